Source: an optimization exercise on an open RTL-to-GDS flow (aim: small area). Production flows keep margins and buffers that such runs may drop.
The RTL was checked by simulation tests, not by an equivalence proof against the original design.
Runs are listed by start time; runs that overlapped did not see each other's results, and the first one shown may already differ from the original design.
Not every run is shown, and edits may drop behaviour that the tests do not exercise.
In runs 4 to 8 the design's own scripts or RTL, not TritonCTS, make the clock network.
The clock port is modelled as an ideal driver, which makes a skipped or thinned clock tree look cheaper than it is; a real chip needs a root buffer or a tree.
Power and IR drop assume default switching activity.

## flow/design.v

```verilog
module fifo (clk,rst,wr,rd,wrptr,rdptr,din,dout,housefull,nostock);
input clk,rst,wr,rd;
input [7:0] din;
output [7:0] dout;
output housefull;
output nostock;
output [3:0] wrptr;
output [3:0] rdptr;
wire [3:0] wrptrplus1;
wire [3:0] rdptrplus1;
reg [7:0] dout;
parameter EMP=0,PAR=1,FUL=2;
reg [1:0] state;
reg [3:0] wrptr,rdptr;
wire housefull,nostock;
integer i;
reg [7:0] Box[1:10];
always @ (posedge clk or posedge rst)
begin
     if (rst)
	     for (i=1;i<=10;i=i+1) 
		   Box[i] <=0;
     else 
	 case (state)
	 EMP,PAR: Box[wrptr]<=wr ? din: Box[wrptr];
	 endcase
end
always @ (posedge clk or posedge rst)
begin
   if (rst) dout<=0;
   else 
   case (state)
   PAR,FUL: dout<=rd ? Box[rdptr] : dout;
   endcase
end
always @ (posedge clk or posedge rst)
begin
     if (rst) state<=EMP;
	 else
	 case (state)
	 EMP: state <= wr? PAR: EMP;
	 PAR: if (wr && wrptrplus1==rdptr) state<=FUL;
	      else if (rd && (rdptrplus1==wrptr))
		     state<=EMP;
		  else state<=PAR;
	FUL: state <= rd ? PAR : FUL;
	endcase
end
assign housefull= (state==FUL);
assign nostock = (state==EMP);
always @ (posedge clk or posedge rst)
begin
if (rst) rdptr <=1;
else
    case (state)
	EMP: rdptr <= rdptr;
	PAR,FUL: rdptr<=rd ? rdptrplus1 : rdptr;
	endcase
end
assign wrptrplus1 = (wrptr==10) ? 1: wrptr+1;
assign rdptrplus1 =  (rdptr==10) ? 1: rdptr+1;
always @ (posedge clk or posedge rst)
begin
    if (rst) wrptr <=1;
	else 
	     case (state)
		 EMP,PAR: wrptr <= wr? wrptrplus1 : wrptr;
		 FUL: wrptr<=wrptr;
		 endcase
	end
endmodule
```

## flow/run.sh

```bash
#!/bin/bash
# synth_recipe.tcl (not shown) runs the flow's synth.tcl, then flattens the netlist and writes it again
# the make line also repeats each setting of config.mk as NAME=value (left out here)
make -C /OpenROAD-flow-scripts/flow DESIGN_CONFIG=/design/flow/config.mk WORK_HOME=/design/flow/orfs CLKGATE_MAP_FILE= SYNTH_SCRIPT=/design/flow/synth_recipe.tcl finish
```

## flow/config.mk

```make
export PLATFORM = sky130hd
export DESIGN_NAME = fifo
export DESIGN_NICKNAME = fifo
export VERILOG_FILES = /design/flow/design.v
export SDC_FILE = /design/flow/constraint.sdc
export NUM_CORES = 4
export LEC_CHECK = 0
export CAP_MARGIN = 20
export CORE_MARGIN = 2
export CORE_UTILIZATION = 40
export SLEW_MARGIN = 20
```

## flow/constraint.sdc

```tcl
create_clock -name core_clock -period 5.0 [get_ports {clk}]
set_input_delay 1.0000 -clock core_clock [delete_from_list [all_inputs] [get_ports {clk}]]
set_output_delay 1.0000 -clock core_clock [all_outputs]
set_load 0.01 [all_outputs]
```

==> impl_results.md, run 1 <==
* Result of the run: timing/DRC/antenna clean
* Launch point of the worst reg-to-reg path: wrptr[1]$_DFFE_PP0P_
* Detailed-route via count at 5675
* Clk Latency, worst-skew pair at between 0.3 and 0.4 ns
* Worst max-slew margin expressed relative to the limit at 21.88%
* Min-Delay Path Class: reg -> reg
* Floorplan Core Area at roughly 15000 sq um
* Mean instance size in the synthesized netlist at 9.094 sq um
* Number of nets in the finished design at just under 700
* Vias per cell at about 6.6
* Slowest stage cell on the critical path: sky130_fd_sc_hd__nor2b_1
* Number of port buffers at 29
* Worst path required time at around 5.3 ns
* Biggest area consumer among synthesized cells: sky130_fd_sc_hd__dfrtp_1
* Crit path max fanout at 24
* Cell variety after synth at 76
* Area overhead of the layout relative to synthesis at 9.963%
* Die area at 16420 sq um
* TritonCTS clock tree: built
* Synthesized flop and latch total at 106
* Critical Path, Cell by Cell: nor2b_1 > a221oi_1 > o221a_1 > o21ai_1 > mux2_2
* Worst hold path startpoint: dout[7]$_DFFE_PP0P_
* Hold Path Stages at 2
* Worst reg2reg setup slack at 1.80 ns
* Resize count post-CTS at 0
* Warnings, synthesis at 2
* Cell area after synthesis at approximately 6200 sq um
* Number of cells on the critical path at 5
* Unrepaired setup endpoints after global routing: no
* Vertical extent of the die at 128.2 microns
* Sequential cell area at approximately 2700 sq um
* Max Cap Violations at 0
* RD Place Congestion at roughly 0.93
* IO Pins at 30
* Kind of cell adding the most delay to the critical path: compound AO/OA/AOI/OAI gates
* Cell at the root of the clock tree: sky130_fd_sc_hd__clkbuf_16
* Number of global-route vias before repair at roughly 5400
* DRT antenna net count at 0
* Wire length of the first global-routing pass at 32690 microns
* Clock buffer count from CTS at 9
* Crit path DAT at between 3 and 4 ns
* Path type of the worst setup path: reg -> reg
* Maximum operating frequency at between 0.3 and 0.4 GHz
* Clock Sink Count at around 110
* Pin count of the biggest net entering global routing at 85
* Share of synthesized area occupied by flip-flops and latches at a little over two fifths
* FF-to-FF End: Box[7][5]$_DFFE_PP0P_
* TritonRoute pass-1 iters at 9
* Global route total overflow at 0
* Top post-synthesis cells by area: sky130_fd_sc_hd__dfrtp_1 (39%), sky130_fd_sc_hd__a31oi_1 (7.6%), sky130_fd_sc_hd__nor2_1 (5.8%)
* Crit-path max cell delay at 0.95 ns
* Estimated wirelength of the detail-placed design at approximately 14000 microns
* Number of fillers in the final layout at between 1000 and 1500
* CTS clock-pin slew for the worst setup and hold paths at roughly 0.070 ns
* Number of buffers inserted by hold repair at cts at 0
* Setup fix buffers added after clock tree synthesis at 0
* Number of standard cells in the layout, taps in and fillers out at around 860
* Horizontal die dimension at 128.2 microns
* Share of flip-flops with an asynchronous set or reset at 92.45%
* Gate Count Post-Synth at between 600 and 700
* Iter 0 DRT Violations at around 710
* Reg2Reg Depth at 5
* Number of DRC violations after detailed routing at 0
* Detail-routed net length per standard cell at 24.59 microns
* H-tree depth reported by CTS at 3
* Synthesized Nets at between 600 and 700
* Endpoint kind of the worst setup timing path: register
* Most common cell after layout, fill and taps aside: sky130_fd_sc_hd__dfrtp_1
* Worst setup path start: wrptr[1]$_DFFE_PP0P_
* Total of endpoints with negative setup slack in the final report at 0
* Most frequent cells in the layout: sky130_fd_sc_hd__dfrtp_1 (96), sky130_fd_sc_hd__nor2_1 (94), sky130_fd_sc_hd__a31oi_1 (75)
* Instance count after placement with tap cells included at 845
* Initial antenna violation count at 0
* Final Hold Vio Count at 0
* Share of the synthesized area in the top cell type at about 39%
* Total routed wirelength at 21180 microns
* Fin Clk Skew at 0.007744 ns
* Antenna cells at 0
* Number of placement rows at 45
* Power density cells at roughly 750 nW/um^2
* Multi-input logic area at ~3100 sq um
* Count of flip-flops with a built-in enable after synthesis at 8
* Worst Hold End: dout[7]$_DFFE_PP0P_
* Starting utilization of the core area at ~41%
* Leading register cell type out of synthesis: sky130_fd_sc_hd__dfrtp_1
* Setup TNS at 0 ns
* Nature of the critical path startpoint: register
* Clock Tree Buf Depth at 2
* Slew at the pin closest to its max-slew limit at between 1 and 1.5 ns
* Final Critical Period at approximately 3.2 ns
* Global-route total usage across every layer at between 20% and 30%
* Total count of max-transition violations in the final report at 0
* CP Buf/Inv Count at 0
* Final cycle utilization of the critical path at a little under two thirds
* Largest vdd supply drop at roughly 0.32 mV
* Share of cells above drive strength 1 at 8.915%
* Static Leak at between 2 and 3 nW
[power by group]
| part | switching (mW) | leakage (nW) | total, mW | internal [mW] |
|---|---|---|---|---|
| registers | 0.480 | 1.15 | 1.73 | 1.25 |
| logic | 1.61 | 1.32 | 2.71 | 1.10 |
| clock network | 0.315 | 0.127 | 0.667 | 0.352 |
[worst reg2reg max path, cell delays in order (launching register included)]
cell	delay [ns]
sky130_fd_sc_hd__dfrtp_1	0.87
sky130_fd_sc_hd__nor2b_1	0.95
sky130_fd_sc_hd__a221oi_1	0.25
sky130_fd_sc_hd__o221a_1	0.28
sky130_fd_sc_hd__o21ai_1	0.51
sky130_fd_sc_hd__mux2_2	0.27
[through the flow]
| stage | worst slack (ns) | cell area [sq um] | hold slack (ns) | power [mW] | util [%] |
|---|---|---|---|---|---|
| after floorplan | 1.441 | 6166 | 0.4881 | 3.496 | - |
| after global placement | 1.742 | 6511 | 0.4683 | 4.295 | 42.99 |
| after detailed placement | 1.719 | 6511 | 0.4816 | 4.359 | 42.99 |
| after CTS | 1.926 | 6778 | 0.4966 | 5.028 | 44.75 |
| after global routing | 1.587 | 6780 | 0.5262 | 5.410 | 44.77 |
| final | 1.805 | 6780 | 0.4868 | 5.106 | 44.77 |
[registers in the layout, indices dropped and copies added, names as in the netlist]
| signal | count |
|---|---|
| Box | 88 |
| wrptr | 4 |
| state | 2 |
| dout | 8 |
| rdptr | 4 |
[layer usage]
layer  GRT usage (%)  wire length (microns)
met5               0                      0
met4           12.73                    905
met3           5.634                   1966
met2           40.23                   9331
met1           36.68                   8972
[synthesized netlist by cell type (3+ instances only)]
cell / instances
sky130_fd_sc_hd__nor3b_1: 3
sky130_fd_sc_hd__and3b_1: 6
sky130_fd_sc_hd__nor3_1: 7
sky130_fd_sc_hd__clkbuf_1: 23
sky130_fd_sc_hd__and2_1: 5
sky130_fd_sc_hd__nand2b_1: 12
sky130_fd_sc_hd__a21o_1: 5
sky130_fd_sc_hd__nand2_1: 43
sky130_fd_sc_hd__ha_1: 4
sky130_fd_sc_hd__buf_1: 5
sky130_fd_sc_hd__nor2_1: 95
sky130_fd_sc_hd__mux2_2: 11
sky130_fd_sc_hd__dfrtp_1: 96
sky130_fd_sc_hd__o2bb2ai_1: 4
sky130_fd_sc_hd__nor2b_1: 16
sky130_fd_sc_hd__nand3_1: 8
sky130_fd_sc_hd__a221oi_1: 3
sky130_fd_sc_hd__mux2i_1: 7
sky130_fd_sc_hd__edfxtp_1: 8
sky130_fd_sc_hd__inv_1: 10
sky130_fd_sc_hd__a222oi_1: 4
sky130_fd_sc_hd__o221ai_1: 6
sky130_fd_sc_hd__a21oi_1: 18
sky130_fd_sc_hd__a22o_1: 24
sky130_fd_sc_hd__nand4_1: 3
sky130_fd_sc_hd__buf_2: 33
sky130_fd_sc_hd__a32oi_1: 4
sky130_fd_sc_hd__a22oi_1: 16
sky130_fd_sc_hd__o22ai_1: 11
sky130_fd_sc_hd__o21ai_0: 28
sky130_fd_sc_hd__inv_2: 3
sky130_fd_sc_hd__a211oi_1: 5
sky130_fd_sc_hd__o21ai_1: 8
sky130_fd_sc_hd__nor2_2: 3
sky130_fd_sc_hd__o2111a_1: 3
sky130_fd_sc_hd__and3_1: 6
sky130_fd_sc_hd__xnor2_1: 5
sky130_fd_sc_hd__a31oi_1: 75
[cell type report]
cell class	instances	area share, %
multi-input combinational	494	46.17
sequential	106	39.75
inverter	14	0.8489
clock buffer	14	3.746
timing repair buffer	43	5.831
clock inverter	2	0.1845
tap	188	3.469
[worst max-delay path by stage]
stage	to
detailed placement	state[0]$_DFFE_PP0P_
global placement	state[0]$_DFFE_PP0P_
floorplan	Box[10][0]$_DFFE_PP0P_
CTS	rdptr[0]
global route	Box[10][6]$_DFFE_PP0P_
finish	Box[7][5]$_DFFE_PP0P_
[cell families after synthesis]
family                   Yosys count  share of synthesized area (%)
AO/OA/AOI/OAI                    239                          27.07
AND/OR/NAND/NOR                  223                          17.69
flip-flops                       106                          43.71
buffers and inverters             78                          5.722
multiplexers                      21                          3.876
XOR/XNOR                           7                          1.116
adder cells (fa/ha/maj)            4                         0.8117
==> inputs of run 2 (changes only) <==
==> flow/design.v (replaced) <==
module fifo (clk,rst,wr,rd,wrptr,rdptr,din,dout,housefull,nostock);
input clk,rst,wr,rd;
input [7:0] din;
output [7:0] dout;
output housefull;
output nostock;
output [3:0] wrptr;
output [3:0] rdptr;
reg [7:0] dout;
reg housefull, nostock;
reg [3:0] wrptr, rdptr;
reg [7:0] Box [1:10];
wire we = wr & ~housefull;
wire re = rd & ~nostock;
function [3:0] succ;
  input [3:0] p;
  begin
    succ[0] = ~p[0];
    succ[1] = (p[1] ^ p[0]) & ~(p[3] & p[1]);
    succ[2] = p[2] ^ (p[1] & p[0]);
    succ[3] = (p[2] & p[1] & p[0]) | (p[3] & ~p[1]);
  end
endfunction
function [10:1] dec;
  input [3:0] p;
  begin
    dec[1]  = ~p[3] & ~p[2] & ~p[1] &  p[0];
    dec[2]  = ~p[3] & ~p[2] &  p[1] & ~p[0];
    dec[3]  = ~p[2] &  p[1] &  p[0];
    dec[4]  =  p[2] & ~p[1] & ~p[0];
    dec[5]  =  p[2] & ~p[1] &  p[0];
    dec[6]  =  p[2] &  p[1] & ~p[0];
    dec[7]  =  p[2] &  p[1] &  p[0];
    dec[8]  =  p[3] & ~p[1] & ~p[0];
    dec[9]  =  p[3] &  p[0];
    dec[10] =  p[3] &  p[1];
  end
endfunction
wire [3:0] wrnext = succ(wrptr);
wire [3:0] rdnext = succ(rdptr);
wire [10:1] wsel = dec(wrptr);
wire [10:1] rsel = dec(rdptr);
integer k;
reg [7:0] rdata;
always @* begin
  rdata = 8'd0;
  for (k = 1; k <= 10; k = k + 1)
    rdata = rdata | ({8{rsel[k]}} & Box[k]);
end
always @(posedge clk) begin
  for (k = 1; k <= 10; k = k + 1)
    if (we & wsel[k]) Box[k] <= din;
end
always @(posedge clk or posedge rst)
  if (rst) dout <= 8'd0;
  else if (re) dout <= rdata;
always @(posedge clk or posedge rst)
  if (rst) wrptr <= 4'd1;
  else if (we) wrptr <= wrnext;
always @(posedge clk or posedge rst)
  if (rst) rdptr <= 4'd1;
  else if (re) rdptr <= rdnext;
always @(posedge clk or posedge rst)
  if (rst) begin
    nostock <= 1'b1;
    housefull <= 1'b0;
  end else if (nostock) begin
    if (wr) nostock <= 1'b0;
  end else if (housefull) begin
    if (rd) housefull <= 1'b0;
  end else begin
    if (wr && wrnext == rdptr) housefull <= 1'b1;
    else if (rd && rdnext == wrptr) nostock <= 1'b1;
  end
endmodule
==> impl_results.md, run 2 <==
* Result of the run: timing/DRC/antenna clean
* Number of fillers in the final layout at 858 (-42%)
* Slowest stage cell on the critical path: sky130_fd_sc_hd__dfstp_2
* Number of port buffers at 29 (unchanged)
* Iter 0 DRT Violations at 191 (-73%)
* Mean instance size in the synthesized netlist at 14.77 sq um (+62%)
* Synth top cells by count: sky130_fd_sc_hd__edfxtp_1 (80), sky130_fd_sc_hd__nand2_1 (16), sky130_fd_sc_hd__dfrtp_1 (15), sky130_fd_sc_hd__nor2_1 (15), sky130_fd_sc_hd__a22o_1 (10)
* Share of cells above drive strength 1 at 11.59% (+2.7 points)
* Reg with most FFs: Box
* Clk Latency, worst-skew pair at 0.36 ns (about the same)
* Final Hold Vio Count at 0 (unchanged)
* Clock Tree Buf Depth at 2 (unchanged)
* RD Place Congestion at 0.8190 (-12%)
* Largest registers: Box: 80 flops, dout: 8 flops
* Count of flip-flops with a built-in enable after synthesis at 80 (+72)
* Die area at 10860 sq um (-34%)
* Cell variety after synth at 47 (-38%)
* Vias per cell at 5.644 (-14%)
* Number of buffers inserted by hold repair at cts at 0 (unchanged)
* Area overhead of the layout relative to synthesis at 15.14%
* Final Critical Period at 3.101 ns (-0.09411 ns)
* Endpoint kind of the worst setup timing path: output pin
* Setup TNS at 0 ns (unchanged)
* Maximum operating frequency at 0.3224 GHz (+3.0%)
* TritonCTS clock tree: built
* Starting utilization of the core area at 41.10% (+0.39 points)
* Wire length of the first global-routing pass at 14610 microns (-55%)
* Most common cell after layout, fill and taps aside: sky130_fd_sc_hd__edfxtp_1
* Crit-path max cell delay at 1.05 ns (+0.10 ns)
* Resize count post-CTS at 0 (unchanged)
* Total count of max-transition violations in the final report at 0 (unchanged)
* Detailed-route via count at 2455 (-57%)
* Cell area after synthesis at 4018 sq um (-35%)
* Number of global-route vias before repair at 2438 (-55%)
* Warnings, synthesis at 2 (unchanged)
* Total routed wirelength at 9418 microns (-56%)
* Horizontal die dimension at 104.2 microns (-19%)
* Number of DRC violations after detailed routing at 0 (unchanged)
* Critical Path, Cell by Cell: clkdlybuf4s50_1
* Crit path DAT at 2.10 ns (-1.39 ns)
* Synthesized flop and latch total at 98 (-7.5%)
* Clock buffer count from CTS at 9 (unchanged)
* Cell at the root of the clock tree: sky130_fd_sc_hd__clkbuf_8
* Slew at the pin closest to its max-slew limit at 1.014 ns (-0.1555 ns)
* Total of endpoints with negative setup slack in the final report at 0 (unchanged)
* Unrepaired setup endpoints after global routing: no
* Max Cap Violations at 0 (unchanged)
* Overall Power at 2.697 mW (-47%)
* Worst path setup slack after routing at 1.899 ns (+0.09411 ns)
* Power density cells at 583.1 nW/um^2 (-23%)
* Static Leak at 1.582 nW (-39%)
* Most frequent cells in the layout: sky130_fd_sc_hd__edfxtp_1 (80), sky130_fd_sc_hd__clkdlybuf4s50_1 (29), sky130_fd_sc_hd__nand2_1 (16)
* CTS clock-pin slew for the worst setup and hold paths at 0.09 ns (+0.02 ns)
* Synthesized Nets at 286 (-59%)
* Crit path max fanout at 39 (+63%)
* Fin Clk Skew at 0.007165 ns (-0.0005789 ns)
* Gate Count Post-Synth at 272 (-60%)
* IO Pins at 30 (unchanged)
* DRT antenna net count at 0 (unchanged)
* Worst path required time at 4.00 ns (-1.29 ns)
* Setup fix buffers added after clock tree synthesis at 0 (unchanged)
* Most frequently used cell type in the post-synthesis netlist: sky130_fd_sc_hd__edfxtp_1
* Final cycle utilization of the critical path at 62.03% (-1.9 points)
* Nature of the critical path startpoint: register
* Max FFs per register at 80 (-9.1%)
* Sequential cell area at 2856 sq um (+6.0%)
* Detail-routed net length per standard cell at 21.65 microns (-12%)
* Final-layout worst hold slack at 0.5147 ns (+0.02795 ns)
* Number of nets in the finished design at 311 (-55%)
* Share of synthesized area occupied by flip-flops and latches at 71.10% (+27 points)
* Global route total overflow at 0 (unchanged)
* Antenna cells at 0 (unchanged)
* Top post-synthesis cells by area: sky130_fd_sc_hd__edfxtp_1 (60%), sky130_fd_sc_hd__dfrtp_1 (9.3%), sky130_fd_sc_hd__a22o_1 (2.2%)
* Path type of the worst setup path: reg -> out
* Clock Sink Count at 98 (-7.5%)
* Number of placement rows at 36 (-20%)
* Floorplan Core Area at 9774 sq um (-35%)
* Multi-input logic area at 1065 sq um (-66%)
* Worst max-slew margin expressed relative to the limit at 31.84% (+10 points)
* Estimated wirelength of the detail-placed design at 6127 microns (-57%)
* Share of the synthesized area in the top cell type at 59.79% (+21 points)
* Global-route total usage across every layer at 18.33% (-8.4 points)
* Largest vdd supply drop at 0.3552 mV (+9.6%)
* TritonRoute pass-1 iters at 5 (-4)
* Vertical extent of the die at 104.2 microns (-19%)
* Post-Place Setup Slack at 1.733 ns (+0.01404 ns)
* Kind of cell adding the most delay to the critical path: flip-flops
* H-tree depth reported by CTS at 3 (unchanged)
* CP Buf/Inv Count at 1 (+1)
* Share of flip-flops with an asynchronous set or reset at 18.37% (-74 points)
* Pin count of the biggest net entering global routing at 40 (-53%)
* Biggest area consumer among synthesized cells: sky130_fd_sc_hd__edfxtp_1
* Leading register cell type out of synthesis: sky130_fd_sc_hd__edfxtp_1
* Min-Delay Path Class: reg -> reg
* Initial antenna violation count at 0 (unchanged)
==> run 2: kinds of logic after synthesis <==
logic type / share of synthesized area (%)
flip-flops: 71.10
AO/OA/AOI/OAI: 12.39
AND/OR/NAND/NOR: 7.755
buffers and inverters: 2.958
XOR/XNOR: 2.398
multiplexers: 2.772
adder cells (fa/ha/maj): 0.6228
==> run 2: report_power, final <==
part	leakage [nW]	switching [mW]	total, mW	internal, mW
registers	0.935	0.185	1.24	1.05
logic	0.554	0.515	0.949	0.434
clock network	0.0925	0.277	0.509	0.232
==> run 2: layer usage <==
metal | track usage, % | wire (microns)
met1 | 25.25 | 4110
met5 | 0 | 0
met2 | 28.20 | 4416
met4 | 9.073 | 338
met3 | 3.195 | 552
==> run 2: final timing paths <==
kind	slack [ns]	to	startpoint	cells after the start
setup reg to reg	2.65	dout[0]$_DFFE_PP0P_	rdptr[0]$_DFFE_PP1P_	4
max in group asynchronous	3.37	dout[6]$_DFFE_PP0P_	rst	2
hold / removal	0.51	dout[4]$_DFFE_PP0P_	dout[4]$_DFFE_PP0P_	1
hold reg to reg	0.51	dout[4]$_DFFE_PP0P_	dout[4]$_DFFE_PP0P_	1
min in group asynchronous	1.11	wrptr[1]$_DFFE_PP0P_	rst	2
setup / recovery	1.90	rdptr[0]	rdptr[0]$_DFFE_PP1P_	1
==> run 2: through the flow <==
stage / instance area (sq um) / util, % / cells
detailed placement: 4420 / 45.23 / 419
floorplan: 4018 / - / 272
finish: 4626 / 47.32 / 435
global placement: 4420 / 45.23 / 419
CTS: 4616 / 47.22 / 435
global route: 4626 / 47.32 / 435
==> run 2: layout make-up <==
cell class | count | area share (%)
flip-flops and latches | 98 | 61.75
multi-input cells | 149 | 23.02
repair buffers | 33 | 6.925
well taps | 133 | 3.598
clock buffers | 10 | 2.759
clock inverters | 6 | 1.461
inverters | 6 | 0.4869
==> inputs of run 3 (changes only) <==
==> flow/flow/run.sh (new file) <==
#!/bin/bash
# Own layout flow: the standard ORFS flow with
#  - synthesis mapped by an area-oriented ABC script (registers are mapped by
#    the same dfflibmap step before ABC, so they match the standard synthesis),
#  - port buffers made of buf_1 cells,
#  - clock tree synthesis without dummy loads.
set -euo pipefail
W=$(pwd)
export AREA_ABC_SCRIPT=$W/flow/area.abc
bash standard.sh \
  SYNTH_SCRIPT=$W/flow/synth.tcl \
  "BUFFER_PORTS_ARGS=-buffer_cell sky130_fd_sc_hd__buf_1" \
  "CTS_ARGS=-sink_clustering_enable -repair_clock_nets -dont_use_dummy_load" \
  finish > $W/flow_make.log 2>&1
==> flow/flow/area.abc (new file) <==
strash
dch -f
map -a
strash
dch -f
map -a
strash
dch -f
map -a
topo
==> flow/flow/synth.tcl (new file) <==
# The standard synthesis script, except that the final ABC mapping uses
# an area-oriented script (flow/area.abc) instead of ORFS's speed script.
proc synth {args} { yosys synth -nofsm -noshare {*}$args }
proc abc {args} {
  set i [lsearch -exact $args -script]
  if { $i >= 0 } { lset args [expr {$i + 1}] $::env(AREA_ABC_SCRIPT) }
  yosys abc {*}$args
}
source $::env(SCRIPTS_DIR)/synth.tcl
# left out here: clear keep_hierarchy, flatten, clean up, hide names made inside functions, write 1_2_yosys.v
==> flow/standard.sh (new file) <==
#!/bin/bash
# synth_recipe.tcl (not shown) runs the flow's synth.tcl, then flattens the netlist and writes it again
# the make line also repeats each setting of config.mk as NAME=value (left out here)
make -C /OpenROAD-flow-scripts/flow DESIGN_CONFIG=/design/flow/config.mk WORK_HOME=/design/flow/orfs CLKGATE_MAP_FILE= SYNTH_SCRIPT=/design/flow/synth_recipe.tcl "${@:-finish}"
removed: flow/run.sh
==> impl_results.md, run 3 <==
* Result of the run: timing/DRC/antenna clean
* Maximum operating frequency at 0.3309 GHz (+2.6%)
* Endpoint kind of the worst setup timing path: register
* Largest vdd supply drop at 0.1488 mV (-58%)
* DRT antenna net count at 0 (unchanged)
* Most common cell after layout, fill and taps aside: sky130_fd_sc_hd__edfxtp_1
* Layout Utilization at 45.54% (-1.8 points)
* Share of synthesized area occupied by flip-flops and latches at 75.70% (+4.6 points)
* CP Buf/Inv Count at 3 (+2)
* Leading register cell type out of synthesis: sky130_fd_sc_hd__edfxtp_1
* Biggest area consumer among synthesized cells: sky130_fd_sc_hd__edfxtp_1
* Min-Delay Path Class: reg -> reg
* Cell area after synthesis at 3774 sq um (-6.1%)
* Resize count post-CTS at 0 (unchanged)
* Slowest stage cell on the critical path: sky130_fd_sc_hd__nor3_1
* Detailed-route via count at 2289 (-6.8%)
* Setup TNS at 0 ns (unchanged)
* Post-placement cell area at 4049 sq um (-8.4%)
* Floorplan Core Area at 9196 sq um (-5.9%)
* Most utilized layer in the global route result: met1
* GR Layer Usage met1 at 26.67% (+1.4 points)
* Number of DRC violations after detailed routing at 0 (unchanged)
* Post-route cell area at 4188 sq um (-9.5%)
* Warnings, synthesis at 2 (unchanged)
* Crit path DAT at 2.99 ns (+0.89 ns)
* Nature of the critical path startpoint: input port
* Sequential Power Share at 51.5% (+5.6 points)
* Clock Sink Count at 98 (unchanged)
* Adder-cell share of the synthesized area at 0.6631% (+0.040 points)
* Clk Latency, worst-skew pair at 0.37 ns (about the same)
* Simple-gate share of the synthesized area at 7.261% (-0.49 points)
* Global-route total usage across every layer at 18.15% (-0.18 points)
* XOR/XNOR Fraction of Synth Area at 1.625% (-0.77 points)
* Wire length of the first global-routing pass at 13230 microns (-9.4%)
* Estimated wirelength of the detail-placed design at 5870 microns (-4.2%)
* Total of endpoints with negative setup slack in the final report at 0 (unchanged)
* Kind of cell adding the most delay to the critical path: simple AND/OR/NAND/NOR gates
* Total count of max-transition violations in the final report at 0 (unchanged)
* Detail-routed net length per standard cell at 20.60 microns (-4.9%)
* Antenna cells at 0 (unchanged)
* Area overhead of the layout relative to synthesis at 10.97%
* Initial antenna violation count at 0 (unchanged)
* Setup fix buffers added after clock tree synthesis at 0 (unchanged)
* Crit path max fanout at 8 (-79%)
* Clock buffer count from CTS at 9 (unchanged)
* Path type of the worst setup path: in -> reg
* Horizontal die dimension at 101.1 microns (-3.0%)
* Final cycle utilization of the critical path at 60.43% (-1.6 points)
* CTS clock-pin slew for the worst setup and hold paths at 0.06 ns (-0.03 ns)
* Vertical extent of the die at 101.1 microns (-3.0%)
* Vias per cell at 5.529 (-2.0%)
* Cell variety after synth at 26 (-45%)
* Unrepaired setup endpoints after global routing: no
* Combinational group share of total power at 31.3% (-3.9 points)
* Most frequent cells in the layout: sky130_fd_sc_hd__edfxtp_1 (80), sky130_fd_sc_hd__buf_1 (29), sky130_fd_sc_hd__clkinv_1 (28)
* RD Place Congestion at 0.8319 (+1.6%)
* Number of port buffers at 29 (unchanged)
* Largest family of logic cells by synthesized area: compound AO/OA/AOI/OAI gates
* Max FFs per register at 80 (unchanged)
* Number of placement rows at 35 (-2.8%)
* H-tree depth reported by CTS at 3 (unchanged)
* Synth top cells by count: sky130_fd_sc_hd__edfxtp_1 (80), sky130_fd_sc_hd__clkinv_1 (28), sky130_fd_sc_hd__nor2_1 (27), sky130_fd_sc_hd__nand2_1 (21), sky130_fd_sc_hd__a221oi_1 (18)
* Slew at the pin closest to its max-slew limit at 1.092 ns (+0.07808 ns)
* Global route total overflow at 0 (unchanged)
* Final Critical Period at 3.022 ns (-0.07962 ns)
* Synthesized-area fraction occupied by ao, oa, aoi and oai cells at 11.97% (-0.43 points)
* TritonRoute pass-1 iters at 4 (-1)
* Total routed wirelength at 8527 microns (-9.5%)
* Gate Count Post-Synth at 261 (-4.0%)
* Share of cells above drive strength 1 at 7.261% (-4.3 points)
* Most frequently used cell type in the post-synthesis netlist: sky130_fd_sc_hd__edfxtp_1
* Cell at the root of the clock tree: sky130_fd_sc_hd__clkbuf_8
* Number of global-route vias before repair at 2240 (-8.1%)
* M3 GR Usage at 4.969% (+1.8 points)
* Met2 track demand over resource in global routing at 26.54% (-1.7 points)
* Share of the synthesized area in the top cell type at 63.66% (+3.9 points)
* Final Hold Vio Count at 0 (unchanged)
* Power density cells at 548.7 nW/um^2 (-5.9%)
* Synthesized flop and latch total at 98 (unchanged)
* TritonCTS clock tree: built
* Number of buffers inserted by hold repair at cts at 0 (unchanged)
* Switching power summed over all nets at 838.3 uW (-14%)
* Pint at 1.460 mW (-15%)
* Fin Clk Skew at 0.02700 ns (+0.01984 ns)
* Synthesized Nets at 275 (-3.8%)
* Most frequent CP cell: sky130_fd_sc_hd__clkinv_1
* Overall Power at 2.298 mW (-15%)
* Clock Tree Buf Depth at 2 (unchanged)
* Mux cell area share after synthesis at 0% (-2.8 points)
* Clk network pwr share at 17.2% (-1.7 points)
* Sw Ratio at 36.48% (+0.26 points)
* Static Leak at 1.332 nW (-16%)
* Critical Path, Cell by Cell: buf_1 > clkinv_1 > nor2_1 > clkinv_1 > or2_2 > nor3_1
* Worst max-slew margin expressed relative to the limit at 26.64% (-5.2 points)
* Crit-path max cell delay at 0.84 ns (-0.21 ns)
* Reg with most FFs: Box
* Mean instance size in the synthesized netlist at 14.46 sq um (-2.1%)
* Largest registers: Box: 80 flops, dout: 8 flops
* IO Pins at 30 (unchanged)
* Instance count after placement with tap cells included at 404 (-3.6%)
* Iter 0 DRT Violations at 278 (+46%)
* Top post-synthesis cells by area: sky130_fd_sc_hd__edfxtp_1 (64%), sky130_fd_sc_hd__dfrtp_1 (9.9%), sky130_fd_sc_hd__a221oi_1 (4.2%)
* Count of flip-flops with a built-in enable after synthesis at 80 (unchanged)
* Worst path required time at 4.96 ns (+0.96 ns)
* Share of flip-flops with an asynchronous set or reset at 18.37% (unchanged)
* Starting utilization of the core area at 41.03% (-0.069 points)
* Die area at 10230 sq um (-5.8%)
* Number of nets in the finished design at 319 (+2.6%)
* Number of standard cells in the layout, taps in and fillers out at 414 (-4.8%)
* Max Cap Violations at 0 (unchanged)
* Pin count of the biggest net entering global routing at 19 (-53%)
## run 3: cell type report
cell class	instances	area [sq um]
tap	111	138.9
multi-input combinational	135	827.0
clock buffer	9	123.9
sequential	98	2856
timing repair buffer	33	136.4
inverter	28	105.1
fill	846	5009
## run 3: per-layer routing
metal | part of all wire, % | wire length [microns]
met5 | 0 | 0
met4 | 1.3 | 109
met3 | 6.0 | 513
met2 | 48 | 4060
met1 | 45 | 3843
## run 3: logic make-up after synthesis
| kind of cell | after synthesis |
|---|---|
| XOR/XNOR | 7 |
| adder cells (fa/ha/maj) | 2 |
| AO/OA/AOI/OAI | 60 |
| flip-flops | 98 |
| buffers and inverters | 28 |
| AND/OR/NAND/NOR | 66 |
## run 3: per-stage QoR
| step | setup WS (ns) | hold WS (ns) |
|---|---|---|
| finish | 1.978 | 0.5163 |
| global route | 1.808 | 0.5498 |
| CTS | 1.978 | 0.5172 |
| detailed placement | 1.617 | 0.5096 |
| global placement | 1.746 | 0.4887 |
| floorplan | 1.946 | 0.4938 |
## run 3: worst paths after layout
check	startpoint	endpoint	slack, ns	cells past startpoint
setup / recovery	wr	Box[4][0]$_DFFE_PP_	1.98	6
hold / removal	nostock$_DFF_PP1_	nostock$_DFF_PP1_	0.52	2
setup reg to reg	housefull$_DFFE_PP0N_	Box[4][0]$_DFFE_PP_	2.42	4
hold reg to reg	nostock$_DFF_PP1_	nostock$_DFF_PP1_	0.52	2
max in group asynchronous	rst	nostock$_DFF_PP1_	3.99	2
min in group asynchronous	rst	dout[2]$_DFFE_PP0P_	0.63	2
## run 3: tightest hold or removal path, delay by kind of cell, from the launching register on
family          cells  cell delay [ns]
compound gates      1             0.07
buf+inv             1             0.05
flops               1             0.38
## run 3: power groups by stage
stage	clock, mW	sequential, mW	combinational (mW)
6_report	0.395	1.18	0.720
5_1_grt	0.440	1.21	0.806
4_1_cts	0.405	1.18	0.715
3_5_place_dp	0	1.20	0.712
3_3_place_gp	0	1.20	0.705
2_1_floorplan	0	1.20	0.443
==> inputs of run 4 (changes only) <==
--- a/flow/flow/run.sh
+++ b/flow/flow/run.sh
@@ -5,3 +5,3 @@
 #  - port buffers made of buf_1 cells,
-#  - clock tree synthesis without dummy loads.
+#  - a small hand-built clock tree (flow/manual_cts.tcl) in place of TritonCTS.
 set -euo pipefail
@@ -9,2 +9,6 @@
 export AREA_ABC_SCRIPT=$W/flow/area.abc
+export MANUAL_CTS_LEAVES=${MANUAL_CTS_LEAVES:-5}
+export MANUAL_CTS_LEAF=${MANUAL_CTS_LEAF:-sky130_fd_sc_hd__clkbuf_8}
+export MANUAL_CTS_ROOT=${MANUAL_CTS_ROOT:-sky130_fd_sc_hd__clkbuf_8}
+export MANUAL_CTS_DIRECT_MAX=${MANUAL_CTS_DIRECT_MAX:-4}
 bash standard.sh \
@@ -12,3 +16,4 @@
   "BUFFER_PORTS_ARGS=-buffer_cell sky130_fd_sc_hd__buf_1" \
-  "CTS_ARGS=-sink_clustering_enable -repair_clock_nets -dont_use_dummy_load" \
+  PRE_CTS_TCL=$W/flow/manual_cts.tcl \
+  ${EXTRA_MAKE_ARGS:-} \
   finish > $W/flow_make.log 2>&1
==> flow/flow/manual_cts.tcl (new file) <==
# Manual clock tree, run as ORFS's PRE_CTS_TCL hook: the clock port drives one
# root buffer, which drives MANUAL_CTS_LEAVES leaf buffers (0: the root drives
# the flip-flops itself), each placed at the centre of a balanced k-means
# cluster of the flip-flop clock pins. With at most MANUAL_CTS_DIRECT_MAX
# leaves there is no root buffer: the clock port drives the leaves. clock_tree_synthesis is then made a no-op.
proc clock_tree_synthesis { args } {
  puts "clock_tree_synthesis skipped: manual clock tree built in PRE_CTS_TCL"
}
set nleaf $::env(MANUAL_CTS_LEAVES)
set leaf_cell $::env(MANUAL_CTS_LEAF)
set root_cell $::env(MANUAL_CTS_ROOT)
set block [ord::get_db_block]
set dbu [$block getDbUnitsPerMicron]
set clknet [$block findNet clk]
set sinks {}
foreach it [$clknet getITerms] {
  set xy [$it getAvgXY]
  lappend sinks [list [[$it getInst] getName]/[[$it getMTerm] getName] \
    [expr {[lindex $xy 1] / double($dbu)}] [expr {[lindex $xy 2] / double($dbu)}]]
}
puts "manual cts: [llength $sinks] sinks"
proc centre { pts } {
  set sx 0.0; set sy 0.0
  foreach p $pts { set sx [expr {$sx + [lindex $p 1]}]; set sy [expr {$sy + [lindex $p 2]}] }
  set n [llength $pts]
  return [list [expr {$sx / $n}] [expr {$sy / $n}]]
}
if { $nleaf > 0 } {
  # k-means, seeded with sinks spread through the list sorted by x+y
  set sorted [lsort -real -command {apply {{a b} {
    expr {([lindex $a 1]+[lindex $a 2]) < ([lindex $b 1]+[lindex $b 2]) ? -1 : 1}}}} $sinks]
  set cents {}
  for {set k 0} {$k < $nleaf} {incr k} {
    set p [lindex $sorted [expr {int(($k + 0.5) * [llength $sorted] / $nleaf)}]]
    lappend cents [list [lindex $p 1] [lindex $p 2]]
  }
  # balanced k-means: each cluster takes at most ceil(n / nleaf) sinks,
  # assigned greedily by distance to the current centres
  set cap [expr {int(ceil([llength $sinks] / double($nleaf)))}]
  for {set iter 0} {$iter < 30} {incr iter} {
    set pairs {}
    set i 0
    foreach p $sinks {
      for {set k 0} {$k < $nleaf} {incr k} {
        set c [lindex $cents $k]
        lappend pairs [list [expr {abs([lindex $p 1]-[lindex $c 0]) + abs([lindex $p 2]-[lindex $c 1])}] $i $k]
      }
      incr i
    }
    set pairs [lsort -real -index 0 $pairs]
    for {set k 0} {$k < $nleaf} {incr k} { set grp($k) {}; set cnt($k) 0 }
    array unset done
    foreach pr $pairs {
      lassign $pr d i k
      if { [info exists done($i)] || $cnt($k) >= $cap } continue
      set done($i) 1
      incr cnt($k)
      lappend grp($k) [lindex $sinks $i]
    }
    set cents {}
    for {set k 0} {$k < $nleaf} {incr k} {
      if { [llength $grp($k)] } { lappend cents [centre $grp($k)] } else { lappend cents {0 0} }
    }
  }
  for {set k 0} {$k < $nleaf} {incr k} {
    if { ![llength $grp($k)] } continue
    set pins {}
    foreach p $grp($k) { lappend pins [get_pins [lindex $p 0]] }
    set c [lindex $cents $k]
    puts "manual cts: leaf $k drives [llength $pins] sinks at $c"
    insert_buffer -buffer_cell $leaf_cell -net clk -load_pins $pins -location $c \
      -buffer_name clkleaf_$k -net_name clknet_leaf_$k
  }
  set direct [expr {$nleaf <= $::env(MANUAL_CTS_DIRECT_MAX)}]
  set lc {}
  for {set k 0} {$k < $nleaf} {incr k} { if { [llength $grp($k)] } { lappend lc [list x [lindex $cents $k 0] [lindex $cents $k 1]] } }
  set rc [centre $lc]
} else {
  set direct 0
  set rc [centre $sinks]
}
if { !$direct } {
  insert_buffer -buffer_cell $root_cell -net clk -location $rc -buffer_name clkroot -net_name clknet_root
}
foreach n [list clknet_root {*}[lmap k [lsort [array names grp]] {set x clknet_leaf_$k}]] {
  set dn [$block findNet $n]
  if { $dn != "NULL" } { $dn setSigType CLOCK }
}
$clknet setSigType CLOCK
set_propagated_clock [all_clocks]
--- a/flow/config.mk
+++ b/flow/config.mk
@@ -9,3 +9,3 @@
 export CORE_MARGIN = 2
-export CORE_UTILIZATION = 40
+export CORE_UTILIZATION = 70
 export SLEW_MARGIN = 20
==> impl_results.md, run 4 <==
* Result of the run: timing/DRC/antenna clean
* Number of port buffers at 29 (unchanged)
* Final cycle utilization of the critical path at 62.12% (+1.7 points)
* Top post-synthesis cells by area: sky130_fd_sc_hd__edfxtp_1 (64%), sky130_fd_sc_hd__dfrtp_1 (9.9%), sky130_fd_sc_hd__a221oi_1 (4.2%)
* Initial antenna violation count at 0 (unchanged)
* Total count of max-transition violations in the final report at 0 (unchanged)
* Number of global-route vias before repair at 2270 (+1.3%)
* Maximum operating frequency at 0.3219 GHz (-2.7%)
* Horizontal die dimension at 77.42 microns (-23%)
* Unrepaired setup endpoints after global routing: no
* Nature of the critical path startpoint: input port
* Estimated wirelength of the detail-placed design at 5835 microns (-0.59%)
* Fin Clk Skew at 0.01039 ns (-0.01661 ns)
* Number of buffers inserted by hold repair at cts at 0 (unchanged)
* Biggest area consumer among synthesized cells: sky130_fd_sc_hd__edfxtp_1
* Mux cell area share after synthesis at 0% (unchanged)
* Area overhead of the layout relative to synthesis at 8.455%
* Starting utilization of the core area at 73.42% (+32 points)
* Slew at the pin closest to its max-slew limit at 1.071 ns (-0.02100 ns)
* Crit path max fanout at 8 (unchanged)
* Wire length of the first global-routing pass at 12720 microns (-3.9%)
* Synthesized-area fraction occupied by ao, oa, aoi and oai cells at 11.97% (unchanged)
* Path type of the worst setup path: in -> reg
* Power density cells at 549.9 nW/um^2 (+0.23%)
* Largest family of logic cells by synthesized area: compound AO/OA/AOI/OAI gates
* Synthesized flop and latch total at 98 (unchanged)
* Share of flip-flops with an asynchronous set or reset at 18.37% (unchanged)
* Max Cap Violations at 0 (unchanged)
* Vertical extent of the die at 77.42 microns (-23%)
* Mean instance size in the synthesized netlist at 14.46 sq um (unchanged)
* Synthesized Nets at 275 (unchanged)
* Detailed-route via count at 2448 (+6.9%)
* Share of cells above drive strength 1 at 6.376% (-0.88 points)
* Antenna cells at 0 (unchanged)
* Synth top cells by count: sky130_fd_sc_hd__edfxtp_1 (80), sky130_fd_sc_hd__clkinv_1 (28), sky130_fd_sc_hd__nor2_1 (27), sky130_fd_sc_hd__nand2_1 (21), sky130_fd_sc_hd__a221oi_1 (18)
* Largest vdd supply drop at 0.3756 mV (+150%)
* Share of synthesized area occupied by flip-flops and latches at 75.70% (unchanged)
* Number of placement rows at 26 (-26%)
* Crit path DAT at 3.08 ns (+0.09 ns)
* Warnings, synthesis at 2 (unchanged)
* CTS clock-pin slew for the worst setup and hold paths at 0.11 ns (+0.05 ns)
* Static Leak at 1.300 nW (-2.4%)
* Number of nets in the finished design at 314 (-1.6%)
* Reg with most FFs: Box
* Floorplan Core Area at 5140 sq um (-44%)
* TritonRoute pass-1 iters at 5 (+1)
* Number of fillers in the final layout at 326 (-61%)
* Global-route total usage across every layer at 28.78% (+11 points)
* XOR/XNOR Fraction of Synth Area at 1.625% (unchanged)
* Final Hold Vio Count at 0 (unchanged)
* Leading register cell type out of synthesis: sky130_fd_sc_hd__edfxtp_1
* Setup fix buffers added after clock tree synthesis at 0 (unchanged)
* Most common cell after layout, fill and taps aside: sky130_fd_sc_hd__edfxtp_1
* Max FFs per register at 80 (unchanged)
* Adder-cell share of the synthesized area at 0.6631% (unchanged)
* Final Critical Period at 3.106 ns (+0.08449 ns)
* Most frequent cells in the layout: sky130_fd_sc_hd__edfxtp_1 (80), sky130_fd_sc_hd__buf_1 (29), sky130_fd_sc_hd__clkinv_1 (28)
* Cell variety after synth at 26 (unchanged)
* Cell area after synthesis at 3774 sq um (unchanged)
* Simple-gate share of the synthesized area at 7.261% (unchanged)
* Gate Count Post-Synth at 261 (unchanged)
* IO Pins at 30 (unchanged)
* DRT antenna net count at 0 (unchanged)
* Endpoint kind of the worst setup timing path: register
* Die area at 5994 sq um (-41%)
* Min-Delay Path Class: reg -> reg
* Number of DRC violations after detailed routing at 0 (unchanged)
* Global route total overflow at 0 (unchanged)
* Setup TNS at 0 ns (unchanged)
* Vias per cell at 6.652 (+20%)
* Instance count after placement with tap cells included at 361 (-11%)
* Total of endpoints with negative setup slack in the final report at 0 (unchanged)
* Share of the synthesized area in the top cell type at 63.66% (unchanged)
* Worst path required time at 4.97 ns (about the same)
* Iter 0 DRT Violations at 295 (+6.1%)
* Most frequently used cell type in the post-synthesis netlist: sky130_fd_sc_hd__edfxtp_1
* Number of standard cells in the layout, taps in and fillers out at 368 (-11%)
* Clk Latency, worst-skew pair at 0.34 ns (-0.03 ns)
* Worst max-slew margin expressed relative to the limit at 28.05% (+1.4 points)
* Pin count of the biggest net entering global routing at 21 (+2)
* Detail-routed net length per standard cell at 22.92 microns (+11%)
* Resize count post-CTS at 0 (unchanged)
* Count of flip-flops with a built-in enable after synthesis at 80 (unchanged)
* Total routed wirelength at 8436 microns (-1.1%)
* RD Place Congestion at 0.9015 (+8.4%)
* Largest registers: Box: 80 flops, dout: 8 flops
[run 4: stage by stage]
| step | hold WS (ns) | utilization (%) | cell area (sq um) | power, mW | worst slack, ns |
|---|---|---|---|---|---|
| 2_1_floorplan | 0.4938 | - | 3774 | 1.643 | 1.946 |
| 3_3_place_gp | 0.4941 | 77.63 | 3990 | 1.898 | 1.724 |
| 3_5_place_dp | 0.5008 | 77.63 | 3990 | 1.925 | 1.606 |
| 4_1_cts | 0.5173 | 79.24 | 4073 | 2.228 | 1.878 |
| 5_1_grt | 0.5509 | 79.63 | 4093 | 2.368 | 1.713 |
| 6_report | 0.5264 | 79.63 | 4093 | 2.251 | 1.894 |
[run 4: per-layer routing]
metal	vias to the layer above	global-route usage, %	share of wire (%)	wire (microns)
li1	1074	-	-	-
met1	1184	40.07	37	3146
met2	165	46.96	49	4102
met3	25	5.465	11	933
met4	0	9.286	3.0	254
met5	-	0	0	0
[run 4: worst paths after layout]
| path | from | to | slack (ns) | cells past startpoint |
|---|---|---|---|---|
| setup / recovery | wr | Box[4][0]$_DFFE_PP_ | 1.89 | 6 |
| hold / removal | nostock$_DFF_PP1_ | nostock$_DFF_PP1_ | 0.53 | 2 |
| setup reg to reg | housefull$_DFFE_PP0N_ | Box[4][0]$_DFFE_PP_ | 2.32 | 4 |
| hold reg to reg | nostock$_DFF_PP1_ | nostock$_DFF_PP1_ | 0.53 | 2 |
| max in group asynchronous | rst | wrptr[0]$_DFFE_PP1P_ | 3.99 | 2 |
| min in group asynchronous | rst | rdptr[3]$_DFFE_PP0P_ | 0.64 | 2 |
[run 4: power breakdown]
group          switching (mW)  internal [mW]
clock                   0.209          0.110
combinational           0.488          0.240
sequential              0.149           1.06
[run 4: worst max-delay path, cell delays in order]
cell	delay, ns
sky130_fd_sc_hd__buf_1	0.12
sky130_fd_sc_hd__clkinv_1	0.10
sky130_fd_sc_hd__nor2_1	0.40
sky130_fd_sc_hd__clkinv_1	0.23
sky130_fd_sc_hd__or2_2	0.40
sky130_fd_sc_hd__nor3_1	0.84
[run 4: cell type report, without the clock buffers]
| cell class | count | area (sq um) | share of cell area, % |
|---|---|---|---|
| timing repair buffer | 31 | 121.4 | 2.965 |
| inverter | 28 | 105.1 | 2.568 |
| multi-input combinational | 135 | 839.6 | 20.51 |
| tap | 70 | 87.58 | 2.140 |
| sequential | 98 | 2856 | 69.80 |
[run 4: logic make-up after synthesis]
group	Yosys count
DFF	98
and+or+nand+nor	66
AOI/OAI and AO/OA	60
buffers and inverters	28
xor gates and xnor gates	7
adders and majority gates	2
==> inputs of run 5 (changes only) <==
--- a/flow/design.v
+++ b/flow/design.v
@@ -43,8 +43,9 @@
 integer k;
-reg [7:0] rdata;
-always @* begin
-  rdata = 8'd0;
-  for (k = 1; k <= 10; k = k + 1)
-    rdata = rdata | ({8{rsel[k]}} & Box[k]);
-end
+wire [10:1] s = {10{re}} & rsel;
+wire hold = ~re;
+wire [7:0] t1 = ~(({8{s[1]}} & Box[1]) | ({8{s[2]}} & Box[2]) | ({8{s[3]}} & Box[3]));
+wire [7:0] t2 = ~(({8{s[4]}} & Box[4]) | ({8{s[5]}} & Box[5]) | ({8{s[6]}} & Box[6]));
+wire [7:0] t3 = ~(({8{s[7]}} & Box[7]) | ({8{s[8]}} & Box[8]) | ({8{s[9]}} & Box[9]));
+wire [7:0] t4 = ~(({8{s[10]}} & Box[10]) | ({8{hold}} & dout));
+wire [7:0] rdata = ~(t1 & t2 & t3 & t4);
 always @(posedge clk) begin
@@ -55,3 +56,3 @@
   if (rst) dout <= 8'd0;
-  else if (re) dout <= rdata;
+  else dout <= rdata;
 always @(posedge clk or posedge rst)
==> flow/flow/area.abc (replaced) <==
strash
&get -n
&dch -f
&nf -E 100 -R 1000
&put
==> impl_results.md, run 5 <==
* Result of the run: timing/DRC/antenna clean
* Pin count of the biggest net entering global routing at 21 (unchanged)
* Number of nets in the finished design at 267 (-15%)
* Slowest stage cell on the critical path: sky130_fd_sc_hd__nor3_1
* Most frequently used cell type in the post-synthesis netlist: sky130_fd_sc_hd__edfxtp_1
* Resize count post-CTS at 0 (unchanged)
* Path type of the worst setup path: in -> reg
* Largest vdd supply drop at 0.3102 mV (-17%)
* Largest registers: Box: 80 flops, dout: 8 flops
* Setup TNS at 0 ns (unchanged)
* Worst path required time at 5.28 ns (+0.31 ns)
* Total of endpoints with negative setup slack in the final report at 0 (unchanged)
* Wire length on met1 at 2943 microns (-6.5%)
* Global route total overflow at 0 (unchanged)
* Die area at 5797 sq um (-3.3%)
* Leading register cell type out of synthesis: sky130_fd_sc_hd__edfxtp_1
* Starting utilization of the core area at 71.77% (-1.6 points)
* Number of global-route vias before repair at 2100 (-7.5%)
* IO Pins at 30 (unchanged)
* Crit path max fanout at 16 (+8)
* Top Layer Used: met4
* CP Buf/Inv Count at 1 (-2)
* Max Cap Violations at 0 (unchanged)
* CTS clock-pin slew for the worst setup and hold paths at 0.12 ns (about the same)
* Power density cells at 531.8 nW/um^2 (-3.3%)
* Detailed-route via count at 2241 (-8.5%)
* Worst path setup slack after routing at 2.146 ns (+0.2525 ns)
* Clk Latency, worst-skew pair at 0.34 ns (about the same)
* Number of placement rows at 26 (unchanged)
* Warnings, synthesis at 2 (unchanged)
* Estimated wirelength of the detail-placed design at 5206 microns (-11%)
* Post-Place Setup Slack at 1.807 ns (+0.2002 ns)
* Sum of met2 wire segment lengths after detailed routing at 3704 microns (-9.7%)
* Nature of the critical path startpoint: input port
* Final Hold Vio Count at 0 (unchanged)
* Slew at the pin closest to its max-slew limit at 1.056 ns (-0.01479 ns)
* Crit path DAT at 3.13 ns (+0.05 ns)
* Cell variety after synth at 27 (+3.8%)
* Wire length of the first global-routing pass at 11560 microns (-9.1%)
* Critical Path, Cell by Cell: buf_1 > nand2_1 > nor2_1 > nand2_1 > nor3_1 > a222oi_1 > nand3_1 > a221o_1
* Share of flip-flops with an asynchronous set or reset at 18.37% (unchanged)
* Crit-path max cell delay at 0.75 ns (-0.09 ns)
* Count of flip-flops with a built-in enable after synthesis at 80 (unchanged)
* Final-layout worst hold slack at 0.4876 ns (-0.03880 ns)
* Maximum operating frequency at 0.3504 GHz (+8.8%)
* Share of synthesized area occupied by flip-flops and latches at 78.43% (+2.7 points)
* Most frequent cells in the layout: sky130_fd_sc_hd__edfxtp_1 (80), sky130_fd_sc_hd__buf_1 (29), sky130_fd_sc_hd__a222oi_1 (24)
* Gate Count Post-Synth at 214 (-18%)
* Worst max-slew margin expressed relative to the limit at 29.43% (+1.4 points)
* Detail-routed net length per standard cell at 23.49 microns (+2.5%)
* Mean instance size in the synthesized netlist at 17.02 sq um (+18%)
* Most frequent CP cell: sky130_fd_sc_hd__nand2_1
* TritonRoute pass-1 iters at 7 (+2)
* Synthesized flop and latch total at 98 (unchanged)
* Synthesized Nets at 228 (-17%)
* Share of cells above drive strength 1 at 6.375% (about the same)
* Floorplan Core Area at 5075 sq um (-1.3%)
* Antenna cells at 0 (unchanged)
* Kind of cell adding the most delay to the critical path: simple AND/OR/NAND/NOR gates
* Horizontal die dimension at 76.14 microns (-1.7%)
* Area overhead of the layout relative to synthesis at 8.794%
* DRT antenna net count at 0 (unchanged)
* Most common cell after layout, fill and taps aside: sky130_fd_sc_hd__edfxtp_1
* Top post-synthesis cells by area: sky130_fd_sc_hd__edfxtp_1 (66%), sky130_fd_sc_hd__dfrtp_1 (10%), sky130_fd_sc_hd__a222oi_1 (6.6%)
* Number of DRC violations after detailed routing at 0 (unchanged)
* Total count of max-transition violations in the final report at 0 (unchanged)
* Iter 0 DRT Violations at 313 (+6.1%)
* Fin Clk Skew at 0.01402 ns (+0.003634 ns)
* Initial antenna violation count at 0 (unchanged)
* Cell area after synthesis at 3642 sq um (-3.5%)
* Total length of routed met3 wires at 788 microns (-16%)
* RD Place Congestion at 0.8461 (-6.1%)
* Vias per cell at 6.981 (+4.9%)
* Setup fix buffers added after clock tree synthesis at 0 (unchanged)
* Final Critical Period at 2.854 ns (-0.2525 ns)
* Share of the synthesized area in the top cell type at 65.96% (+2.3 points)
* Max FFs per register at 80 (unchanged)
* Vertical extent of the die at 76.14 microns (-1.7%)
* Endpoint kind of the worst setup timing path: register
* Biggest area consumer among synthesized cells: sky130_fd_sc_hd__edfxtp_1
* Unrepaired setup endpoints after global routing: no
* Min-Delay Path Class: reg -> reg
* Static Leak at 1.298 nW (-0.17%)
* Number of buffers inserted by hold repair at cts at 0 (unchanged)
* Overall Power at 2.107 mW (-6.4%)
* Synth top cells by count: sky130_fd_sc_hd__edfxtp_1 (80), sky130_fd_sc_hd__a222oi_1 (24), sky130_fd_sc_hd__dfrtp_1 (15), sky130_fd_sc_hd__nand2_1 (14), sky130_fd_sc_hd__nor2_1 (13)
* Reg with most FFs: Box
* Global-route total usage across every layer at 26.32% (-2.5 points)
* Number of port buffers at 29 (unchanged)
* Number of standard cells in the layout, taps in and fillers out at 321 (-13%)
* Final cycle utilization of the critical path at 57.08% (-5.0 points)
* Total routed wirelength at 7539 microns (-11%)
* Instance count after placement with tap cells included at 315 (-13%)
[run 5: worst register-to-register path: stages, from the launching register on]
cell and delay [ns]:
sky130_fd_sc_hd__dfstp_2 0.58, sky130_fd_sc_hd__clkinv_1 0.09, sky130_fd_sc_hd__nand2_1 0.46, sky130_fd_sc_hd__nor2_1 0.11
sky130_fd_sc_hd__and2_0 0.37, sky130_fd_sc_hd__a222oi_1 0.46, sky130_fd_sc_hd__nand3_1 0.15, sky130_fd_sc_hd__a221o_1 0.29
[run 5: cells by family after synthesis]
logic type / Yosys count / share of synthesized area, %
xor+xnor: 5 / 1.202
compound gates: 50 / 11.95
buf+inv: 2 / 0.2062
flops: 98 / 78.43
fa+ha+maj: 2 / 0.6869
simple gates: 57 / 7.523
[run 5: worst paths after layout]
check	from	endpoint	slack (ns)	cells after the start
hold / removal	Box[10][3]$_DFFE_PP_	dout[3]$_DFF_PP0_	0.49	1
setup / recovery	rd	dout[1]$_DFF_PP0_	2.15	8
max in group asynchronous	rst	nostock$_DFF_PP1_	4.00	2
min in group asynchronous	rst	wrptr[3]$_DFFE_PP0P_	0.64	2
setup reg to reg	nostock$_DFF_PP1_	dout[4]$_DFF_PP0_	2.38	7
hold reg to reg	Box[10][3]$_DFFE_PP_	dout[3]$_DFF_PP0_	0.49	1
[run 5: cell type report, without the clock buffers]
type	instances	area, sq um
sequential	98	2856
fill	308	1112
multi-input combinational	114	804.5
timing repair buffer	31	123.9
tap	70	87.58
inverter	2	7.507
[run 5: stage by stage]
step                util [%]  cell area (sq um)
finish                 78.08               3963
global route           78.08               3963
CTS                    77.79               3948
detailed placement     76.16               3865
global placement       75.94               3854
floorplan                  -               3642
[run 5: report_power, final]
group	leakage (nW)	total (mW)	internal (mW)	switching (mW)
logic	0.317	0.576	0.219	0.356
clock network	0.0431	0.323	0.110	0.213
registers	0.938	1.21	1.05	0.154
[run 5: layer usage]
| metal | track usage (%) | vias up |
|---|---|---|
| met5 | 0 | - |
| met1 | 40.39 | 1092 |
| met4 | 4.182 | 0 |
| met2 | 44.11 | 158 |
| met3 | 1.659 | 13 |
| li1 | - | 978 |
==> inputs of run 6 (changes only) <==
--- a/flow/flow/run.sh
+++ b/flow/flow/run.sh
@@ -9,3 +9,3 @@
 export AREA_ABC_SCRIPT=$W/flow/area.abc
-export MANUAL_CTS_LEAVES=${MANUAL_CTS_LEAVES:-5}
+export MANUAL_CTS_LEAVES=${MANUAL_CTS_LEAVES:-6}
 export MANUAL_CTS_LEAF=${MANUAL_CTS_LEAF:-sky130_fd_sc_hd__clkbuf_8}
@@ -13,2 +13,5 @@
 export MANUAL_CTS_DIRECT_MAX=${MANUAL_CTS_DIRECT_MAX:-4}
+export MANUAL_CTS_METHOD=${MANUAL_CTS_METHOD:-bisect}
+export MANUAL_CTS_MAX_SLEW=${MANUAL_CTS_MAX_SLEW:-0.112}
+export MANUAL_CTS_BIG=${MANUAL_CTS_BIG:-sky130_fd_sc_hd__clkbuf_16}
 bash standard.sh \
--- a/flow/flow/manual_cts.tcl
+++ b/flow/flow/manual_cts.tcl
@@ -27,37 +27,62 @@
 }
+# recursive bisection: split the sinks along the wider side of their bounding
+# box, in proportion to the number of leaves each side gets
+proc bisect { pts k } {
+  if { $k <= 1 } { return [list $pts] }
+  set xs [lmap p $pts {lindex $p 1}]
+  set ys [lmap p $pts {lindex $p 2}]
+  set w [expr {[tcl::mathfunc::max {*}$xs] - [tcl::mathfunc::min {*}$xs]}]
+  set h [expr {[tcl::mathfunc::max {*}$ys] - [tcl::mathfunc::min {*}$ys]}]
+  set idx [expr {$w >= $h ? 1 : 2}]
+  set sorted [lsort -real -index $idx $pts]
+  set k1 [expr {$k / 2}]
+  set n1 [expr {int(round([llength $pts] * double($k1) / $k))}]
+  return [concat [bisect [lrange $sorted 0 [expr {$n1 - 1}]] $k1] \
+    [bisect [lrange $sorted $n1 end] [expr {$k - $k1}]]]
+}
 if { $nleaf > 0 } {
-  # k-means, seeded with sinks spread through the list sorted by x+y
-  set sorted [lsort -real -command {apply {{a b} {
-    expr {([lindex $a 1]+[lindex $a 2]) < ([lindex $b 1]+[lindex $b 2]) ? -1 : 1}}}} $sinks]
-  set cents {}
-  for {set k 0} {$k < $nleaf} {incr k} {
-    set p [lindex $sorted [expr {int(($k + 0.5) * [llength $sorted] / $nleaf)}]]
-    lappend cents [list [lindex $p 1] [lindex $p 2]]
-  }
-  # balanced k-means: each cluster takes at most ceil(n / nleaf) sinks,
-  # assigned greedily by distance to the current centres
-  set cap [expr {int(ceil([llength $sinks] / double($nleaf)))}]
-  for {set iter 0} {$iter < 30} {incr iter} {
-    set pairs {}
-    set i 0
-    foreach p $sinks {
-      for {set k 0} {$k < $nleaf} {incr k} {
-        set c [lindex $cents $k]
-        lappend pairs [list [expr {abs([lindex $p 1]-[lindex $c 0]) + abs([lindex $p 2]-[lindex $c 1])}] $i $k]
-      }
-      incr i
+  if { [info exists ::env(MANUAL_CTS_METHOD)] && $::env(MANUAL_CTS_METHOD) == "bisect" } {
+    set k 0
+    set cents {}
+    foreach g [bisect $sinks $nleaf] {
+      set grp($k) $g
+      lappend cents [centre $g]
+      incr k
     }
-    set pairs [lsort -real -index 0 $pairs]
-    for {set k 0} {$k < $nleaf} {incr k} { set grp($k) {}; set cnt($k) 0 }
-    array unset done
-    foreach pr $pairs {
-      lassign $pr d i k
-      if { [info exists done($i)] || $cnt($k) >= $cap } continue
-      set done($i) 1
-      incr cnt($k)
-      lappend grp($k) [lindex $sinks $i]
-    }
+  } else {
+    # k-means, seeded with sinks spread through the list sorted by x+y
+    set sorted [lsort -real -command {apply {{a b} {
+      expr {([lindex $a 1]+[lindex $a 2]) < ([lindex $b 1]+[lindex $b 2]) ? -1 : 1}}}} $sinks]
     set cents {}
     for {set k 0} {$k < $nleaf} {incr k} {
-      if { [llength $grp($k)] } { lappend cents [centre $grp($k)] } else { lappend cents {0 0} }
+      set p [lindex $sorted [expr {int(($k + 0.5) * [llength $sorted] / $nleaf)}]]
+      lappend cents [list [lindex $p 1] [lindex $p 2]]
+    }
+    # balanced k-means: each cluster takes at most ceil(n / nleaf) sinks,
+    # assigned greedily by distance to the current centres
+    set cap [expr {int(ceil([llength $sinks] / double($nleaf)))}]
+    for {set iter 0} {$iter < 30} {incr iter} {
+      set pairs {}
+      set i 0
+      foreach p $sinks {
+        for {set k 0} {$k < $nleaf} {incr k} {
+          set c [lindex $cents $k]
+          lappend pairs [list [expr {abs([lindex $p 1]-[lindex $c 0]) + abs([lindex $p 2]-[lindex $c 1])}] $i $k]
+        }
+        incr i
+      }
+      set pairs [lsort -real -index 0 $pairs]
+      for {set k 0} {$k < $nleaf} {incr k} { set grp($k) {}; set cnt($k) 0 }
+      array unset done
+      foreach pr $pairs {
+        lassign $pr d i k
+        if { [info exists done($i)] || $cnt($k) >= $cap } continue
+        set done($i) 1
+        incr cnt($k)
+        lappend grp($k) [lindex $sinks $i]
+      }
+      set cents {}
+      for {set k 0} {$k < $nleaf} {incr k} {
+        if { [llength $grp($k)] } { lappend cents [centre $grp($k)] } else { lappend cents {0 0} }
+      }
     }
@@ -90 +115,21 @@
 set_propagated_clock [all_clocks]
+# Upsize any buffer whose output slew, estimated from the placement, is over
+# MANUAL_CTS_MAX_SLEW ns (root first, since its slew feeds the leaves').
+if { [info exists ::env(MANUAL_CTS_MAX_SLEW)] } {
+  set limit $::env(MANUAL_CTS_MAX_SLEW)
+  set roots {}
+  set leaves {}
+  foreach i [$block getInsts] {
+    if { [string match clkroot* [$i getName]] } { lappend roots [$i getName] }
+    if { [string match clkleaf_* [$i getName]] } { lappend leaves [$i getName] }
+  }
+  set bufs [concat $roots $leaves]
+  foreach b $bufs {
+    estimate_parasitics -placement
+    set sl [get_property [get_pins $b/X] slew_max]
+    if { $sl > $limit } {
+      puts "manual cts: $b slew $sl over $limit, upsized to $::env(MANUAL_CTS_BIG)"
+      replace_cell [get_cells $b] $::env(MANUAL_CTS_BIG)
+    }
+  }
+}
--- a/flow/config.mk
+++ b/flow/config.mk
@@ -7,5 +7,5 @@
 export LEC_CHECK = 0
-export CAP_MARGIN = 20
+export CAP_MARGIN = 5
 export CORE_MARGIN = 2
 export CORE_UTILIZATION = 70
-export SLEW_MARGIN = 20
+export SLEW_MARGIN = 5
==> impl_results.md, run 6 <==
* Sw Ratio at 33.78% (-0.58 points)
* Largest registers: Box: 80 flops, dout: 8 flops
* Post-placement cell area at 3854 sq um (-0.29%)
* Last element of the critical path: dout[5]$_DFF_PP0_
* Switching power summed over all nets at 714.1 uW (-1.4%)
* Final Hold Vio Count at 0 (unchanged)
* Floorplan Core Area at 5075 sq um (unchanged)
* Worst max-slew margin expressed relative to the limit at 21.63% (-7.8 points)
* Number of placement rows at 26 (unchanged)
* Number of port buffers at 29 (unchanged)
* Worst reg2reg setup slack at 2.34 ns (-0.04 ns)
* Initial antenna violation count at 0 (unchanged)
* Warnings, synthesis at 2 (unchanged)
* Number of buffers inserted by hold repair at cts at 0 (unchanged)
* Leading register cell type out of synthesis: sky130_fd_sc_hd__edfxtp_1
* Detailed-route via count at 2197 (-2.0%)
* Fin Clk Skew at 0.01684 ns (+0.002817 ns)
* Worst setup path start: rd
* Synthesized Nets at 228 (unchanged)
* Iter 0 DRT Violations at 343 (+9.6%)
* Starting utilization of the core area at 71.77% (unchanged)
* Synthesized flop and latch total at 98 (unchanged)
* Detail-routed net length per standard cell at 23.21 microns (-1.2%)
* Min-Delay Path Class: reg -> reg
* Multi-input logic area at 778.2 sq um (-3.3%)
* Endpoint kind of the worst setup timing path: register
* Combinational group share of total power at 27.0% (-0.3 points)
* Antenna cells at 0 (unchanged)
* Biggest area consumer among synthesized cells: sky130_fd_sc_hd__edfxtp_1
* Share of cells above drive strength 1 at 5.512% (-0.86 points)
* Share of the synthesized area in the top cell type at 65.96% (unchanged)
* Reg2Reg Depth at 7 (unchanged)
* Largest vdd supply drop at 0.3499 mV (+13%)
* Estimated wirelength of the detail-placed design at 5237 microns (+0.59%)
* Power density cells at 533.8 nW/um^2 (+0.37%)
* Cell area after synthesis at 3642 sq um (unchanged)
* TritonRoute pass-1 iters at 7 (unchanged)
* Setup fix buffers added after clock tree synthesis at 0 (unchanged)
* Synth top cells by count: sky130_fd_sc_hd__edfxtp_1 (80), sky130_fd_sc_hd__a222oi_1 (24), sky130_fd_sc_hd__dfrtp_1 (15), sky130_fd_sc_hd__nand2_1 (14), sky130_fd_sc_hd__nor2_1 (13)
* Pint at 1.400 mW (+1.2%)
* Most frequent cells in the layout: sky130_fd_sc_hd__edfxtp_1 (80), sky130_fd_sc_hd__buf_1 (29), sky130_fd_sc_hd__a222oi_1 (24)
* Global-route total usage across every layer at 26.10% (-0.21 points)
* Slew at the pin closest to its max-slew limit at 1.173 ns (+0.1168 ns)
* Die area at 5797 sq um (unchanged)
* Horizontal die dimension at 76.14 microns (unchanged)
* Final Critical Period at 2.839 ns (-0.01440 ns)
* Gate Count Post-Synth at 214 (unchanged)
* Post-route cell area at 3960 sq um (about the same)
* Number of DRC violations after detailed routing at 0 (unchanged)
* Total of endpoints with negative setup slack in the final report at 0 (unchanged)
* Vias per cell at 6.781 (-2.9%)
* Worst path required time at 5.28 ns (about the same)
* Path type of the worst setup path: in -> reg
* Most common cell after layout, fill and taps aside: sky130_fd_sc_hd__edfxtp_1
* Worst hold path startpoint: Box[10][0]$_DFFE_PP_
* Sequential cell area at 2856 sq um (unchanged)
* Maximum operating frequency at 0.3522 GHz (+0.51%)
* Share of synthesized area occupied by flip-flops and latches at 78.43% (unchanged)
* Number of global-route vias before repair at 2158 (+2.8%)
* Resize count post-CTS at 0 (unchanged)
* Clk network pwr share at 16.1% (+0.8 points)
* Static Leak at 1.310 nW (+0.95%)
* Top post-synthesis cells by area: sky130_fd_sc_hd__edfxtp_1 (66%), sky130_fd_sc_hd__dfrtp_1 (10%), sky130_fd_sc_hd__a222oi_1 (6.6%)
* Mean instance size in the synthesized netlist at 17.02 sq um (unchanged)
* Final cycle utilization of the critical path at 56.79% (-0.29 points)
* Crit path max fanout at 16 (unchanged)
* RD Place Congestion at 0.8461 (unchanged)
* Sequential Power Share at 56.9% (-0.4 points)
* Most frequently used cell type in the post-synthesis netlist: sky130_fd_sc_hd__edfxtp_1
* Global route total overflow at 0 (unchanged)
* Reg with most FFs: Box
* Max FFs per register at 80 (unchanged)
* FF-to-FF End: dout[4]$_DFF_PP0_
* Crit path DAT at 3.12 ns (about the same)
* IO Pins at 30 (unchanged)
* Vertical extent of the die at 76.14 microns (unchanged)
* Total count of max-transition violations in the final report at 0 (unchanged)
* Launch point of the worst reg-to-reg path: nostock$_DFF_PP1_
* Wire length of the first global-routing pass at 11550 microns (-0.12%)
* Max Cap Violations at 0 (unchanged)
* Pin count of the biggest net entering global routing at 19 (-9.5%)
* Cell variety after synth at 27 (unchanged)
* Nature of the critical path startpoint: input port
* Unrepaired setup endpoints after global routing: no
* Share of flip-flops with an asynchronous set or reset at 18.37% (unchanged)
* CTS clock-pin slew for the worst setup and hold paths at 0.10 ns (-0.02 ns)
* Total routed wirelength at 7521 microns (-0.24%)
* Number of nets in the finished design at 270 (+1.1%)
* Number of fillers in the final layout at 310 (+0.65%)
* Count of flip-flops with a built-in enable after synthesis at 80 (unchanged)
* Clk Latency, worst-skew pair at 0.34 ns (about the same)
* Setup TNS at 0 ns (unchanged)
* Area overhead of the layout relative to synthesis at 8.726% (about the same)
* DRT antenna net count at 0 (unchanged)
* Result of the run: timing/DRC/antenna clean
-- run 6: worst min-delay path by stage --
stage,depth (start not counted),to
6_report,1,dout[0]$_DFF_PP0_
5_1_grt,1,dout[5]$_DFF_PP0_
3_5_place_dp,1,dout[0]$_DFF_PP0_
4_1_cts,1,dout[3]$_DFF_PP0_
2_1_floorplan,1,dout[0]$_DFF_PP0_
3_3_place_gp,1,dout[3]$_DFF_PP0_
-- run 6: layout make-up, without the clock buffers --
type,instances,area share [%]
Inverter,2,0.1896
Tap cell,70,2.212
Multi-Input combinational cell,114,19.65
Sequential cell,98,72.13
Timing Repair Buffer,33,3.381
-- run 6: per-layer routing --
layer	up-vias	GRT usage [%]	wire length, microns
li1	985	-	-
met1	1068	38.01	2916
met2	135	44.02	3790
met3	9	2.962	712
met4	0	5.818	102
met5	-	0	0
-- run 6: worst max-delay path, stage by stage --
cell and delay, ns:
sky130_fd_sc_hd__buf_1 0.12, sky130_fd_sc_hd__nand2_1 0.36, sky130_fd_sc_hd__nor3_1 0.97, sky130_fd_sc_hd__a222oi_1 0.34, sky130_fd_sc_hd__nand3_1 0.21, sky130_fd_sc_hd__a221o_1 0.12
-- run 6: power groups by stage --
stage	clock network [mW]	logic, mW	registers (mW)
after floorplan	0	0.356	1.21
after CTS	0.341	0.568	1.20
after global placement	0	0.540	1.20
final	0.341	0.570	1.20
after global routing	0.375	0.625	1.22
after detailed placement	0	0.563	1.22
-- run 6: logic make-up (layout without fill, tap and decap cells) --
kind of cell | after synthesis | after routing | share of synthesized area, %
adder cells (fa/ha/maj) | 2 | 2 | 0.6869
buffers and inverters | 2 | 42 | 0.2062
AND/OR/NAND/NOR | 57 | 57 | 7.523
XOR/XNOR | 5 | 5 | 1.202
AO/OA/AOI/OAI | 50 | 50 | 11.95
flip-flops | 98 | 98 | 78.43
-- run 6: metrics by stage --
step	setup WS [ns]	hold WS [ns]	util, %	power, mW	std cells
after global routing	1.970	0.5055	78.03	2.221	324
final	2.161	0.4854	78.03	2.114	324
after floorplan	2.362	0.4554	-	1.563	214
after global placement	1.733	0.4589	75.94	1.742	315
after detailed placement	1.695	0.4692	75.94	1.780	315
after CTS	2.017	0.4878	77.84	2.107	322
==> inputs of run 7 (changes only) <==
==> flow/flow/run.sh (replaced) <==
#!/bin/bash
# Own layout flow: the standard ORFS flow with
#  - synthesis mapped by an area-oriented ABC script (registers are mapped by
#    the same dfflibmap step before ABC, so they match the standard synthesis),
#  - port buffers made of buf_1 cells,
#  - a small hand-built clock tree of two inverter levels (flow/manual_cts.tcl)
#    in place of TritonCTS.
set -euo pipefail
W=$(pwd)
export AREA_ABC_SCRIPT=$W/flow/area.abc
export MANUAL_CTS_LEAVES=${MANUAL_CTS_LEAVES:-6}
export MANUAL_CTS_LEAF=${MANUAL_CTS_LEAF:-sky130_fd_sc_hd__inv_6}
export MANUAL_CTS_ROOT=${MANUAL_CTS_ROOT:-sky130_fd_sc_hd__inv_8}
export MANUAL_CTS_LEAF_BIG=${MANUAL_CTS_LEAF_BIG:-sky130_fd_sc_hd__inv_8}
export MANUAL_CTS_ROOT_BIG=${MANUAL_CTS_ROOT_BIG:-sky130_fd_sc_hd__inv_12}
export MANUAL_CTS_MAX_SLEW=${MANUAL_CTS_MAX_SLEW:-0.112}
export MANUAL_CTS_ROOT_MAX_SLEW=${MANUAL_CTS_ROOT_MAX_SLEW:-0.25}
bash standard.sh \
  SYNTH_SCRIPT=$W/flow/synth.tcl \
  "BUFFER_PORTS_ARGS=-buffer_cell sky130_fd_sc_hd__buf_1" \
  PRE_CTS_TCL=$W/flow/manual_cts.tcl \
  ${EXTRA_MAKE_ARGS:-} \
  finish > $W/flow_make.log 2>&1
==> flow/flow/manual_cts.tcl (replaced) <==
# Manual clock tree, run as ORFS's PRE_CTS_TCL hook in place of TritonCTS.
# The flip-flops' clock pins are split by recursive bisection of their
# placement into MANUAL_CTS_LEAVES groups of near-equal size. Each group is
# driven by one leaf cell (MANUAL_CTS_LEAF) at the group's centre; a root cell
# (MANUAL_CTS_ROOT) at the centre of the leaves drives the leaves from the
# clock port. Root and leaf are both buffers or both inverters, so the clock
# keeps its polarity. Any root or leaf whose output slew, estimated from the
# placement, is over MANUAL_CTS_MAX_SLEW ns (MANUAL_CTS_ROOT_MAX_SLEW for the
# root, whose output reaches no flip-flop) is then upsized to
# MANUAL_CTS_ROOT_BIG or MANUAL_CTS_LEAF_BIG. clock_tree_synthesis is made a
# no-op (and so is repair_clock_inverters), and the rest of ORFS's CTS step (placement legalisation, timing
# repair) runs as usual.
proc clock_tree_synthesis { args } {
  puts "clock_tree_synthesis skipped: manual clock tree built in PRE_CTS_TCL"
}
# ORFS clones clock inverters next to their loads after this hook; the tree's
# own inverters must stay as built.
proc repair_clock_inverters { args } {
  puts "repair_clock_inverters skipped: manual clock tree built in PRE_CTS_TCL"
}
set nleaf $::env(MANUAL_CTS_LEAVES)
set ::mcts_block [ord::get_db_block]
set ::mcts_db [ord::get_db]
set ::mcts_dbu [$::mcts_block getDbUnitsPerMicron]
set block $::mcts_block
set dbu $::mcts_dbu
set clknet [$block findNet clk]

proc centre { pts } {
  set sx 0.0; set sy 0.0
  foreach p $pts { set sx [expr {$sx + [lindex $p 1]}]; set sy [expr {$sy + [lindex $p 2]}] }
  set n [llength $pts]
  return [list [expr {$sx / $n}] [expr {$sy / $n}]]
}

# split along the wider side of the bounding box, in proportion to the number
# of groups each side gets
proc bisect { pts k } {
  if { $k <= 1 } { return [list $pts] }
  set xs [lmap p $pts {lindex $p 1}]
  set ys [lmap p $pts {lindex $p 2}]
  set w [expr {[tcl::mathfunc::max {*}$xs] - [tcl::mathfunc::min {*}$xs]}]
  set h [expr {[tcl::mathfunc::max {*}$ys] - [tcl::mathfunc::min {*}$ys]}]
  set idx [expr {$w >= $h ? 1 : 2}]
  set sorted [lsort -real -index $idx $pts]
  set k1 [expr {$k / 2}]
  set n1 [expr {int(round([llength $pts] * double($k1) / $k))}]
  return [concat [bisect [lrange $sorted 0 [expr {$n1 - 1}]] $k1] \
    [bisect [lrange $sorted $n1 end] [expr {$k - $k1}]]]
}

# a driver cell of the given master at loc (um), input on innet, output on a
# new clock net that the given iterms move to
proc add_driver { cell name innet iterms loc } {
  set block $::mcts_block
  set db $::mcts_db
  set dbu $::mcts_dbu
  set master [$db findMaster $cell]
  set inst [odb::dbInst_create $block $master $name]
  set outnet [odb::dbNet_create $block ${name}_net]
  $outnet setSigType CLOCK
  foreach it $iterms {
    $it disconnect
    $it connect $outnet
  }
  foreach mt [$master getMTerms] {
    if { [$mt getSigType] != "SIGNAL" } continue
    if { [$mt getIoType] == "INPUT" } {
      [$inst findITerm [$mt getName]] connect $innet
    } elseif { [$mt getIoType] == "OUTPUT" } {
      [$inst findITerm [$mt getName]] connect $outnet
    }
  }
  set x [expr {int([lindex $loc 0] * $dbu - [$master getWidth] / 2)}]
  set y [expr {int([lindex $loc 1] * $dbu - [$master getHeight] / 2)}]
  $inst setLocation $x $y
  $inst setPlacementStatus PLACED
  return $inst
}

set sinks {}
foreach it [$clknet getITerms] {
  set xy [$it getAvgXY]
  lappend sinks [list $it [expr {[lindex $xy 1] / double($dbu)}] \
    [expr {[lindex $xy 2] / double($dbu)}]]
}
puts "manual cts: [llength $sinks] sinks, $nleaf leaves"

# root first, driving nothing yet; the leaves then take their inputs from it.
# With MANUAL_CTS_ROOT none the clock port drives the leaves itself.
set has_root [expr {$::env(MANUAL_CTS_ROOT) != "none"}]
if { $has_root } {
  set root [add_driver $::env(MANUAL_CTS_ROOT) clkroot $clknet {} [centre $sinks]]
  set rootnet [$block findNet clkroot_net]
} else {
  set rootnet $clknet
}
set leaves {}
set lcs {}
set k 0
foreach g [bisect $sinks $nleaf] {
  set c [centre $g]
  lappend lcs [list x {*}$c]
  lappend leaves [add_driver $::env(MANUAL_CTS_LEAF) clkleaf_$k $rootnet \
    [lmap p $g {lindex $p 0}] $c]
  puts "manual cts: leaf $k drives [llength $g] sinks at $c"
  incr k
}
set rc [centre $lcs]
if { $has_root } {
$root setLocation [expr {int([lindex $rc 0] * $dbu)}] [expr {int([lindex $rc 1] * $dbu)}]
}
$clknet setSigType CLOCK
set_propagated_clock [all_clocks]

proc out_slew { inst } {
  foreach it [$inst getITerms] {
    if { [$it isOutputSignal] } {
      set pin [get_pins [$inst getName]/[[$it getMTerm] getName]]
      return [get_property $pin slew_max]
    }
  }
}
set drivers $leaves
set bigs [lrepeat [llength $leaves] $::env(MANUAL_CTS_LEAF_BIG)]
set limits [lrepeat [llength $leaves] $::env(MANUAL_CTS_MAX_SLEW)]
if { $has_root } {
  set drivers [list $root {*}$drivers]
  set bigs [list $::env(MANUAL_CTS_ROOT_BIG) {*}$bigs]
  set limits [list $::env(MANUAL_CTS_ROOT_MAX_SLEW) {*}$limits]
}
foreach inst $drivers big $bigs limit $limits {
  estimate_parasitics -placement
  set sl [out_slew $inst]
  puts "manual cts: [$inst getName] output slew $sl"
  if { $sl > $limit } {
    puts "manual cts: [$inst getName] over $limit, upsized to $big"
    replace_cell [get_cells [$inst getName]] $big
  }
}
==> impl_results.md, run 7 <==
* Number of fillers in the final layout at 311 (+0.32%)
* Share of flip-flops with an asynchronous set or reset at 18.37% (unchanged)
* Die area at 5797 sq um (unchanged)
* Overall Power at 2.060 mW (-2.5%)
* CTS clock-pin slew for the worst setup and hold paths at 0.11 ns (about the same)
* Endpoint kind of the worst setup timing path: register
* Min-Delay Path Class: reg -> reg
* DRT antenna net count at 0 (unchanged)
* Reg2Reg Depth at 7 (unchanged)
* Number of DRC violations after detailed routing at 0 (unchanged)
* Share of synthesized area occupied by flip-flops and latches at 78.43% (unchanged)
* RD Place Congestion at 0.8461 (unchanged)
* Worst Hold End: dout[0]$_DFF_PP0_
* Gate Count Post-Synth at 214 (unchanged)
* Maximum operating frequency at 0.3320 GHz (-5.7%)
* Estimated wirelength of the detail-placed design at 5237 microns (unchanged)
* Static Leak at 1.289 nW (-1.6%)
* Share of the synthesized area in the top cell type at 65.96% (unchanged)
* Setup TNS at 0 ns (unchanged)
* Detailed-route via count at 2246 (+2.2%)
* Initial antenna violation count at 0 (unchanged)
* Number of port buffers at 29 (unchanged)
* Global route total overflow at 0 (unchanged)
* TritonRoute pass-1 iters at 8 (+1)
* Fin Clk Skew at 0.01680 ns (-0.00003740 ns)
* Floorplan Core Area at 5075 sq um (unchanged)
* Number of nets in the finished design at 269 (-0.37%)
* Post-route cell area at 3928 sq um (-0.82%)
* Mean instance size in the synthesized netlist at 17.02 sq um (unchanged)
* Most frequent cells in the layout: sky130_fd_sc_hd__edfxtp_1 (80), sky130_fd_sc_hd__buf_1 (29), sky130_fd_sc_hd__a222oi_1 (24)
* Sequential Power Share at 58.3% (+1.4 points)
* Synthesized flop and latch total at 98 (unchanged)
* Critical Path, Cell by Cell: buf_1 > nand2_1 > nor3_1 > a222oi_1 > nand3_1 > a221o_1
* Hold Path Stages at 1 (unchanged)
* Horizontal die dimension at 76.14 microns (unchanged)
* Detail-routed net length per standard cell at 22.95 microns (-1.1%)
* Warnings, synthesis at 2 (unchanged)
* Crit-path max cell delay at 0.97 ns (about the same)
* Resize count post-CTS at 0 (unchanged)
* Vias per cell at 6.954 (+2.5%)
* Final Critical Period at 3.012 ns (+0.1730 ns)
* Largest vdd supply drop at 0.3088 mV (-12%)
* Number of global-route vias before repair at 2129 (-1.3%)
* Power density cells at 524.6 nW/um^2 (-1.7%)
* Top post-synthesis cells by area: sky130_fd_sc_hd__edfxtp_1 (66%), sky130_fd_sc_hd__dfrtp_1 (10%), sky130_fd_sc_hd__a222oi_1 (6.6%)
* Sw Ratio at 36.31% (+2.5 points)
* Area overhead of the layout relative to synthesis at 7.832%
* Starting utilization of the core area at 71.77% (unchanged)
* IO Pins at 30 (unchanged)
* Synth top cells by count: sky130_fd_sc_hd__edfxtp_1 (80), sky130_fd_sc_hd__a222oi_1 (24), sky130_fd_sc_hd__dfrtp_1 (15), sky130_fd_sc_hd__nand2_1 (14), sky130_fd_sc_hd__nor2_1 (13)
* Combinational group share of total power at 27.7% (+0.7 points)
* Path type of the worst setup path: in -> reg
* Largest registers: Box: 80 flops, dout: 8 flops
* Global-route total usage across every layer at 25.90% (-0.20 points)
* Unrepaired setup endpoints after global routing: no
* Number of placement rows at 26 (unchanged)
* Most frequently used cell type in the post-synthesis netlist: sky130_fd_sc_hd__edfxtp_1
* Count of flip-flops with a built-in enable after synthesis at 80 (unchanged)
* Switching power summed over all nets at 748.0 uW (+4.8%)
* Vertical extent of the die at 76.14 microns (unchanged)
* Pint at 1.312 mW (-6.2%)
* Crit path max fanout at 16 (unchanged)
* Final cycle utilization of the critical path at 60.25% (+3.5 points)
* FF-to-FF End: dout[4]$_DFF_PP0_
* Cell area after synthesis at 3642 sq um (unchanged)
* Nature of the critical path startpoint: input port
* Max Cap Violations at 0 (unchanged)
* Most common cell after layout, fill and taps aside: sky130_fd_sc_hd__edfxtp_1
* Total routed wirelength at 7413 microns (-1.4%)
* Leading register cell type out of synthesis: sky130_fd_sc_hd__edfxtp_1
* Reg with most FFs: Box
* Antenna cells at 0 (unchanged)
* Number of buffers inserted by hold repair at cts at 0 (unchanged)
* Iter 0 DRT Violations at 307 (-10%)
* Share of cells above drive strength 1 at 5.534% (+0.022 points)
* Biggest area consumer among synthesized cells: sky130_fd_sc_hd__edfxtp_1
* Max FFs per register at 80 (unchanged)
* Launch point of the worst reg-to-reg path: nostock$_DFF_PP1_
* Slew at the pin closest to its max-slew limit at 1.134 ns (-0.03881 ns)
* Worst hold path startpoint: Box[10][0]$_DFFE_PP_
* Worst reg2reg setup slack at 2.40 ns (+0.06 ns)
* Synthesized Nets at 228 (unchanged)
* Cell variety after synth at 27 (unchanged)
* Worst path required time at 5.11 ns (-0.17 ns)
* Slowest stage cell on the critical path: sky130_fd_sc_hd__nor3_1
* Final Hold Vio Count at 0 (unchanged)
* Setup fix buffers added after clock tree synthesis at 0 (unchanged)
* Clk Latency, worst-skew pair at 0.17 ns (-0.17 ns)
* Result of the run: timing/DRC/antenna clean
* Total of endpoints with negative setup slack in the final report at 0 (unchanged)
* Post-placement cell area at 3854 sq um (unchanged)
* Pin count of the biggest net entering global routing at 19 (unchanged)
* Worst max-slew margin expressed relative to the limit at 23.80% (+2.2 points)
* Clk network pwr share at 14.0% (-2.1 points)
* Crit path DAT at 3.12 ns (about the same)
* Wire length of the first global-routing pass at 11480 microns (-0.60%)
* Total count of max-transition violations in the final report at 0 (unchanged)
-- run 7: power by group through the flow --
stage	Combinational [mW]	Sequential (mW)	Clock [mW]
global placement	0.540	1.20	0
global route	0.625	1.22	0.323
finish	0.570	1.20	0.289
CTS	0.565	1.20	0.292
floorplan	0.356	1.21	0
detailed placement	0.563	1.22	0
-- run 7: kinds of logic after synthesis --
family / share of synthesized area (%)
DFF: 78.43
and+or+nand+nor: 7.523
AOI/OAI and AO/OA: 11.95
xor gates and xnor gates: 1.202
buffers and inverters: 0.2062
adders and majority gates: 0.6869
-- run 7: area by class of cell --
cell class | count | area [sq um] | share of cell area [%]
inverter | 9 | 71.32 | 1.816
sequential | 98 | 2856 | 72.73
tap | 70 | 87.58 | 2.230
timing repair buffer | 32 | 128.9 | 3.281
multi-input combinational | 114 | 783.3 | 19.94
-- run 7: how the worst max path moves through the flow --
stage               from                  end  cells past startpoint
finish                rd    dout[5]$_DFF_PP0_                      6
global route          rd    dout[1]$_DFF_PP0_                      8
CTS                   rd    dout[1]$_DFF_PP0_                      7
detailed placement    rd    dout[1]$_DFF_PP0_                      7
global placement      rd    dout[1]$_DFF_PP0_                      7
floorplan             wr  Box[1][0]$_DFFE_PP_                      3
-- run 7: layer usage --
metal | global-route usage [%] | vias up | wire (microns)
li1 | - | 985 | -
met1 | 38.38 | 1088 | 2855
met2 | 44.20 | 161 | 3702
met3 | 2.014 | 12 | 753
met4 | 4.727 | 0 | 102
met5 | 0 | - | 0
-- run 7: stage by stage --
stage	std cells	worst slack [ns]	hold slack, ns	utilization, %
after floorplan	214	2.362	0.4554	-
after global placement	315	1.733	0.4589	75.94
after detailed placement	315	1.695	0.4692	75.94
after CTS	322	1.851	0.4861	77.19
after global routing	323	1.822	0.5068	77.39
final	323	1.988	0.4833	77.39
-- run 7: worst max-delay path, delay by kind of cell --
kind            cells  cell delay [ns]
simple gates        3             1.54
compound gates      2             0.45
buf+inv             1             0.12
==> inputs of run 8 (changes only) <==
--- a/flow/config.mk
+++ b/flow/config.mk
@@ -7,5 +7,6 @@
 export LEC_CHECK = 0
-export CAP_MARGIN = 5
+export CAP_MARGIN = 0
 export CORE_MARGIN = 2
 export CORE_UTILIZATION = 70
-export SLEW_MARGIN = 5
+export GPL_TIMING_DRIVEN = 0
+export SLEW_MARGIN = 0
==> impl_results.md, run 8 <==
* TritonRoute pass-1 iters at 6 (-2)
* Fin Clk Skew at 0.01373 ns (-0.003071 ns)
* Global route total overflow at 0 (unchanged)
* Maximum operating frequency at 0.2975 GHz (-10%)
* Unrepaired setup endpoints after global routing: no
* Detailed-route via count at 2189 (-2.5%)
* Path type of the worst setup path: in -> reg
* IO Pins at 30 (unchanged)
* Number of port buffers at 29 (unchanged)
* Combinational group share of total power at 27.2% (-0.5 points)
* Crit path max fanout at 8 (-8)
* DRT antenna net count at 0 (unchanged)
* Leading register cell type out of synthesis: sky130_fd_sc_hd__edfxtp_1
* Floorplan Core Area at 5075 sq um (unchanged)
* Pin count of the biggest net entering global routing at 19 (unchanged)
* Min-Delay Path Class: reg -> reg
* Wire length of the first global-routing pass at 10940 microns (-4.7%)
* Estimated wirelength of the detail-placed design at 4999 microns (-4.5%)
* Global-route total usage across every layer at 23.94% (-2.0 points)
* Share of flip-flops with an asynchronous set or reset at 18.37% (unchanged)
* Most frequently used cell type in the post-synthesis netlist: sky130_fd_sc_hd__edfxtp_1
* Number of placement rows at 26 (unchanged)
* Result of the run: timing/DRC/antenna clean
* Area overhead of the layout relative to synthesis at 7.317%
* Cell area after synthesis at 3642 sq um (unchanged)
* Largest registers: Box: 80 flops, dout: 8 flops
* Final Hold Vio Count at 0 (unchanged)
* Worst max-slew margin expressed relative to the limit at 8.907% (-15 points)
* Total routed wirelength at 6803 microns (-8.2%)
* Most common cell after layout, fill and taps aside: sky130_fd_sc_hd__edfxtp_1
* Gate Count Post-Synth at 214 (unchanged)
* Total count of max-transition violations in the final report at 0 (unchanged)
* Cell variety after synth at 27 (unchanged)
* Biggest area consumer among synthesized cells: sky130_fd_sc_hd__edfxtp_1
* Worst path required time at 5.11 ns (about the same)
* Warnings, synthesis at 2 (unchanged)
* Nature of the critical path startpoint: input port
* Max FFs per register at 80 (unchanged)
* Share of cells above drive strength 1 at 4.400% (-1.1 points)
* Initial antenna violation count at 0 (unchanged)
* Die area at 5797 sq um (unchanged)
* Final cycle utilization of the critical path at 67.23% (+7.0 points)
* Power density cells at 525.0 nW/um^2 (about the same)
* Number of buffers inserted by hold repair at cts at 0 (unchanged)
* Mean instance size in the synthesized netlist at 17.02 sq um (unchanged)
* Sequential Power Share at 58.4% (about the same)
* Largest vdd supply drop at 0.3122 mV (+1.1%)
* Iter 0 DRT Violations at 330 (+7.5%)
* Synth top cells by count: sky130_fd_sc_hd__edfxtp_1 (80), sky130_fd_sc_hd__a222oi_1 (24), sky130_fd_sc_hd__dfrtp_1 (15), sky130_fd_sc_hd__nand2_1 (14), sky130_fd_sc_hd__nor2_1 (13)
* Synthesized Nets at 228 (unchanged)
* Sw Ratio at 36.18% (-0.13 points)
* Switching power summed over all nets at 742.4 uW (-0.75%)
* Starting utilization of the core area at 71.77% (unchanged)
* Number of global-route vias before repair at 2094 (-1.6%)
* Resize count post-CTS at 0 (unchanged)
* Share of synthesized area occupied by flip-flops and latches at 78.43% (unchanged)
* Reg with most FFs: Box
* Post-Place Setup Slack at 1.395 ns (-0.2996 ns)
* Total of endpoints with negative setup slack in the final report at 0 (unchanged)
* Setup TNS at 0 ns (unchanged)
* Horizontal die dimension at 76.14 microns (unchanged)
* Setup fix buffers added after clock tree synthesis at 0 (unchanged)
* Max Cap Violations at 0 (unchanged)
* Layout Utilization at 77.02% (-0.37 points)
* Most frequent cells in the layout: sky130_fd_sc_hd__edfxtp_1 (80), sky130_fd_sc_hd__buf_1 (29), sky130_fd_sc_hd__a222oi_1 (24)
* RD Place Congestion at 0.8394 (-0.79%)
* Vias per cell at 6.841 (-1.6%)
* Worst path setup slack after routing at 1.638 ns (-0.3494 ns)
* Top post-synthesis cells by area: sky130_fd_sc_hd__edfxtp_1 (66%), sky130_fd_sc_hd__dfrtp_1 (10%), sky130_fd_sc_hd__a222oi_1 (6.6%)
* Endpoint kind of the worst setup timing path: register
* Share of the synthesized area in the top cell type at 65.96% (unchanged)
* Clk Latency, worst-skew pair at 0.17 ns (about the same)
* Final Critical Period at 3.362 ns (+0.3494 ns)
* Pint at 1.310 mW (-0.20%)
* Slew at the pin closest to its max-slew limit at 1.354 ns (+0.2197 ns)
* Static Leak at 1.273 nW (-1.3%)
* Crit path DAT at 3.47 ns (+0.35 ns)
* CTS clock-pin slew for the worst setup and hold paths at 0.10 ns (about the same)
* Detail-routed net length per standard cell at 21.26 microns (-7.4%)
* Vertical extent of the die at 76.14 microns (unchanged)
* Number of DRC violations after detailed routing at 0 (unchanged)
* Synthesized flop and latch total at 98 (unchanged)
* Antenna cells at 0 (unchanged)
* Number of nets in the finished design at 266 (-1.1%)
* Count of flip-flops with a built-in enable after synthesis at 80 (unchanged)
* Clk network pwr share at 14.4% (+0.4 points)
run 8: power groups by stage:
stage	clock, mW	sequential, mW	combinational [mW]
5_1_grt	0.333	1.22	0.611
2_1_floorplan	0	1.21	0.356
3_3_place_gp	0	1.20	0.531
6_report	0.296	1.20	0.557
3_5_place_dp	0	1.21	0.554
4_1_cts	0.295	1.19	0.556
run 8: layout make-up:
class                      count  area [sq um]
inverter                       9         71.32
fill                         314          1166
sequential                    98          2856
timing repair buffer          29         108.9
multi-input combinational    114         784.5
tap                           70         87.58
run 8: worst paths after layout:
| kind | startpoint | end | slack, ns | depth (start not counted) |
|---|---|---|---|---|
| hold / removal | Box[10][5]$_DFFE_PP_ | dout[5]$_DFF_PP0_ | 0.49 | 1 |
| min in group asynchronous | rst | rdptr[3]$_DFFE_PP0N_ | 0.78 | 2 |
| setup reg to reg | nostock$_DFF_PP1_ | dout[5]$_DFF_PP0_ | 2.23 | 6 |
| hold reg to reg | Box[10][5]$_DFFE_PP_ | dout[5]$_DFF_PP0_ | 0.49 | 1 |
| max in group asynchronous | rst | wrptr[0]$_DFFE_PP1P_ | 3.88 | 2 |
| setup / recovery | rd | dout[5]$_DFF_PP0_ | 1.64 | 7 |
run 8: metrics by stage:
stage	power, mW	cells	cell area (sq um)	hold slack [ns]
after detailed placement	1.766	313	3845	0.4723
final	2.052	320	3909	0.4928
after floorplan	1.563	214	3642	0.4554
after global routing	2.162	320	3909	0.5073
after CTS	2.045	320	3909	0.4950
after global placement	1.726	313	3839	0.4590
run 8: metal layers:
metal  global-route usage, %  vias to the layer above  routed length (microns)
met1                   36.36                     1070                     2753
li1                        -                      987                        -
met5                       0                        -                        0
met3                   3.199                        9                      568
met2                   39.64                      123                     3420
met4                   2.727                        0                       60
run 8: cells by family (layout without fill, tap and decap cells):
logic type	Yosys count	after routing	synth area share (%)
AND/OR/NAND/NOR	57	57	7.523
buffers and inverters	2	38	0.2062
XOR/XNOR	5	5	1.202
adder cells (fa/ha/maj)	2	2	0.6869
flip-flops	98	98	78.43
AO/OA/AOI/OAI	50	50	11.95
run 8: worst max-delay path, stage by stage:
cell	delay, ns
sky130_fd_sc_hd__buf_1	0.12
sky130_fd_sc_hd__nor2b_1	0.37
sky130_fd_sc_hd__nand2_1	0.19
sky130_fd_sc_hd__nor4_1	1.05
sky130_fd_sc_hd__a222oi_1	0.40
sky130_fd_sc_hd__nand3_1	0.21
sky130_fd_sc_hd__a221o_1	0.12

-- separate check: timing with driven ports --
No port has a modelled driver above. Below, the same layouts with a new extraction and two added sets of constraints. Step 1, drivers: a clkbuf_16 drives clk and a buf_2 each remaining input, both assumed. Step 2 moves the port delays by t, midway between the first and last clock arrival at a register: inputs arrive t later, outputs are due t later. That takes back most of the time a late clock gives input paths. Slacks: ideal ports / drivers / drivers and shift; pairs: ideal ports / drivers.
run | t, ns | slack for setup (ns) | worst setup path at the end | cell pins on the clock port's net
run 1 | 0.400 | 1.805 / 1.805 / 1.653 | input to register | 1
run 2 | 0.393 | 1.899 / 1.867 / 1.772 | input to register | 1
run 3 | 0.385 | 1.978 / 1.988 / 1.603 | input to register | 1
run 4 | 0.365 | 1.894 / 1.894 / 1.529 | input to register | 1
run 5 | 0.362 | 2.146 / 2.152 / 1.790 | input to register | 1
run 6 | 0.361 | 2.161 / 2.164 / 1.803 | input to register | 1
run 7 | 0.207 | 1.988 / 2.011 / 1.805 | input to register | 1
run 8 | 0.210 | 1.638 / 1.655 / 1.445 | input to register | 1
After both steps every run listed still meets setup and hold. For run 3, which loses most, drivers alone change the setup slack by +0.010 ns; drivers and shift together by -0.375 ns.
